Context: an optimization exercise on an open-source flow, tuned for small area and a short achievable clock period. The choices shown serve that exercise and are no tape-out recipe. At most, simulation tests tie the RTL to the original design; equivalence was not proved. The runs stand in the order in which they began. Some may have run side by side, so a run need not build on the results above it, and the first need not be the original design. Some runs may be left out. An edit can pass the tests and still lose a function that they never use. For run 2, only the layout was checked, not whether the RTL still works. No driver is modelled on the clock port, so clocking that relies on it looks cheaper here than on a real chip. No activity file was given, so power comes from the tool's default toggle rates.

## design.v

```verilog
`timescale 1ns / 1ps
module CPU_TOP(clk, reset, switches, leds,
               imem_addr, imem_data,
               dmem_addr, dmem_wdata, dmem_we, dmem_rdata);
    input clk, reset;
    input[23:0] switches;
    output wire [23:0] leds;
    output wire [13:0] imem_addr;
    input  wire [31:0] imem_data;
    output wire [13:0] dmem_addr;
    output wire [31:0] dmem_wdata;
    output wire        dmem_we;
    input  wire [31:0] dmem_rdata;
    wire cpu_clock;
    wire Branch, nBranch, Jmp, Jal, Jr, Zero, RegWrite, RegDst;
    wire [31:0] Instruction; 
    wire [31:0] Addr_Result; 
    wire [31:0] Read_data_1;     
    wire [31:0] Read_data_2; 
    wire [31:0] read_data;
    wire [31:0] link_addr;
    wire [31:0] branch_base_addr;
    wire [31:0] pco;
    wire [31:0] Imme_extend;
    wire        ALUSrc;  
    wire        MemorIOtoReg; 
    wire        MemRead; 
    wire        MemWrite;
    wire        IORead;
    wire        IOWrite;
    wire        I_format;
    wire        Sftmd;
    wire [1:0]  ALUOp;
    wire [31:0] ALU_Result; 
    wire [31:0] read_data_from_memory; 
    wire [31:0] address; 
    wire [31:0] write_data; 
    wire [15:0] ioread_data;
    wire        switchcs;
    wire [15:0] switchrdata; 
    wire        ledcs;
    assign cpu_clock = clk;
    ControllerIO controller(
        .Opcode(Instruction[31:26]), 
        .Function_opcode(Instruction[5:0]), 
        .Jr(Jr), 
        .Jmp(Jmp), 
        .Jal(Jal), 
        .Branch(Branch), 
        .nBranch(nBranch),
        .RegDST(RegDst), 
        .Alu_resultHigh(ALU_Result[31:10]), 
        .MemorIOtoReg(MemorIOtoReg), 
        .RegWrite(RegWrite), 
        .MemRead(MemRead), 
        .MemWrite(MemWrite), 
        .IORead(IORead), 
        .IOWrite(IOWrite), 
        .ALUSrc(ALUSrc), 
        .I_format(I_format), 
        .Sftmd(Sftmd), 
        .ALUOp(ALUOp)
    );
    assign dmem_addr = address[15:2];
    assign dmem_wdata = write_data;
    assign dmem_we = MemWrite;
    assign read_data_from_memory = dmem_rdata;
    ALU alu(
        .Read_data_1(Read_data_1), 
        .Read_data_2(Read_data_2), 
        .Imme_extend(Imme_extend), 
        .Function_opcode(Instruction[5:0]), 
        .opcode(Instruction[31:26]), 
        .ALUOp(ALUOp), 
        .Shamt(Instruction[10:6]), 
        .Sftmd(Sftmd), 
        .ALUSrc(ALUSrc), 
        .I_format(I_format), 
        .Jr(Jr), 
        .PC_plus_4(branch_base_addr),
        .Zero(Zero), 
        .ALU_Result(ALU_Result), 
        .Addr_Result(Addr_Result)
    );
    Decoder decoder(
        .read_data_1(Read_data_1),
        .read_data_2(Read_data_2),
        .Instruction(Instruction),
        .read_data(read_data),
        .ALU_result(ALU_Result),
        .Jal(Jal),
        .RegWrite(RegWrite),
        .MemtoReg(MemorIOtoReg),
        .RegDst(RegDst),
        .imme_extend(Imme_extend),
        .clock(cpu_clock),
        .reset(reset),
        .opcplus4(link_addr)
    );
    IFetch fetchInstru(
        .Instruction(Instruction), 
        .branch_base_addr(branch_base_addr),
        .Addr_result(Addr_Result),
        .Read_data_1(Read_data_1),
        .Branch(Branch),
        .nBranch(nBranch),
        .Jmp(Jmp),
        .Jal(Jal),
        .Jr(Jr),
        .Zero(Zero),
        .clock(cpu_clock),
        .reset(reset),
        .link_addr(link_addr),
        .pco(pco),
        .imem_addr(imem_addr),
        .imem_data(imem_data)
    );
    Switch in_put(
        .switclk(cpu_clock),
        .switrst(reset), 
        .switchread(IORead), 
        .switchcs(switchcs),
        .switchaddr(address[1:0]), 
        .switchrdata(switchrdata), 
        .switch_i(switches)
    );
    LED out_put(
        .led_clk(cpu_clock), 
        .ledrst(reset), 
        .ledwrite(IOWrite), 
        .ledcs(ledcs), 
        .ledaddr(address[1:0]),
        .ledwdata(write_data[15:0]), 
        .ledout(leds)
    );
    assign ioread_data = switchrdata;
    MemOrIO muxx(
        .mRead(MemRead), 
        .mWrite(MemWrite), 
        .ioRead(IORead), 
        .ioWrite(IOWrite),
        .addr_in(ALU_Result), 
        .addr_out(address), 
        .m_rdata(read_data_from_memory), 
        .io_rdata(ioread_data), 
        .r_wdata(read_data), 
        .r_rdata(Read_data_2), 
        .write_data(write_data), 
        .LEDCtrl(ledcs), 
        .SwitchCtrl(switchcs)
    );
endmodule
`timescale 1ns / 1ps
module ControllerIO(Opcode, Function_opcode, Jr, Jmp, Jal, Branch, nBranch, RegDST, 
    Alu_resultHigh, 
    MemorIOtoReg, RegWrite, 
    MemRead, MemWrite, 
    IORead, IOWrite, 
    ALUSrc, I_format, Sftmd, ALUOp);
    input[5:0]   Opcode;     
    input[5:0]   Function_opcode;   
    input[21:0]  Alu_resultHigh;  
    output       Jr;         
    output       Jmp;        
    output       Jal;        
    output       Branch;     
    output       nBranch;    
    output       RegDST;     
    output       RegWrite;   
    output       MemWrite;   
    output       MemorIOtoReg;  
    output       MemRead;  
    output       IORead;  
    output       IOWrite;  
    output       ALUSrc;     
    output       I_format;   
    output       Sftmd;      
    output[1:0]  ALUOp;
    wire R_format, sw, lw;
    assign Jr = ((Function_opcode == 6'b001000) && (Opcode == 6'b000000)) ? 1'b1 : 1'b0;
    assign Jmp = (Opcode == 6'b000010) ? 1'b1 : 1'b0;
    assign Jal =  (Opcode == 6'b000011) ? 1'b1 : 1'b0;
    assign Branch =  (Opcode == 6'b000100) ? 1'b1 : 1'b0;
    assign nBranch = (Opcode == 6'b000101) ? 1'b1 : 1'b0;
    assign R_format = (Opcode == 6'b000000) ? 1'b1 : 1'b0;
    assign I_format = (Opcode[5:3] == 3'b001) ? 1'b1 : 1'b0;
    assign RegDST = R_format && (~I_format && ~lw);
    assign RegWrite = ((R_format || Jal || I_format || lw) && !(Jr)) ? 1'b1 : 1'b0;
    assign sw = (Opcode == 6'b101011) ? 1'b1 : 1'b0;
    assign lw = (Opcode == 6'b100011) ? 1'b1 : 1'b0;
    assign MemWrite = (sw  == 1'b1 && (Alu_resultHigh[21:0] != 22'h3FFFFF)) ? 1'b1 : 1'b0;
    assign MemRead = (lw  == 1'b1 && (Alu_resultHigh[21:0] != 22'h3FFFFF)) ? 1'b1 : 1'b0;
    assign IORead = (lw  == 1'b1 && (Alu_resultHigh[21:0] == 22'h3FFFFF)) ? 1'b1 : 1'b0;
    assign IOWrite = (sw  == 1'b1 && (Alu_resultHigh[21:0] == 22'h3FFFFF)) ? 1'b1 : 1'b0;
    assign MemorIOtoReg = IORead || MemRead;
    assign ALUOp = {(R_format || I_format), (Branch || nBranch)};
    assign Sftmd =  ((Function_opcode[5:3] == 3'b000) && R_format)? 1'b1:1'b0;
    assign ALUSrc = (I_format || lw || sw) ? 1'b1:1'b0;
endmodule
`timescale 1ns / 1ps
module ALU(
    Read_data_1, Read_data_2, Imme_extend, Function_opcode, opcode, ALUOp, Shamt, Sftmd, ALUSrc, I_format, Jr, PC_plus_4,
    Zero, ALU_Result, Addr_Result
);
    input [31:0] Read_data_1;            
    input [31:0] Read_data_2;            
    input [31:0] Imme_extend;            
    input [5:0] Function_opcode;         
    input [5:0] opcode;                  
    input [4:0] Shamt;                   
    input [31:0] PC_plus_4;              
    input [1:0] ALUOp;                   
    input ALUSrc;                        
    input I_format;                      
    input Sftmd;                         
    input Jr;                            
    output Zero;                         
    output reg [31:0] ALU_Result;        
    output [31:0] Addr_Result;           
    wire[31:0] Ainput,Binput;            
    wire[5:0] Exe_code;                  
    wire[2:0] ALU_ctl;                   
    wire[2:0] Sftm;                      
    reg[31:0] Shift_Result;              
    wire[32:0] Branch_Addr;              
    assign Sftm = Function_opcode[2:0];
    assign Ainput = Read_data_1;
    assign Binput = (ALUSrc == 1'b0) ? Read_data_2 : Imme_extend;
    assign Exe_code = (I_format == 1'b0) ? Function_opcode : { 3'b000 , opcode[2:0] };
    assign ALU_ctl[0] = (Exe_code[0] | Exe_code[3]) & ALUOp[1];
    assign ALU_ctl[1] = ( (!Exe_code[2]) | (!ALUOp[1]) );
    assign ALU_ctl[2] = (Exe_code[1] & ALUOp[1]) | ALUOp[0];
    assign Zero = ALU_output_mux == 32'd0 ? 1'b1 : 1'b0;
    assign Branch_Addr = PC_plus_4[31:2] + Imme_extend;
    assign Addr_Result = Branch_Addr;
    always @* begin  
        if(Sftmd) begin
            case(Sftm[2:0]) 
                3'b000:Shift_Result = Binput << Shamt;  
                3'b010:Shift_Result = Binput >> Shamt;  
                3'b100:Shift_Result = Binput << Ainput;  
                3'b110:Shift_Result = Binput >> Ainput;  
                3'b011:Shift_Result = $signed(Binput) >>> Shamt;  
                3'b111:Shift_Result = $signed(Binput) >>> Ainput;  
                default:Shift_Result = Binput; 
            endcase 
        end
        else begin
            Shift_Result = Binput; 
        end
    end
    reg[31:0] ALU_output_mux;            
    always @(ALU_ctl or Ainput or Binput) begin
        case (ALU_ctl)
            3'b000 : ALU_output_mux = Ainput & Binput;
            3'b001 : ALU_output_mux = Ainput | Binput;
            3'b010 : ALU_output_mux = Ainput + Binput;
            3'b011 : ALU_output_mux = Ainput + Binput; 
            3'b100 : ALU_output_mux = Ainput ^ Binput; 
            3'b101 : ALU_output_mux = ~(Ainput | Binput); 
            3'b110 : ALU_output_mux = Ainput - Binput;
            3'b111 : ALU_output_mux = Ainput - Binput; 
            default: ALU_output_mux = 32'h00000000;
        endcase
    end
    always @* begin 
        if(((ALU_ctl==3'b111) && (Exe_code[3]==1))||((ALU_ctl[2:1]==2'b11) && (I_format==1))) begin 
            ALU_Result =  ($signed(Ainput) < $signed(Binput)) ? 32'd1 : 32'd0; 
        end
        else if((ALU_ctl==3'b101) && (I_format==1)) begin 
            ALU_Result[31:0]={Binput[15:0],{16{1'b0}}}; 
        end
        else if(Sftmd==1) begin
            ALU_Result = Shift_Result; 
        end
        else begin
            ALU_Result = ALU_output_mux[31:0]; 
        end 
    end
endmodule
`timescale 1ns / 1ps
module Decoder(read_data_1,
                read_data_2, 
                Instruction, 
                read_data, 
                ALU_result, 
                Jal, 
                RegWrite, 
                MemtoReg, 
                RegDst, 
                imme_extend, 
                clock, 
                reset, 
                opcplus4);
    input[31:0]  Instruction;
    input[31:0]  read_data;  
    input[31:0]  ALU_result;
    input        Jal; 
    input        RegWrite;
    input        MemtoReg;
    input        RegDst;
    input        clock, reset;
    input[31:0]  opcplus4;       
    output[31:0] read_data_1;
    output[31:0] read_data_2;
    output[31:0] imme_extend;
    reg   [31:0] register_bud [0:31];
    wire  [4:0] rs, rt, rd;
    wire  [4:0] writereg;
    wire  [15:0] imm = {16{Instruction[15]}};
    wire  rst;
    assign rs = Instruction[25:21];
    assign rt = Instruction[20:16];
    assign rd = Instruction[15:11];
    assign read_data_1 = (rs == 0) ? 32'b0 : register_bud[rs];
    assign read_data_2 = (rt == 0) ? 32'b0 : register_bud[rt];
    assign imme_extend = {imm, Instruction[15:0]};
    assign rst = ~reset;
    always @(posedge clock or negedge rst) begin
        if (rst == 1'b0) begin
            register_bud[1] <= 32'b0;
            register_bud[2] <= 32'b0;
            register_bud[3] <= 32'b0;
            register_bud[4] <= 32'b0;
            register_bud[5] <= 32'b0;
            register_bud[6] <= 32'b0;
            register_bud[7] <= 32'b0;
            register_bud[8] <= 32'b0;
            register_bud[9] <= 32'b0;
            register_bud[10]<= 32'b0;
            register_bud[11]<= 32'b0;
            register_bud[12]<= 32'b0;
            register_bud[13]<= 32'b0;
            register_bud[14]<= 32'b0;
            register_bud[15]<= 32'b0;
            register_bud[16]<= 32'b0;
            register_bud[17]<= 32'b0;
            register_bud[18]<= 32'b0;
            register_bud[19]<= 32'b0;
            register_bud[20]<= 32'b0;
            register_bud[21]<= 32'b0;
            register_bud[22]<= 32'b0;
            register_bud[23]<= 32'b0;
            register_bud[24]<= 32'b0;
            register_bud[25]<= 32'b0;
            register_bud[26]<= 32'b0;
            register_bud[27]<= 32'b0;
            register_bud[28]<= 32'b0;
            register_bud[29]<= 32'b0;
            register_bud[30]<= 32'b0;
            register_bud[31]<= 32'b0;
        end
        else begin
            if (Jal == 1'b1) begin
                register_bud[31] <= opcplus4;
            end
            else if (RegWrite == 1'b1) begin
                if (MemtoReg == 1'b1) begin
                    if (RegDst == 1'b1 && rd != 0) begin
                        register_bud[rd] <= read_data;
                    end 
                    else if (rt != 0) begin
                        register_bud[rt] <= read_data;
                    end
                end 
                else begin
                    if (RegDst == 1'b1 && rd != 0) begin
                        register_bud[rd] <= ALU_result;
                    end 
                    else if (rt != 0) begin
                        register_bud[rt] <= ALU_result;
                    end
                end
            end
        end
    end
endmodule
`timescale 1ns / 1ps
module IFetch(
    Instruction, 
    branch_base_addr,
    Addr_result,
    Read_data_1,
    Branch,
    nBranch,
    Jmp,
    Jal,
    Jr,
    Zero,
    clock,
    reset,
    link_addr,
    pco,
    imem_addr,
    imem_data
    );
    input[31:0]  Addr_result;
    input[31:0]  Read_data_1;
    input        Branch;
    input        nBranch;
    input        Jmp;
    input        Jal;
    input        Jr;
    input        Zero;
    input        clock;
    input        reset;    
    input [31:0] imem_data;
    output     [31:0] Instruction;            
    output     [31:0] branch_base_addr;
    output     [31:0] link_addr;
    output reg [31:0] pco;       
    output     [13:0] imem_addr;
    reg [31:0] next_pc;
    wire [31:0] pc_plus4;
    assign pc_plus4[31:2] = pco[31:2] + 1'b1;
    assign pc_plus4[1:0] = pco[1:0];
    assign branch_base_addr = pc_plus4;
    assign imem_addr = pco[15:2];
    assign Instruction = imem_data;
    assign link_addr = next_pc / 4;
    always @(*) begin
         if(Jr == 1'b1)begin
            next_pc = Read_data_1 * 4;
         end
         else if((Branch == 1'b1 && Zero == 1'b1) || (nBranch == 1'b1 && Zero == 1'b0)) begin
            next_pc = Addr_result * 4;
         end
         else begin
            next_pc = branch_base_addr;
         end
    end
    always @(posedge clock or posedge reset) begin
        if (reset) begin
            pco <= 32'h0000_0000;
        end 
        else if (Jal == 1'b1 || Jmp == 1'b1) begin
            pco <= {4'b0000, Instruction[27:2], 2'b0};
        end
        else begin
            pco <= next_pc;
        end
    end
endmodule
`timescale 1ns / 1ps
module MemOrIO( mRead, mWrite, ioRead, ioWrite,addr_in, addr_out, m_rdata, io_rdata, r_wdata, r_rdata, write_data, LEDCtrl, SwitchCtrl); 
    input mRead;  
    input mWrite;  
    input ioRead;  
    input ioWrite;  
    input[31:0] addr_in;  
    output[31:0] addr_out;  
    input[31:0] m_rdata;  
    input[15:0] io_rdata;  
    output[31:0] r_wdata;  
    input[31:0] r_rdata;  
    output reg[31:0] write_data;  
    output LEDCtrl;  
    output SwitchCtrl;  
    assign addr_out = addr_in;
    assign r_wdata = (ioRead == 1'b1) ? {16'h0000, io_rdata} : m_rdata;
    assign LEDCtrl = (ioWrite == 1'b1) ? 1'b1 : 1'b0;
    assign SwitchCtrl = (ioRead == 1'b1) ? 1'b1 : 1'b0;
    always @(*) begin
        if ((mWrite==1)||(ioWrite==1)) begin
            write_data = ((mWrite == 1'b1) ? r_rdata : {16'b0000000000000000, r_rdata[15:0]});
        end
        else begin
            write_data = 32'h00000000; 
        end
    end
endmodule
`timescale 1ns / 1ps
module Switch(switclk, switrst, switchread, switchcs,switchaddr, switchrdata, switch_i);
    input switclk;
    input switrst;
    input switchcs;
    input[1:0] switchaddr;
    input switchread;
    output reg [15:0] switchrdata;
    input [23:0] switch_i;
    reg [15:0] switchreg;
    always @(*) begin
        if(switchcs && switchread) begin
            if(switchaddr==2'b00)
                switchrdata = switch_i[15:0];    
            else if(switchaddr==2'b10)
                switchrdata = { 8'h00, switch_i[23:16] };  
            else 
                switchrdata = switchreg;
        end
        else begin
            switchrdata = switchreg;
        end
    end
    always@(posedge switclk or posedge switrst) begin
        if(switrst) begin
            switchreg <= 0;
        end
        else begin
            switchreg <= switchrdata;
        end
    end
endmodule
`timescale 1ns / 1ps
`timescale 1ns / 1ps
module LED(led_clk, ledrst, ledwrite, ledcs, ledaddr,ledwdata, ledout);
    input led_clk;    		     
    input ledrst; 		         
    input ledwrite;		       	 
    input ledcs;		      	 
    input[1:0] ledaddr;	         
    input[15:0] ledwdata;	  	 
    output[23:0] ledout;		 
    reg [23:0] ledout;
    always@(posedge led_clk or posedge ledrst) begin
        if(ledrst) begin
            ledout <= 24'h000000;
        end
		else if(ledcs && ledwrite) begin
			if(ledaddr == 2'b00)
				ledout[23:0] <= { ledout[23:16], ledwdata[15:0] };
			else if(ledaddr == 2'b10 )
				ledout[23:0] <= { ledwdata[7:0], ledout[15:0] };
			else
				ledout <= ledout;
        end
		else begin
            ledout <= ledout;
        end
    end
endmodule
```

## run.sh

```bash
#!/bin/bash
# synth_recipe.tcl (not shown) runs the flow's synth.tcl, then flattens the netlist and writes it again
# the make line also repeats each setting of config.mk as NAME=value (left out here)
make -C /OpenROAD-flow-scripts/flow DESIGN_CONFIG=/design/flow/config.mk WORK_HOME=/design/flow/orfs CLKGATE_MAP_FILE= SYNTH_SCRIPT=/design/flow/synth_recipe.tcl finish
```

## constraint.sdc

```tcl
create_clock -name core_clock -period 20.0 [get_ports {clk}]
set_input_delay 4.0000 -clock core_clock [delete_from_list [all_inputs] [get_ports {clk}]]
set_output_delay 4.0000 -clock core_clock [all_outputs]
set_load 0.01 [all_outputs]
```

## config.mk

```make
export PLATFORM = sky130hd
export DESIGN_NAME = CPU_TOP
export DESIGN_NICKNAME = CPU_TOP
export VERILOG_FILES = /design/flow/design.v
export SDC_FILE = /design/flow/constraint.sdc
export NUM_CORES = 4
export LEC_CHECK = 0
export CAP_MARGIN = 20
export CELL_PAD_IN_SITES_DETAIL_PLACEMENT = 1
export CELL_PAD_IN_SITES_GLOBAL_PLACEMENT = 2
export CORE_MARGIN = 2
export CORE_UTILIZATION = 25
export PLACE_DENSITY = 0.3
export SLEW_MARGIN = 20
```

==> results.toml, run 1 <==
[logic_synthesis]
ys_types = 135
synth-edff-count = 0
ys_ff_latch = 1062
syn_inst = 8692
ys_warn_count = 7
synth-main-ff-cell = "dfrtp_1"
seq_area_frac_synth_pct = 36.5
synthArstFlopShare_pct = 100
netlist_area_sq_um = 72900
avgSynthCellArea_sq_um = 8.39

[clock_tree]
insertion_delay_ns = 0.88
cts.reportedPaths.clkPinSlew_ns = 0.06
cts_root_buf = "clkbuf_16"
cts_tree = "done"
cts_setup_buffers = 0
cts_hold_buf = 0
clk_path_buf_depth = 4
cts_resized = 0
clock_sinks = 1062
htree_levels = 4
cts_inserted_buffers = 148

[job]
drv_cap = 0

[min_path]
hold_class = "flip-flop to flip-flop"

[global_route]
grt_pass1_wl_um = 803000
antenna_found_initial = 83
grt_util_all_layers_pct = 40.4
grt-ovfl-total = 0
grt_pass1_vias = 78600
grt_max_degree = 145

[die]
top_level_ports = 175
dieArea_sq_um = 296000
coreArea_sq_um = 291000
rows = 198
initial_utilization_pct = 25.1
die_width_um = 544
die_y_um = 544

[layout]
final_cell_mix = "dfrtp_1 (1062), nand2_1 (869), and3_1 (717), o21ai_0 (673), nor2_1 (623)"
drive_above_1_share_pct = 16.4
layout.nets = 8882
regArea_sq_um = 26600
fin_area_sq_um = 86100
fillers = 33400
final_common_cell = "dfrtp_1"
multi_input_area_sq_um = 43300
areaGrowthSynthToFinish_pct = 18.1

[timing]
worst_pin_slew_ns = 1.28
hold_violations = 0
max_slew_margin_pct = 14.6
worst_hold_slack_ns = 0.476
fin_skew_ns = 0.100
setup_violations = 0
setup_slack_ns = 0.986
final_max_slew_viol_count = 0
timing.final.crit_share_pct = 95.1
fmax_ghz = 0.0526
rsz0062_at_grt = "false"
period_minus_slack_ns = 19.01
fin_tns_setup_ns = 0

[worst_setup_path]
crit_top_cell = "buf_4"
cpPeakStageDelay_ns = 1.11
worstPathMaxFanout = 44
reg2reg_slack_ns = 8.67
worst_path_max_delay_cell = "nor2_4"
cp.required_ns = 16.00
startpoint_type = "input port"
crit_arrival_ns = 15.01
critPathKind = "input port to output port"
end_kind = "output port"

[run_status]
status = "complete, no violations"

[route]
via_per_inst = 6.39
postRouteAntennaNets = 0
drtIter0Drc = 9688
routedWlPerCell_um = 48.3
drc = 0
wl_um = 614000
drt-pass1-iter-count = 5
vias = 81200

[pwr]
pwr_density_cell_nw_per_um2 = 103
peakVddDrop_uv = 65.5
p_leak_nw = 38.2
total_power_w = 0.00882

[placed_design]
preCtsSetupSlack_ns = 1.42
place_area_sq_um = 81000
dp_hpwl_um = 443000
numPortBuffers = 174
gp_congestion = 0.987
## critical path, delay by kind of cell
family / cells / cell delay [ns]
and+or+nand+nor: 11 / 4.40
muxes: 1 / 0.06
AOI/OAI and AO/OA: 12 / 4.35
buffers and inverters: 6 / 1.71
adders and majority gates: 1 / 0.38
## sequential cells by signal, summed over array words and instances (netlist names)
name / count
fetchInstru.pco: 30
decoder.register_bud: 992
in_put.switchreg: 16
out_put.ledout: 24
## synth_stat cells, drive strengths merged (17+ instances only)
master | count | area share (%)
dfrtp | 1062 | 36
nand2 | 887 | 4.6
and3 | 744 | 6.4
o21ai | 709 | 4.9
nor2 | 693 | 3.6
clkbuf | 682 | 3.8
a21oi | 597 | 4.1
nand3 | 330 | 2.3
mux2 | 318 | 5.0
a2111oi | 221 | 2.7
mux2i | 201 | 2.8
a22oi | 185 | 1.9
buf | 177 | 1.4
nand4 | 170 | 1.5
inv | 137 | 0.71
ha | 126 | 2.2
nor3 | 124 | 0.88
a221oi | 101 | 1.2
a31oi | 91 | 0.79
o211ai | 78 | 0.80
a211oi | 75 | 0.79
nor4 | 68 | 0.62
a22o | 55 | 0.66
o31ai | 55 | 0.61
xnor2 | 49 | 0.59
nand2b | 43 | 0.38
a21o | 41 | 0.42
and2 | 41 | 0.36
o22ai | 36 | 0.31
nor2b | 33 | 0.29
nand3b | 30 | 0.32
o21a | 29 | 0.30
or2 | 26 | 0.22
a2bb2oi | 25 | 0.30
o221ai | 24 | 0.29
or3 | 24 | 0.21
a221o | 21 | 0.29
a211o | 20 | 0.24
and4 | 20 | 0.25
nor3b | 18 | 0.19
o311ai | 17 | 0.20
## power by group
| group | leakage (nW) | switching [W] | internal, W |
|---|---|---|---|
| Combinational | 21.5 | 0.00224 | 0.000868 |
| Sequential | 14.3 | 0.000448 | 0.00247 |
| Clock | 2.39 | 0.00115 | 0.00165 |
| Total | 38.2 | 0.00384 | 0.00498 |
## metal layers
metal | up-vias | wire [um] | global-route usage [%]
li1 | 32300 | - | -
met1 | 42700 | 248000 | 50.9
met2 | 4711 | 267000 | 61.8
met3 | 1423 | 49200 | 8.67
met4 | 24 | 49200 | 27.6
met5 | - | 146 | 0
## path summary, 6_finish.rpt
kind                                            start                      endpoint  cells past startpoint
setup / recovery                        imem_data[17]                dmem_wdata[18]                     31
hold reg to reg                   in_put.switchreg[1]           in_put.switchreg[1]                      2
max in group asynchronous                       reset  decoder.register_bud[24][18]                      6
hold / removal                    in_put.switchreg[1]           in_put.switchreg[1]                      2
setup reg to reg           decoder.register_bud[7][8]  decoder.register_bud[31][29]                     30
min in group asynchronous                       reset    decoder.register_bud[8][5]                      2
## through the flow
stage | util, % | cells
final | 29.6 | 12700
after global routing | 29.6 | 12700
after CTS | 29.5 | 12700
after detailed placement | 27.9 | 12400
after global placement | 27.8 | 12400
after floorplan | - | 8692
## cells by family after synthesis
kind of cell    synth area share [%]
simple gates                    22.9
compound gates                  23.4
flops                           36.5
buf+inv                         6.07
mux                             8.11
fa+ha+maj                       2.25
xor+xnor                       0.769
## area by class of cell
class | instances | area share [%]
Clock buffer | 208 | 5.05
Sequential cell | 1062 | 30.9
Multi-Input combinational cell | 6627 | 50.3
Antenna cell | 47 | 0.137
Inverter | 142 | 0.624
Timing Repair Buffer | 682 | 6.72
Clock inverter | 41 | 0.626
Tap cell | 3900 | 5.67
==> run 2, diff against run 1 <==
==> design.v (replaced) <==
`timescale 1ns / 1ps
module CPU_TOP(clk, reset, switches, leds,
               imem_addr, imem_data,
               dmem_addr, dmem_wdata, dmem_we, dmem_rdata);
    input clk, reset;
    input[23:0] switches;
    output wire [23:0] leds;
    output wire [13:0] imem_addr;
    input  wire [31:0] imem_data;
    output wire [13:0] dmem_addr;
    output wire [31:0] dmem_wdata;
    output wire        dmem_we;
    input  wire [31:0] dmem_rdata;
    wire [31:0] instr = imem_data;
    wire [5:0]  op    = instr[31:26];
    wire [4:0]  rs    = instr[25:21];
    wire [4:0]  rt    = instr[20:16];
    wire [4:0]  rd    = instr[15:11];
    wire [5:0]  f     = instr[5:0];
    wire r_fmt  = (op == 6'b000000);
    wire i_fmt  = (op[5:3] == 3'b001);
    wire is_lw  = (op == 6'b100011);
    wire is_sw  = (op == 6'b101011);
    wire is_jal = (op == 6'b000011);
    wire is_jr  = r_fmt & (f == 6'b001000);
    reg  [31:2] pc;
    reg  [31:1] valid;
    reg  [23:0] led_r;
    reg  [15:0] sh_r;
    wire [32*32-1:0] rf;                       
    assign rf[31:0] = 32'b0;
    wire [31:0] sel_a, sel_b;
    assign sel_a[0] = 1'b0;
    assign sel_b[0] = 1'b0;
    genvar g, h;
    generate
        for (g = 1; g < 32; g = g + 1) begin : sel
            assign sel_a[g] = valid[g] & (rs == g);
            assign sel_b[g] = valid[g] & (rt == g);
        end
    endgenerate
    wire [31:0] A, B;
    generate
        for (g = 0; g < 32; g = g + 1) begin : rd_
            wire [31:1] col;
            for (h = 1; h < 32; h = h + 1) begin : c
                assign col[h] = rf[32*h + g];
            end
            rdbit ra (.s(sel_a[31:1]), .d(col), .y(A[g]));
            rdbit rb (.s(sel_b[31:1]), .d(col), .y(B[g]));
        end
    endgenerate
    wire [15:0] addr_lo;
    wire        is_io;
    agu u_agu (.a(A), .imm(instr[15:0]), .addr(addr_lo), .io(is_io));
    wire [31:0] alu_y;
    alu u_alu (.a(A), .b(B), .instr(instr), .y(alu_y));
    wire [31:2] pc_inc, pc_nxt;
    pcu u_pcu (.pc(pc), .a(A), .b(B), .instr(instr), .pc_inc(pc_inc), .pc_nxt(pc_nxt));
    wire [1:0]  a10 = addr_lo[1:0];
    wire [15:0] sw_val = (a10 == 2'b00) ? switches[15:0] :
                         (a10 == 2'b10) ? {8'b0, switches[23:16]} : sh_r;
    wire [31:0] ldata  = is_io ? {16'b0, sw_val} : dmem_rdata;
    wire        wen   = (r_fmt & ~is_jr) | i_fmt | is_lw | is_jal;
    wire [4:0]  waddr = is_jal ? 5'd31 : ((r_fmt & (rd != 5'd0)) ? rd : rt);
    wire [31:0] wd    = is_jal ? {2'b00, pc_inc} : (is_lw ? ldata : alu_y);
    generate
        for (g = 1; g < 32; g = g + 1) begin : regs
            reg  [31:0] q;
            wire [31:0] d;
            wire we   = wen & (waddr == g);
            wire we_n = ~we;
            for (h = 0; h < 32; h = h + 1) begin : b
                wrbit w (.we(we), .we_n(we_n), .wd(wd[h]), .q(q[h]), .d(d[h]));
            end
            always @(posedge clk)
                q <= d;
            always @(posedge clk or posedge reset)
                if (reset) valid[g] <= 1'b0;
                else if (we) valid[g] <= 1'b1;
            assign rf[32*g +: 32] = q;
        end
    endgenerate
    always @(posedge clk or posedge reset) begin
        if (reset) pc <= 30'b0;
        else       pc <= pc_nxt;
    end
    always @(posedge clk or posedge reset) begin
        if (reset) begin
            led_r <= 24'b0;
        end else if (is_sw & is_io) begin
            if (a10 == 2'b00)      led_r[15:0]  <= B[15:0];
            else if (a10 == 2'b10) led_r[23:16] <= B[7:0];
        end
    end
    always @(posedge clk or posedge reset) begin
        if (reset)                         sh_r <= 16'b0;
        else if (is_lw & is_io & ~a10[0])  sh_r <= sw_val;
    end
    assign leds       = led_r;
    assign imem_addr  = pc[15:2];
    assign dmem_addr  = addr_lo[15:2];
    assign dmem_wdata = B;
    assign dmem_we    = is_sw & ~is_io;
endmodule
module wrbit(we, we_n, wd, q, d);
    input  we, we_n, wd, q;
    output d;
    assign d = (we & wd) | (we_n & q);
endmodule
module rdbit(s, d, y);
    input  [31:1] s;
    input  [31:1] d;
    output        y;
    assign y = |(s & d);
endmodule
module agu(a, imm, addr, io);
    input  [31:0] a;
    input  [15:0] imm;
    output [15:0] addr;
    output        io;
    wire [31:0] se = {{16{imm[15]}}, imm};
    assign addr = a[15:0] + imm;
    wire [10:0] lo10 = {1'b0, a[9:0]} + {1'b0, imm[9:0]};
    wire [21:0] hx = a[31:10];
    wire [21:0] hy = se[31:10];
    wire [21:0] ht = hx ^ hy;
    wire [21:0] hg = hx & hy;
    assign io = (ht[0] ^ lo10[10]) & (&(ht[21:1] ^ hg[20:0]));
endmodule
module alu(a, b, instr, y);
    input  [31:0] a, b;
    input  [31:0] instr;
    output [31:0] y;
    wire [5:0]  op    = instr[31:26];
    wire [4:0]  shamt = instr[10:6];
    wire [5:0]  f     = instr[5:0];
    wire        i_fmt = (op[5:3] == 3'b001);
    wire [31:0] se    = {{16{instr[15]}}, instr[15:0]};
    wire [31:0] b2  = i_fmt ? se : b;
    wire [2:0]  ctl = i_fmt ? {op[1], ~op[2], op[0]} : {f[1], ~f[2], f[0] | f[3]};
    wire        sub = ctl[2] & ctl[1];
    wire [32:0] as1 = {a, 1'b1} + {b2 ^ {32{sub}}, sub};
    wire [31:0] addsub = as1[32:1];
    wire        lt  = (a[31] ^ b2[31]) ? a[31] : addsub[31];
    reg [31:0] logic_r;
    always @* begin
        case ({ctl[2], ctl[0]})
            2'b00:   logic_r = a & b2;
            2'b01:   logic_r = a | b2;
            2'b10:   logic_r = a ^ b2;
            default: logic_r = ~(a | b2);
        endcase
    end
    wire        sh_left = ~f[1];
    wire        fill    = f[1] & f[0] & b[31];
    wire [4:0]  amt     = f[2] ? a[4:0] : shamt;
    wire        big     = f[2] & (|a[31:5]);
    reg  [31:0] b_rev, r_rev;
    integer m;
    always @* for (m = 0; m < 32; m = m + 1) b_rev[m] = b[31-m];
    wire [31:0] sh_in  = sh_left ? b_rev : b;
    wire [63:0] sh_ext = {{32{fill}}, sh_in} >> amt;
    wire [31:0] sh_r0  = big ? {32{fill}} : sh_ext[31:0];
    always @* for (m = 0; m < 32; m = m + 1) r_rev[m] = sh_r0[31-m];
    wire [31:0] sh_out = (f[0] & ~f[1]) ? b : (sh_left ? r_rev : sh_r0);
    wire is_slt   = i_fmt ? (op[1] & ~op[2]) : ((ctl == 3'b111) & f[3]);
    wire is_lui   = i_fmt & (op[2:0] == 3'b111);
    wire is_shift = ~i_fmt & (f[5:3] == 3'b000);
    assign y = is_slt   ? {31'b0, lt} :
               is_lui   ? {instr[15:0], 16'b0} :
               is_shift ? sh_out :
               ctl[1]   ? addsub : logic_r;
endmodule
module pcu(pc, a, b, instr, pc_inc, pc_nxt);
    input  [31:2] pc;
    input  [31:0] a, b;
    input  [31:0] instr;
    output [31:2] pc_inc;
    output [31:2] pc_nxt;
    wire [5:0]  op     = instr[31:26];
    wire        is_beq = (op == 6'b000100);
    wire        is_bne = (op == 6'b000101);
    wire        is_jmp = (op[5:1] == 5'b00001);
    wire        is_jr  = (op == 6'b000000) & (instr[5:0] == 6'b001000);
    wire [29:0] se     = {{14{instr[15]}}, instr[15:0]};
    assign pc_inc = pc + 30'd1;
    wire [30:0] bt = {pc, 1'b1} + {se, 1'b1};
    wire [31:2] br_tgt = bt[30:1];
    wire        eq     = (a == b);
    wire        take   = (is_beq & eq) | (is_bne & ~eq);
    assign pc_nxt = is_jmp ? {4'b0000, instr[27:2]} :
                    is_jr  ? a[29:0] :
                    take   ? br_tgt : pc_inc;
endmodule
--- a/config.mk
+++ b/config.mk
@@ -9,6 +9,7 @@
 export CELL_PAD_IN_SITES_DETAIL_PLACEMENT = 1
 export CELL_PAD_IN_SITES_GLOBAL_PLACEMENT = 2
 export CORE_MARGIN = 2
-export CORE_UTILIZATION = 25
-export PLACE_DENSITY = 0.3
+export CORE_UTILIZATION = 45
+export PLACE_DENSITY = 0.55
 export SLEW_MARGIN = 20
+export SYNTH_HIERARCHICAL = 1
==> results.toml, run 2 <==
[layout]
layout.nets = 6457
areaGrowthSynthToFinish_pct = 17.1
largest_reg_flops = 992
drive_above_1_share_pct = 11.8
largest_register = "regs.q"
top_regs = "regs.q (992), valid (31), pc (30)"
instances_no_fill = 8000
fillers = 14000
final_common_cell = "a22o_1"
final_cell_mix = "a22o_1 (1059), dfxtp_1 (992), a22oi_1 (784), buf_4 (255), nand2_1 (236)"
fin_area_sq_um = 67500

[pwr]
pwr_density_cell_nw_per_um2 = 108
total_power_w = 0.00731
peakVddDrop_uv = 87.7
p_leak_nw = 27.1

[placed_design]
place_area_sq_um = 63000
dp_cells = 7735
numPortBuffers = 174
gp_congestion = 1.02
dp_hpwl_um = 207000

[die]
die_y_um = 362
rows = 131
top_level_ports = 175
dieArea_sq_um = 131000
die_width_um = 362
coreArea_sq_um = 127000
initial_utilization_pct = 45.3

[worst_setup_path]
end_kind = "output port"
worstPathMaxFanout = 32
crit_family = "simple AND/OR/NAND/NOR gates"
cp.required_ns = 16.00
rr_worst_depth = 22
crit_arrival_ns = 10.62
path_depth = 17
startpoint_type = "input port"
cp_cell_sequence = "clkdlybuf4s50_1, nor3b_1, and3_1, buf_4, a222oi_1, nand3_1, or4_1, ha_1, fa_1, a21oi_1, o21ai_1, a211oi_2, xnor2_1, and3_1, buf_4, nor4_1, clkdlybuf4s50_1"
cpPeakStageDelay_ns = 1.07
critPathKind = "input port to output port"
worst_path_max_delay_cell = "clkdlybuf4s50_1"
cp_num_buf_inv = 4

[global_route]
grt_pass1_vias = 58400
grt_pass1_wl_um = 450000
grt_max_degree = 68
grt_util_all_layers_pct = 47.2
grt-ovfl-total = 0
antenna_found_initial = 76

[clock_tree]
cts_inserted_buffers = 118
cts.reportedPaths.clkPinSlew_ns = 0.06
cts_root_buf = "clkbuf_16"
cts_hold_buf = 0
cts_setup_buffers = 0
clk_path_buf_depth = 3
insertion_delay_ns = 0.83
htree_levels = 3
clock_sinks = 1093
cts_resized = 0
cts_tree = "done"

[logic_synthesis]
synthSimpleGateAreaFrac_pct = 10.5
seq_area_frac_synth_pct = 38.8
ys_top_cells_by_area = "dfxtp_1 (34%), a22o_1 (16%), a22oi_1 (10%), dfrtp_1 (4.4%), ha_1 (3.6%)"
avgSynthCellArea_sq_um = 9.90
synth-edff-count = 0
synth_fa_ha_area_share_pct = 3.77
yosysTopAreaCell = "dfxtp_1"
synthXorXnorAreaFrac_pct = 3.05
synth_mux_area_share_pct = 4.18
synth_common_cells = "a22o_1 (1059), dfxtp_1 (992), a22oi_1 (784)"
synth_top_area_share_pct = 34.4
synth-main-ff-cell = "dfxtp_1"
yosys.cell_count.top_type = "a22o_1"
syn_inst = 5825
ys_ff_latch = 1093
netlist_area_sq_um = 57700
synth_compound_area_share_pct = 37.2
synth_top_family_by_area = "compound AO/OA/AOI/OAI gates"
ys_warn_count = 8
ys_types = 99
synthArstFlopShare_pct = 9.24

[timing]
fin_skew_ns = 0.0977
timing.final.crit_share_pct = 73.1
fin_tns_setup_ns = 0
fmax_ghz = 0.0684
final_max_slew_viol_count = 0
worst_pin_slew_ns = 1.29
setup_violations = 0
worst_hold_slack_ns = 0.484
rsz0062_at_grt = "false"
period_minus_slack_ns = 14.62
hold_violations = 0
max_slew_margin_pct = 14.3

[run_status]
status = "complete, no violations"

[job]
drv_cap = 0

[min_path]
whs_path_depth = 2
hold_class = "flip-flop to flip-flop"

[route]
vias = 60700
drtIter0Drc = 8781
via_per_inst = 7.58
postRouteAntennaNets = 0
wl_um = 321000
routedWlPerCell_um = 40.1
drc = 0
drt-pass1-iter-count = 9
[run 2: tightest hold or removal path, delay by kind of cell, from the launching register on]
family	cells	cell delay (ns)
compound gates	1	0.05
buf+inv	1	0.04
flops	1	0.35
[run 2: kinds of logic (layout without fill, tap and decap cells)]
logic type      Yosys count  count (layout)
mux                     188             188
fa+ha+maj               170             170
other cells               0              38
flops                  1093            1093
compound gates         2689            2689
simple gates           1156            1156
buf+inv                 328             803
xor+xnor                201             201
[run 2: layout make-up]
cell class	instances	area, sq um	share of cell area [%]
clock inverters	52	790	1.17
inverters	146	551	0.816
repair buffers	434	3780	5.60
multi-input cells	4404	34300	50.9
flip-flops and latches	1093	22400	33.2
well taps	1662	2080	3.08
clock buffers	171	3490	5.17
diodes	38	95.1	0.141
[run 2: path summary, 6_finish.rpt]
| check | from | endpoint | slack, ns |
|---|---|---|---|
| worst max-delay path | imem_data[21] | dmem_we | 5.38 |
| worst min-delay path | valid[19] | valid[19] | 0.48 |
| worst max register to register | valid[9] | regs[13].q[22] | 12.00 |
| worst min register to register | valid[19] | valid[19] | 0.48 |
| max in group asynchronous | reset | led_r[11] | 14.82 |
| min in group asynchronous | reset | sh_r[13] | 3.64 |
[run 2: per-module statistics from Yosys (local to each module, per instance)]
module / cells inside / times used
wrbit: 1 / 992
alu: 1255 / 1
pcu: 487 / 1
rdbit: 20 / 64
CPU_TOP: 1659 / 1
agu: 152 / 1
[run 2: report_power, final]
group	internal (W)	switching (W)	total (W)
sequential	0.00247	0.000285	0.00275
clock	0.00141	0.00100	0.00241
combinational	0.000761	0.00138	0.00215
[run 2: through the flow]
stage                     util (%)  setup slack [ns]
after floorplan                  -              7.46
after global placement        49.5              5.71
after detailed placement      49.5              5.66
after CTS                     52.8              5.66
after global routing          53.0              5.25
final                         53.0              5.38
[run 2: routing by layer]
layer	track usage, %	share of wire (%)	vias to the layer above
li1	-	-	24800
met5	0	0.11	-
met1	57.1	37	30600
met4	39.7	9.7	46
met3	13.6	11	1149
met2	69.2	42	4076
==> run 3, diff against run 2 <==
--- a/design.v
+++ b/design.v
@@ -33,12 +33,8 @@
     assign sel_a[0] = 1'b0;
     assign sel_b[0] = 1'b0;
     genvar g, h;
-    generate
-        for (g = 1; g < 32; g = g + 1) begin : sel
-            assign sel_a[g] = valid[g] & (rs == g);
-            assign sel_b[g] = valid[g] & (rt == g);
-        end
-    endgenerate
+    regsel u_sela (.r(rs), .v(valid), .s(sel_a[31:1]));
+    regsel u_selb (.r(rt), .v(valid), .s(sel_b[31:1]));
     wire [31:0] A, B;
     generate
         for (g = 0; g < 32; g = g + 1) begin : rd_
@@ -51,12 +47,19 @@
         end
     endgenerate
     wire [15:0] addr_lo;
-    wire        is_io;
-    agu u_agu (.a(A), .imm(instr[15:0]), .addr(addr_lo), .io(is_io));
+    agu u_agu (.a(A[15:0]), .imm(instr[15:0]), .addr(addr_lo));
+    wire [20:0] io_zh;
+    wire        io_t0, io_c10, rest_n, io_xn, is_io, we_o;
+    iocond u_ioc (.a(A), .imm(instr[15:0]), .zh(io_zh), .t0(io_t0), .c10(io_c10));
+    nand21 u_rst (.z(io_zh), .y(rest_n));
+    g_xnor2 u_ix (.a(io_t0), .b(io_c10), .y(io_xn));      
+    g_nor2  u_io (.a(rest_n), .b(io_xn), .y(is_io));
+    g_o21a  u_we (.a1(rest_n), .a2(io_xn), .b1(is_sw), .y(we_o));
     wire [31:0] alu_y;
-    alu u_alu (.a(A), .b(B), .instr(instr), .y(alu_y));
+    wire        eq;
+    alu u_alu (.a(A), .b(B), .instr(instr), .y(alu_y), .eq(eq));
     wire [31:2] pc_inc, pc_nxt;
-    pcu u_pcu (.pc(pc), .a(A), .b(B), .instr(instr), .pc_inc(pc_inc), .pc_nxt(pc_nxt));
+    pcu u_pcu (.pc(pc), .a(A), .eq(eq), .instr(instr), .pc_inc(pc_inc), .pc_nxt(pc_nxt));
     wire [1:0]  a10 = addr_lo[1:0];
     wire [15:0] sw_val = (a10 == 2'b00) ? switches[15:0] :
                          (a10 == 2'b10) ? {8'b0, switches[23:16]} : sh_r;
@@ -101,7 +104,53 @@
     assign imem_addr  = pc[15:2];
     assign dmem_addr  = addr_lo[15:2];
     assign dmem_wdata = B;
-    assign dmem_we    = is_sw & ~is_io;
+    assign dmem_we    = we_o;
+endmodule
+module g_aoi222(input a1, b1, a2, b2, a3, b3, output y);
+    assign y = ~((a1 & b1) | (a2 & b2) | (a3 & b3));
+endmodule
+module g_nand2(input a, b, output y);
+    assign y = ~(a & b);
+endmodule
+module g_nand3(input a, b, c, output y);
+    assign y = ~(a & b & c);
+endmodule
+module g_nand4(input a, b, c, d, output y);
+    assign y = ~(a & b & c & d);
+endmodule
+module g_or3(input a, b, c, output y);
+    assign y = a | b | c;
+endmodule
+module g_mux2i(input s, a1, a0, output y);
+    assign y = ~(s ? a1 : a0);
+endmodule
+module regsel(r, v, s);
+    input  [4:0]  r;
+    input  [31:1] v;
+    output [31:1] s;
+    wire [3:0] hi;
+    wire [7:0] lo;
+    predec2 ph (.r(r[4:3]), .y(hi));
+    predec3 pl (.r(r[2:0]), .y(lo));
+    genvar k;
+    generate
+        for (k = 1; k < 32; k = k + 1) begin : d
+            g_and3 a (.a(v[k]), .b(hi[k >> 3]), .c(lo[k & 7]), .y(s[k]));
+        end
+    endgenerate
+endmodule
+module predec2(r, y);
+    input  [1:0] r;
+    output [3:0] y;
+    assign y = 4'b1 << r;
+endmodule
+module predec3(r, y);
+    input  [2:0] r;
+    output [7:0] y;
+    assign y = 8'b1 << r;
+endmodule
+module g_and3(input a, b, c, output y);
+    assign y = a & b & c;
 endmodule
 module wrbit(we, we_n, wd, q, d);
     input  we, we_n, wd, q;
@@ -112,69 +161,256 @@
     input  [31:1] s;
     input  [31:1] d;
     output        y;
-    assign y = |(s & d);
+    wire [10:0] t;
+    wire [2:0]  u;
+    genvar i;
+    generate
+        for (i = 0; i < 10; i = i + 1) begin : g
+            g_aoi222 a (.a1(s[3*i+1]), .b1(d[3*i+1]), .a2(s[3*i+2]), .b2(d[3*i+2]),
+                        .a3(s[3*i+3]), .b3(d[3*i+3]), .y(t[i]));
+        end
+    endgenerate
+    g_nand2 n0 (.a(s[31]), .b(d[31]), .y(t[10]));
+    g_nand4 n1 (.a(t[0]), .b(t[1]), .c(t[2]), .d(t[3]), .y(u[0]));
+    g_nand4 n2 (.a(t[4]), .b(t[5]), .c(t[6]), .d(t[7]), .y(u[1]));
+    g_nand3 n3 (.a(t[8]), .b(t[9]), .c(t[10]), .y(u[2]));
+    g_or3   o1 (.a(u[0]), .b(u[1]), .c(u[2]), .y(y));
 endmodule
-module agu(a, imm, addr, io);
-    input  [31:0] a;
+module agu(a, imm, addr);
+    input  [15:0] a;
     input  [15:0] imm;
     output [15:0] addr;
-    output        io;
+    assign addr = a + imm;
+endmodule
+module iocond(a, imm, zh, t0, c10);
+    input  [31:0] a;
+    input  [15:0] imm;
+    output [20:0] zh;
+    output        t0, c10;
     wire [31:0] se = {{16{imm[15]}}, imm};
-    assign addr = a[15:0] + imm;
     wire [10:0] lo10 = {1'b0, a[9:0]} + {1'b0, imm[9:0]};
     wire [21:0] hx = a[31:10];
     wire [21:0] hy = se[31:10];
     wire [21:0] ht = hx ^ hy;
     wire [21:0] hg = hx & hy;
-    assign io = (ht[0] ^ lo10[10]) & (&(ht[21:1] ^ hg[20:0]));
+    assign zh  = ht[21:1] ^ hg[20:0];
+    assign t0  = ht[0];
+    assign c10 = lo10[10];
+endmodule
+module nand21(z, y);
+    input  [20:0] z;
+    output        y;
+    assign y = ~(&z);
+endmodule
+module g_o21a(input a1, a2, b1, output y);
+    assign y = (a1 | a2) & b1;
 endmodule
-module alu(a, b, instr, y);
+module alu(a, b, instr, y, eq);
     input  [31:0] a, b;
     input  [31:0] instr;
     output [31:0] y;
+    output        eq;                       
     wire [5:0]  op    = instr[31:26];
     wire [4:0]  shamt = instr[10:6];
     wire [5:0]  f     = instr[5:0];
     wire        i_fmt = (op[5:3] == 3'b001);
     wire [31:0] se    = {{16{instr[15]}}, instr[15:0]};
-    wire [31:0] b2  = i_fmt ? se : b;
     wire [2:0]  ctl = i_fmt ? {op[1], ~op[2], op[0]} : {f[1], ~f[2], f[0] | f[3]};
-    wire        sub = ctl[2] & ctl[1];
-    wire [32:0] as1 = {a, 1'b1} + {b2 ^ {32{sub}}, sub};
-    wire [31:0] addsub = as1[32:1];
-    wire        lt  = (a[31] ^ b2[31]) ? a[31] : addsub[31];
-    reg [31:0] logic_r;
-    always @* begin
-        case ({ctl[2], ctl[0]})
-            2'b00:   logic_r = a & b2;
-            2'b01:   logic_r = a | b2;
-            2'b10:   logic_r = a ^ b2;
-            default: logic_r = ~(a | b2);
-        endcase
-    end
-    wire        sh_left = ~f[1];
-    wire        fill    = f[1] & f[0] & b[31];
-    wire [4:0]  amt     = f[2] ? a[4:0] : shamt;
-    wire        big     = f[2] & (|a[31:5]);
-    reg  [31:0] b_rev, r_rev;
-    integer m;
-    always @* for (m = 0; m < 32; m = m + 1) b_rev[m] = b[31-m];
-    wire [31:0] sh_in  = sh_left ? b_rev : b;
-    wire [63:0] sh_ext = {{32{fill}}, sh_in} >> amt;
-    wire [31:0] sh_r0  = big ? {32{fill}} : sh_ext[31:0];
-    always @* for (m = 0; m < 32; m = m + 1) r_rev[m] = sh_r0[31-m];
-    wire [31:0] sh_out = (f[0] & ~f[1]) ? b : (sh_left ? r_rev : sh_r0);
+    wire        is_br = (op[5:1] == 5'b00010);
+    wire        sub = is_br | (ctl[2] & ctl[1]);
+    wire        i_fmt_n = ~i_fmt;
+    wire [31:0] bx;
+    genvar i;
+    generate
+        for (i = 0; i < 32; i = i + 1) begin : ob
+            wire b2;
+            g_ao22 m (.a1(i_fmt), .b1(se[i]), .a2(i_fmt_n), .b2(b[i]), .y(b2));
+            g_xor2 x (.a(b2), .b(sub), .y(bx[i]));
+        end
+    endgenerate
+    wire [31:0] p, g, sum;
+    wire [32:0] c;
+    generate
+        for (i = 0; i < 32; i = i + 1) begin : pg
+            g_ha h (.a(a[i]), .b(bx[i]), .s(p[i]), .c(g[i]));
+        end
+    endgenerate
+    carries u_c (.p(p), .g(g), .cin(sub), .c(c));
+    and32 u_eq (.z(p), .y(eq));
+    generate
+        for (i = 0; i < 32; i = i + 1) begin : sm
+            g_xor2 x (.a(p[i]), .b(c[i]), .y(sum[i]));
+        end
+    endgenerate
+    wire        lt = (a[31] ^ ~bx[31]) ? a[31] : sum[31];
+    wire [31:0] sh;
+    wire        fill = f[1] & f[0] & b[31];
+    shifter u_sh (.b(b), .a(a[4:0]), .f(f), .shamt(shamt), .fill(fill), .y(sh));
     wire is_slt   = i_fmt ? (op[1] & ~op[2]) : ((ctl == 3'b111) & f[3]);
     wire is_lui   = i_fmt & (op[2:0] == 3'b111);
     wire is_shift = ~i_fmt & (f[5:3] == 3'b000);
-    assign y = is_slt   ? {31'b0, lt} :
-               is_lui   ? {instr[15:0], 16'b0} :
-               is_shift ? sh_out :
-               ctl[1]   ? addsub : logic_r;
+    wire pass     = f[0] & ~f[1];
+    wire big      = f[2] & (|a[31:5]);
+    wire other    = ~is_slt & ~is_lui & ~is_shift;
+    wire e_sh   = is_shift & ~pass & ~big;
+    wire e_pass = is_shift & pass;
+    wire e_fill = is_shift & ~pass & big & fill;
+    wire e_ar   = other & ctl[1];
+    wire e_lg   = other & ~ctl[1];
+    wire e_and  = e_lg & ~ctl[2] & ~ctl[0];
+    wire e_or   = e_lg & ~ctl[2] &  ctl[0];
+    wire e_xor  = e_lg &  ctl[2] & ~ctl[0];
+    wire e_nor  = e_lg &  ctl[2] &  ctl[0];
+    wire k_g    = e_and | e_or;                 
+    wire k_p    = e_or | e_xor;                 
+    wire e_lui  = is_lui;
+    wire e_slt  = is_slt;
+    wire e_fill_n = ~e_fill;
+    generate
+        for (i = 0; i < 32; i = i + 1) begin : rb
+            wire xn;
+            if (i == 0)       g_nand2 xo (.a(e_slt), .b(lt), .y(xn));
+            else if (i >= 16) g_nand2 xo (.a(e_lui), .b(instr[i-16]), .y(xn));
+            else              assign xn = 1'b1;
+            resbit u (.sh(sh[i]), .sum(sum[i]), .p(p[i]), .g(g[i]), .b(b[i]), .xn(xn),
+                      .fn(e_fill_n), .e_sh(e_sh), .e_ar(e_ar), .k_g(k_g), .k_p(k_p),
+                      .e_nor(e_nor), .e_pass(e_pass), .y(y[i]));
+        end
+    endgenerate
+endmodule
+module resbit(sh, sum, p, g, b, xn, fn, e_sh, e_ar, k_g, k_p, e_nor, e_pass, y);
+    input sh, sum, p, g, b, xn, fn, e_sh, e_ar, k_g, k_p, e_nor, e_pass;
+    output y;
+    wire t1, t2, npg;
+    g_nor2   n  (.a(p), .b(g), .y(npg));
+    g_aoi222 a1 (.a1(e_sh), .b1(sh), .a2(e_ar), .b2(sum), .a3(k_g), .b3(g), .y(t1));
+    g_aoi222 a2 (.a1(k_p), .b1(p), .a2(e_nor), .b2(npg), .a3(e_pass), .b3(b), .y(t2));
+    g_nand4  o  (.a(t1), .b(t2), .c(xn), .d(fn), .y(y));
+endmodule
+module and32(z, y);
+    input  [31:0] z;
+    output        y;
+    assign y = &z;
+endmodule
+module carries(p, g, cin, c);
+    input  [31:0] p, g;
+    input         cin;
+    output [32:0] c;
+    reg [31:0] G, P;
+    reg [31:0] gg [0:5];
+    reg [31:0] pp [0:5];
+    integer l, j;
+    always @* begin
+        gg[0] = g;
+        pp[0] = p;
+        gg[0][0] = g[0] | (p[0] & cin);
+        for (l = 0; l < 5; l = l + 1) begin
+            gg[l+1] = gg[l];
+            pp[l+1] = pp[l];
+            for (j = 0; j < 32; j = j + 1)
+                if (((j + 1) % (1 << (l + 1))) == 0) begin
+                    gg[l+1][j] = gg[l][j] | (pp[l][j] & gg[l][j - (1 << l)]);
+                    pp[l+1][j] = pp[l][j] & pp[l][j - (1 << l)];
+                end
+        end
+        G = gg[5];
+        P = pp[5];
+        for (l = 3; l >= 0; l = l - 1)
+            for (j = 0; j < 32; j = j + 1)
+                if (((j + 1) % (1 << (l + 1))) == (1 << l) && j >= (1 << (l + 1))) begin
+                    G[j] = G[j] | (P[j] & G[j - (1 << l)]);
+                    P[j] = P[j] & P[j - (1 << l)];
+                end
+    end
+    assign c = {G, cin};
+endmodule
+module carries16(p, g, cin, c);
+    input  [15:0] p, g;
+    input         cin;
+    output [16:0] c;
+    reg [15:0] G, P;
+    reg [15:0] gg [0:4];
+    reg [15:0] pp [0:4];
+    integer l, j;
+    always @* begin
+        gg[0] = g;
+        pp[0] = p;
+        gg[0][0] = g[0] | (p[0] & cin);
+        for (l = 0; l < 4; l = l + 1) begin
+            gg[l+1] = gg[l];
+            pp[l+1] = pp[l];
+            for (j = 0; j < 16; j = j + 1)
+                if (((j + 1) % (1 << (l + 1))) == 0) begin
+                    gg[l+1][j] = gg[l][j] | (pp[l][j] & gg[l][j - (1 << l)]);
+                    pp[l+1][j] = pp[l][j] & pp[l][j - (1 << l)];
+                end
+        end
+        G = gg[4];
+        P = pp[4];
+        for (l = 2; l >= 0; l = l - 1)
+            for (j = 0; j < 16; j = j + 1)
+                if (((j + 1) % (1 << (l + 1))) == (1 << l) && j >= (1 << (l + 1))) begin
+                    G[j] = G[j] | (P[j] & G[j - (1 << l)]);
+                    P[j] = P[j] & P[j - (1 << l)];
+                end
+    end
+    assign c = {G, cin};
+endmodule
+module g_ao22(input a1, b1, a2, b2, output y);
+    assign y = (a1 & b1) | (a2 & b2);
+endmodule
+module g_xor2(input a, b, output y);
+    assign y = a ^ b;
+endmodule
+module g_ha(input a, b, output s, c);
+    assign s = a ^ b;
+    assign c = a & b;
+endmodule
+module g_xnor2(input a, b, output y);
+    assign y = ~(a ^ b);
+endmodule
+module g_or2(input a, b, output y);
+    assign y = a | b;
+endmodule
+module g_nor2(input a, b, output y);
+    assign y = ~(a | b);
 endmodule
-module pcu(pc, a, b, instr, pc_inc, pc_nxt);
+module g_inv(input a, output y);
+    assign y = ~a;
+endmodule
+module shifter(b, a, f, shamt, fill, y);
+    input  [31:0] b;
+    input  [4:0]  a;
+    input  [5:0]  f;
+    input  [4:0]  shamt;
+    input         fill;
+    output [31:0] y;
+    wire       left = ~f[1];
+    wire       right = f[1];
+    wire [4:0] amt  = f[2] ? a : shamt;
+    wire [31:0] x0, x1, x2, x3, x4, x5;
+    genvar i;
+    generate
+        for (i = 0; i < 32; i = i + 1) begin : st
+            g_ao22 m0 (.a1(left), .b1(b[31-i]), .a2(right), .b2(b[i]), .y(x0[i]));
+            if (i + 1 < 32)  g_mux2i m1 (.s(amt[0]), .a1(x0[i+1]),  .a0(x0[i]), .y(x1[i]));
+            else             g_mux2i m1 (.s(amt[0]), .a1(fill),     .a0(x0[i]), .y(x1[i]));
+            if (i + 2 < 32)  g_mux2i m2 (.s(amt[1]), .a1(x1[i+2]),  .a0(x1[i]), .y(x2[i]));
+            else             g_mux2i m2 (.s(amt[1]), .a1(~fill),    .a0(x1[i]), .y(x2[i]));
+            if (i + 4 < 32)  g_mux2i m3 (.s(amt[2]), .a1(x2[i+4]),  .a0(x2[i]), .y(x3[i]));
+            else             g_mux2i m3 (.s(amt[2]), .a1(fill),     .a0(x2[i]), .y(x3[i]));
+            if (i + 8 < 32)  g_mux2i m4 (.s(amt[3]), .a1(x3[i+8]),  .a0(x3[i]), .y(x4[i]));
+            else             g_mux2i m4 (.s(amt[3]), .a1(~fill),    .a0(x3[i]), .y(x4[i]));
+            if (i + 16 < 32) g_mux2i m5 (.s(amt[4]), .a1(x4[i+16]), .a0(x4[i]), .y(x5[i]));
+            else             g_mux2i m5 (.s(amt[4]), .a1(fill),     .a0(x4[i]), .y(x5[i]));
+            g_mux2i mo (.s(left), .a1(x5[31-i]), .a0(x5[i]), .y(y[i]));
+        end
+    endgenerate
+endmodule
+module pcu(pc, a, eq, instr, pc_inc, pc_nxt);
     input  [31:2] pc;
-    input  [31:0] a, b;
+    input  [31:0] a;
+    input         eq;
     input  [31:0] instr;
     output [31:2] pc_inc;
     output [31:2] pc_nxt;
@@ -183,13 +419,63 @@
     wire        is_bne = (op == 6'b000101);
     wire        is_jmp = (op[5:1] == 5'b00001);
     wire        is_jr  = (op == 6'b000000) & (instr[5:0] == 6'b001000);
-    wire [29:0] se     = {{14{instr[15]}}, instr[15:0]};
-    assign pc_inc = pc + 30'd1;
-    wire [30:0] bt = {pc, 1'b1} + {se, 1'b1};
-    wire [31:2] br_tgt = bt[30:1];
-    wire        eq     = (a == b);
-    wire        take   = (is_beq & eq) | (is_bne & ~eq);
-    assign pc_nxt = is_jmp ? {4'b0000, instr[27:2]} :
-                    is_jr  ? a[29:0] :
-                    take   ? br_tgt : pc_inc;
+    wire        s      = instr[15];
+    wire [13:0] hi   = pc[31:18];
+    wire [13:0] hi_p, hi_m;
+    wire [16:0] lo_i;
+    wire [30:0] ic;                       
+    wire [14:0] hc;                       
+    wire [14:0] nb;                       
+    assign ic[0] = 1'b1;
+    assign hc[0] = 1'b1;
+    assign nb[0] = 1'b0;
+    genvar k;
+    generate
+        for (k = 0; k < 16; k = k + 1) begin : inc_lo
+            g_ha h (.a(pc[k+2]), .b(ic[k]), .s(lo_i[k]), .c(ic[k+1]));
+        end
+        for (k = 0; k < 14; k = k + 1) begin : inc_hi
+            g_ha h (.a(hi[k]), .b(hc[k]), .s(hi_p[k]), .c(hc[k+1]));
+            g_xnor2 x (.a(hi[k]), .b(nb[k]), .y(hi_m[k]));
+            g_or2   o (.a(hi[k]), .b(nb[k]), .y(nb[k+1]));
+        end
+    endgenerate
+    assign lo_i[16] = ic[16];
+    assign pc_inc = {lo_i[16] ? hi_p : hi, lo_i[15:0]};
+    wire [15:0] bp, bg, bs;
+    wire [16:0] bc;
+    generate
+        for (k = 0; k < 16; k = k + 1) begin : bpg
+            g_ha h (.a(pc[k+2]), .b(instr[k]), .s(bp[k]), .c(bg[k]));
+            g_xor2 x (.a(bp[k]), .b(bc[k]), .y(bs[k]));
+        end
+    endgenerate
+    carries16 u_bc (.p(bp), .g(bg), .cin(1'b1), .c(bc));
+    wire [17:0] lo_b = {bc[16], bs, 1'b1};
+    wire        c16  = lo_b[17];
+    wire take  = (is_beq & eq) | (is_bne & ~eq);
+    wire e_j   = is_jmp;
+    wire e_jr  = is_jr;
+    wire e_bt  = take;
+    wire e_inc = ~is_jmp & ~is_jr & ~take;
+    wire k_p   = (e_bt & c16 & ~s) | (e_inc & lo_i[16]);
+    wire k_m   = e_bt & s & ~c16;
+    wire k_0   = (e_bt & (c16 == s)) | (e_inc & ~lo_i[16]);
+    wire [29:0] tgt = {4'b0000, instr[27:2]};
+    genvar i;
+    generate
+        for (i = 0; i < 16; i = i + 1) begin : lo
+            wire t1, t2;
+            g_aoi222 ua (.a1(e_j), .b1(tgt[i]), .a2(e_jr), .b2(a[i]), .a3(e_bt), .b3(lo_b[i+1]), .y(t1));
+            g_nand2  un (.a(e_inc), .b(lo_i[i]), .y(t2));
+            g_nand2  uo (.a(t1), .b(t2), .y(pc_nxt[i+2]));
+        end
+        for (i = 16; i < 30; i = i + 1) begin : hi_
+            wire t1, t2, t3;
+            g_aoi222 ua (.a1(e_j), .b1(tgt[i]), .a2(e_jr), .b2(a[i]), .a3(k_p), .b3(hi_p[i-16]), .y(t1));
+            g_nand2  un (.a(k_m), .b(hi_m[i-16]), .y(t2));
+            g_nand2  um (.a(k_0), .b(hi[i-16]), .y(t3));
+            g_nand3  uo (.a(t1), .b(t2), .c(t3), .y(pc_nxt[i+2]));
+        end
+    endgenerate
 endmodule
==> config.mk (replaced) <==
export PLATFORM = sky130hd
export DESIGN_NAME = CPU_TOP
export DESIGN_NICKNAME = CPU_TOP
export VERILOG_FILES = /design/flow/design.v
export SDC_FILE = /design/flow/constraint.sdc
export NUM_CORES = 4
export LEC_CHECK = 0
export CAP_MARGIN = 20
export CELL_PAD_IN_SITES_DETAIL_PLACEMENT = 0
export CELL_PAD_IN_SITES_GLOBAL_PLACEMENT = 1
export CORE_MARGIN = 2
export CORE_UTILIZATION = 40
export CTS_BUF_LIST = sky130_fd_sc_hd__clkbuf_16
export CTS_CLUSTER_DIAMETER = 60
export CTS_CLUSTER_SIZE = 18
export PLACE_DENSITY = 0.5
export SLEW_MARGIN = 20
export SYNTH_HIERARCHICAL = 1
==> results.toml, run 3 <==
[clock_tree]
insertion_delay_ns = 0.74
cts.reportedPaths.clkPinSlew_ns = 0.07
cts_tree = "done"
cts_inserted_buffers = 107
clk_path_buf_depth = 3
cts_resized = 0
cts_setup_buffers = 0
clock_sinks = 1093
cts_hold_buf = 0
htree_levels = 3
cts_root_buf = "clkbuf_16"

[die]
dieArea_sq_um = 132000
rows = 131
top_level_ports = 175
die_y_um = 364
initial_utilization_pct = 40.4
die_width_um = 364
coreArea_sq_um = 128000

[placed_design]
dp_hpwl_um = 172000
gp_congestion = 0.927
preCtsSetupSlack_ns = 6.47
dp_cells = 6742
numPortBuffers = 174
place_area_sq_um = 57400

[worst_setup_path]
end_kind = "output port"
startpoint_type = "input port"
worstPathMaxFanout = 32
cp.required_ns = 16.00
worst_path_max_delay_cell = "clkdlybuf4s50_1"
critPathKind = "input port to output port"
cpPeakStageDelay_ns = 0.82
crit_arrival_ns = 9.79
cp_cell_sequence = "clkdlybuf4s50_1, nor2_1, and3_2, a222oi_1, nand4_1, or3_1, ha_1, a21oi_1, o21ai_0, or3_1, xnor2_1, o21a_1, clkdlybuf4s50_1"

[route]
vias = 52800
routedWlPerCell_um = 39.9
drt-pass1-iter-count = 15
via_per_inst = 7.59
drtIter0Drc = 11600
drc = 0
wl_um = 278000
postRouteAntennaNets = 0

[layout]
areaGrowthSynthToFinish_pct = 18.2
fin_area_sq_um = 61200
fillers = 11900
drive_above_1_share_pct = 12.5
largest_register = "regs.q"
final_common_cell = "a22o_1"
top_regs = "regs.q (992), valid (31), pc (30)"
final_cell_mix = "a22o_1 (1057), dfxtp_1 (992), a222oi_1 (734), mux2i_1 (219), buf_4 (199)"
layout.nets = 5339
largest_reg_flops = 992
instances_no_fill = 6961

[timing]
hold_violations = 0
rsz0062_at_grt = "false"
setup_violations = 0
fin_skew_ns = 0.0448
worst_pin_slew_ns = 1.26
fmax_ghz = 0.0725
worst_hold_slack_ns = 0.500
final_max_slew_viol_count = 0
max_slew_margin_pct = 16.2
period_minus_slack_ns = 13.79
fin_tns_setup_ns = 0
setup_slack_ns = 6.21
timing.final.crit_share_pct = 69.0

[global_route]
grt_pass1_wl_um = 383000
grt_util_all_layers_pct = 39.9
grt_pass1_vias = 49100
grt-ovfl-total = 0
antenna_found_initial = 41
grt_max_degree = 65

[pwr]
p_leak_nw = 24.9
peakVddDrop_uv = 71.1
pwr_density_cell_nw_per_um2 = 110

[run_status]
status = "complete, no violations"

[logic_synthesis]
syn_inst = 4690
netlist_area_sq_um = 51800
ys_warn_count = 13
avgSynthCellArea_sq_um = 11.0

[job]
drv_cap = 0

[min_path]
hold_class = "flip-flop to flip-flop"
run 3: changes by cell type in the layout (fill, tap and decap cells not counted), moves of 56 or more:
cell,before,now
a22oi_1,784,8
a222oi_1,64,734
xnor2_1,153,25
o21ai_0,154,28
a21oi_1,169,46
mux2i_1,108,219
nand3_1,205,100
nor2_1,182,84
inv_1,145,60
a221oi_2,64,0
or4_1,69,5
xor2_1,48,108
buf_4,255,199
run 3: routing by layer:
layer	vias to the layer above	part of all wire (%)	global-route usage [%]
met1	26000	38	49.0
met2	4135	43	60.7
met4	30	6.8	25.5
li1	21700	-	-
met5	-	0.080	0
met3	980	12	12.4
run 3: critical path: cells and delay by family:
kind	cells	cell delay, ns
compound gates	4	1.07
buf+inv	2	1.38
xor+xnor	1	0.24
fa+ha+maj	1	0.42
simple gates	5	2.61
run 3: area by class of cell:
cell class	count	area [sq um]	area share (%)
diodes	15	37.5	0.0613
flip-flops and latches	1093	22400	36.6
well taps	1729	2160	3.54
clock inverters	90	913	1.49
multi-input cells	3489	29300	47.9
repair buffers	379	3360	5.49
inverters	55	210	0.344
clock buffers	111	2780	4.54
run 3: final timing paths:
path / from / endpoint / slack [ns] / depth (start not counted)
setup / recovery: imem_data[25] / dmem_we / 6.21 / 13
hold / removal: regs[8].q[29] / regs[8].q[29] / 0.50 / 1
setup reg to reg: valid[4] / regs[9].q[23] / 12.66 / 15
hold reg to reg: regs[8].q[29] / regs[8].q[29] / 0.50 / 1
max in group asynchronous: reset / led_r[17] / 14.99 / 3
min in group asynchronous: reset / sh_r[15] / 3.81 / 2
run 3: where the power goes:
part / internal, W / leakage [nW] / switching [W]
Clock: 0.00112 / 1.82 / 0.00105
Combinational: 0.000678 / 13.8 / 0.00111
Sequential: 0.00251 / 9.28 / 0.000291
run 3: per-stage QoR:
step	utilization [%]	total power (W)
3_3_place_gp	44.8	0.00453
4_1_cts	47.7	0.00669
5_1_grt	47.8	0.00697
3_5_place_dp	44.8	0.00455
6_report	47.8	0.00676
2_1_floorplan	-	0.00379
==> run 4, diff against run 3 <==
==> flow/run.sh (new file) <==
#!/bin/bash
# Own flow: the standard layout (standard.sh) with
#  - ports buffered with buf_4 instead of the default delay-buffer choice,
#  - timing repair aiming below the clock period (setup margin).
# Each tool's full output is in orfs/logs/; standard.sh's own output in standard.log.
set -uo pipefail
here=$(pwd)
export BUFFER_PORTS_ARGS="-buffer_cell sky130_fd_sc_hd__buf_4"
export SETUP_SLACK_MARGIN=9
bash standard.sh > $here/standard.log 2>&1
==> standard.sh (new file) <==
#!/bin/bash
# synth_recipe.tcl (not shown) runs the flow's synth.tcl, then flattens the netlist and writes it again
# the make line also repeats each setting of config.mk as NAME=value (left out here)
make -C /OpenROAD-flow-scripts/flow DESIGN_CONFIG=/design/flow/config.mk WORK_HOME=/design/flow/orfs CLKGATE_MAP_FILE= SYNTH_SCRIPT=/design/flow/synth_recipe.tcl "${@:-finish}"
removed: run.sh
==> results.toml, run 4 <==
[pwr]
total_power_w = 0.00690
clock_power_share_pct = 32.3
pwr_density_cell_nw_per_um2 = 111
intPower_w = 0.00436
switching_share_pct = 36.8
peakVddDrop_uv = 72.5
p_leak_nw = 25.5
pwr-share-comb_pct = 27.2
power.sequential.fraction_pct = 40.6
switchingPower_w = 0.00254

[min_path]
hold_end = "valid[27]"
hold_class = "flip-flop to flip-flop"
whs_path_depth = 2
min-delay-start = "valid[27]"

[timing]
max_slew_margin_pct = 17.2
fin_skew_ns = 0.0586
setup_slack_ns = 7.97
rsz0062_at_grt = "true"
fmax_ghz = 0.0831
period_minus_slack_ns = 12.03
final_max_slew_viol_count = 0
worst_pin_slew_ns = 1.24
fin_tns_setup_ns = 0
timing.final.crit_share_pct = 60.2
hold_violations = 0
setup_violations = 0

[logic_synthesis]
netlist_area_sq_um = 51800
avgSynthCellArea_sq_um = 11.0
syn_inst = 4690
ys_warn_count = 13

[layout]
layout.nets = 5383
drive_above_1_share_pct = 18.0
top_regs = "regs.q (992), valid (31), pc (30)"
areaGrowthSynthToFinish_pct = 20.3
final_common_cell = "a22o_1"
regArea_sq_um = 22400
instances_no_fill = 7008
final_core_util_pct = 48.6
multi_input_area_sq_um = 29900
fillers = 11800
largest_reg_flops = 992
final_cell_mix = "a22o_1 (1057), dfxtp_1 (992), a222oi_1 (734), buf_4 (379), mux2i_1 (219)"
largest_register = "regs.q"

[die]
die_y_um = 364
die_width_um = 364
rows = 131
initial_utilization_pct = 40.4
dieArea_sq_um = 132000
coreArea_sq_um = 128000
top_level_ports = 175

[global_route]
grt_util_all_layers_pct = 41.7
grt_pass1_vias = 49200
grt-ovfl-total = 0
antenna_found_initial = 20
grt_pass1_wl_um = 394000
grt_max_degree = 65

[clock_tree]
cts_hold_buf = 0
clk_path_buf_depth = 3
cts_tree = "done"
cts_root_buf = "clkbuf_16"
htree_levels = 3
cts_inserted_buffers = 108
clock_sinks = 1093
cts.reportedPaths.clkPinSlew_ns = 0.07
insertion_delay_ns = 0.76

[placed_design]
dp_cells = 6736
numPortBuffers = 174
preCtsSetupSlack_ns = 7.28
gp_congestion = 0.931
dp_hpwl_um = 172000

[worst_setup_path]
r2r-end = "regs[2].q[0]"
rr_worst_depth = 25
timing.rr.start = "valid[1]"
cp_cell_sequence = "buf_6, nor3b_1, and3_2, buf_8, a222oi_1, nand4_1, or3_4, ha_4, nand2_4, nor3_4, o211ai_2, buf_4, nand2_2, xor2_1, buf_4"
crit_top_cell = "buf_4"
cp.required_ns = 16.00
startpoint_type = "input port"
end_kind = "output port"
crit_family = "simple AND/OR/NAND/NOR gates"
reg2reg_slack_ns = 12.60
cpPeakStageDelay_ns = 0.80
critPathKind = "input port to output port"
worst_path_max_delay_cell = "or3_4"
worstPathMaxFanout = 32
cp_num_buf_inv = 4
crit_arrival_ns = 8.03

[route]
drt-pass1-iter-count = 14
drtIter0Drc = 13300
via_per_inst = 7.67
drc = 0
postRouteAntennaNets = 0
wl_um = 293000
vias = 53800
routedWlPerCell_um = 41.8

[job]
drv_cap = 0

[run_status]
status = "complete, no violations"
[run 4: layer usage]
layer | wire length [um] | up-vias | GRT usage [%]
met4 | 23100 | 20 | 29.1
met5 | 214 | - | 0.508
met1 | 110000 | 26600 | 52.6
met2 | 119000 | 4477 | 59.3
met3 | 40600 | 946 | 14.6
li1 | - | 21800 | -
[run 4: per-stage QoR]
step | instance area (sq um) | hold WS (ns)
after CTS | 61600 | 0.485
after detailed placement | 56900 | 0.470
after floorplan | 51900 | 0.442
after global routing | 62200 | 0.508
after global placement | 56900 | 0.469
final | 62300 | 0.492
[run 4: timing repair]
action                                  4_1_cts  5_1_grt
cloned                                        5        8
pin swaps                                    46       62
buffers inserted                             17       22
endpoints found under the setup margin       29       22
resized for setup                           111       53
[run 4: power groups by stage]
stage / logic, W / clock network, W / registers, W
after floorplan: 0.00105 / 0 / 0.00274
after global placement: 0.00173 / 0 / 0.00283
after detailed placement: 0.00174 / 0 / 0.00282
after CTS: 0.00178 / 0.00223 / 0.00278
after global routing: 0.00195 / 0.00232 / 0.00283
final: 0.00187 / 0.00223 / 0.00280
[run 4: how the worst max path moves through the flow]
stage	start	endpoint	slack [ns]	depth (start not counted)
6_report	imem_data[22]	dmem_addr[7]	7.97	15
5_1_grt	imem_data[25]	dmem_addr[9]	8.00	14
4_1_cts	imem_data[25]	dmem_we	8.03	14
3_5_place_dp	imem_data[23]	dmem_addr[9]	7.28	14
3_3_place_gp	imem_data[23]	dmem_we	7.21	14
2_1_floorplan	imem_data[24]	dmem_addr[10]	9.00	12
[run 4: tightest hold or removal path, cell delays in order (launching register included)]
cell     delay, ns
dfrtp_1       0.36
inv_1         0.04
o31ai_1       0.05
[run 4: cell type report]
type | count | share of cell area, %
Sequential cell | 1093 | 35.9
Inverter | 55 | 0.338
Tap cell | 1729 | 3.47
Multi-Input combinational cell | 3489 | 48.1
Clock buffer | 110 | 4.42
Timing Repair Buffer | 422 | 5.99
Antenna cell | 17 | 0.0683
Clock inverter | 93 | 1.70
==> run 5, diff against run 4 <==
--- a/design.v
+++ b/design.v
@@ -63,10 +63,27 @@
     wire [1:0]  a10 = addr_lo[1:0];
     wire [15:0] sw_val = (a10 == 2'b00) ? switches[15:0] :
                          (a10 == 2'b10) ? {8'b0, switches[23:16]} : sh_r;
-    wire [31:0] ldata  = is_io ? {16'b0, sw_val} : dmem_rdata;
     wire        wen   = (r_fmt & ~is_jr) | i_fmt | is_lw | is_jal;
     wire [4:0]  waddr = is_jal ? 5'd31 : ((r_fmt & (rd != 5'd0)) ? rd : rt);
-    wire [31:0] wd    = is_jal ? {2'b00, pc_inc} : (is_lw ? ldata : alu_y);
+    wire [31:0] link  = {2'b00, pc_inc};
+    wire [31:0] wd;
+    wire e_jal = is_jal;
+    wire e_mem = is_lw & ~is_io;
+    wire e_sw  = is_lw & is_io;
+    wire e_alu = ~is_jal & ~is_lw;
+    generate
+        for (g = 0; g < 32; g = g + 1) begin : wdm
+            wire t1, t2;
+            g_aoi222 ua (.a1(e_jal), .b1(link[g]), .a2(e_mem), .b2(dmem_rdata[g]),
+                         .a3(e_alu), .b3(alu_y[g]), .y(t1));
+            if (g < 16) begin : s
+                g_nand2 un (.a(e_sw), .b(sw_val[g]), .y(t2));
+                g_nand2 uo (.a(t1), .b(t2), .y(wd[g]));
+            end else begin : n
+                g_inv   uo (.a(t1), .y(wd[g]));
+            end
+        end
+    endgenerate
     generate
         for (g = 1; g < 32; g = g + 1) begin : regs
             reg  [31:0] q;
@@ -372,12 +389,12 @@
 module g_or2(input a, b, output y);
     assign y = a | b;
 endmodule
-module g_nor2(input a, b, output y);
-    assign y = ~(a | b);
-endmodule
 module g_inv(input a, output y);
     assign y = ~a;
 endmodule
+module g_nor2(input a, b, output y);
+    assign y = ~(a | b);
+endmodule
 module shifter(b, a, f, shamt, fill, y);
     input  [31:0] b;
     input  [4:0]  a;
==> config.mk (replaced) <==
export PLATFORM = sky130hd
export DESIGN_NAME = CPU_TOP
export DESIGN_NICKNAME = CPU_TOP
export VERILOG_FILES = /design/flow/design.v
export SDC_FILE = /design/flow/constraint.sdc
export NUM_CORES = 4
export LEC_CHECK = 0
export CAP_MARGIN = 10
export CELL_PAD_IN_SITES_DETAIL_PLACEMENT = 0
export CELL_PAD_IN_SITES_GLOBAL_PLACEMENT = 1
export CORE_MARGIN = 2
export CORE_UTILIZATION = 40
export CTS_BUF_LIST = sky130_fd_sc_hd__clkbuf_16
export CTS_CLUSTER_DIAMETER = 120
export CTS_CLUSTER_SIZE = 24
export PLACE_DENSITY = 0.5
export SLEW_MARGIN = 10
export SYNTH_HIERARCHICAL = 1
==> results.toml, run 5 <==
[logic_synthesis]
avgSynthCellArea_sq_um = 11.2
netlist_area_sq_um = 51400
syn_inst = 4591
ys_warn_count = 13

[placed_design]
dp_hpwl_um = 164000
gp_congestion = 1.03
preCtsSetupSlack_ns = 7.53
numPortBuffers = 174
dp_cells = 6565

[clock_tree]
cts_inserted_buffers = 53
cts_tree = "done"
insertion_delay_ns = 0.73
clock_sinks = 1093
cts_hold_buf = 0
clk_path_buf_depth = 3
htree_levels = 2
cts_root_buf = "clkbuf_16"
cts.reportedPaths.clkPinSlew_ns = 0.08

[route]
drc = 0
wl_um = 293000
vias = 53100
drt-pass1-iter-count = 14
drtIter0Drc = 13700
routedWlPerCell_um = 43.0
via_per_inst = 7.78
postRouteAntennaNets = 0

[global_route]
grt_pass1_vias = 48000
grt_max_degree = 65
antenna_found_initial = 24
grt_pass1_wl_um = 397000
grt-ovfl-total = 0
grt_util_all_layers_pct = 42.2

[die]
die_y_um = 363
dieArea_sq_um = 131000
top_level_ports = 175
initial_utilization_pct = 40.3
coreArea_sq_um = 128000
rows = 131
die_width_um = 363

[timing]
fmax_ghz = 0.0833
fin_skew_ns = 0.0473
setup_slack_ns = 8.00
max_slew_margin_pct = 6.64
final_max_slew_viol_count = 0
hold_violations = 0
setup_violations = 0
fin_tns_setup_ns = 0
period_minus_slack_ns = 12.00
timing.final.crit_share_pct = 60.0
worst_pin_slew_ns = 1.40
rsz0062_at_grt = "true"

[worst_setup_path]
rr_worst_depth = 26
critPathKind = "input port to output port"
startpoint_type = "input port"
crit_arrival_ns = 8.00
cp.required_ns = 16.00
end_kind = "output port"
worstPathMaxFanout = 7

[layout]
largest_register = "regs.q"
drive_above_1_share_pct = 17.9
multi_input_area_sq_um = 30200
largest_reg_flops = 992
regArea_sq_um = 22400
fillers = 11900
top_regs = "regs.q (992), valid (31), pc (30)"
areaGrowthSynthToFinish_pct = 17.7
final_cell_mix = "a22o_1 (1057), dfxtp_1 (992), a222oi_1 (766), buf_4 (427), nand2_1 (227)"
instances_no_fill = 6822
final_common_cell = "a22o_1"
layout.nets = 5349

[pwr]
p_leak_nw = 24.6
peakVddDrop_uv = 79.6
pwr_density_cell_nw_per_um2 = 85.5

[min_path]
hold_class = "flip-flop to flip-flop"
whs_path_depth = 2

[job]
drv_cap = 0

[run_status]
status = "complete, no violations"
run 5: cell count changes in the layout (fill, tap and decap cells not counted), sizes merged, moves of 22 or more:
cell	change
a222oi	+32
and3	+27
buf	+71
clkbuf	-60
clkinv	-27
inv	-52
mux2i	-22
nand2	+38
nor3	-29
o31ai	-32
or3	-33
run 5: per-layer routing:
metal | part of all wire [%] | vias up | global-route usage, %
met4 | 7.9 | 14 | 26.9
met3 | 14 | 907 | 14.9
met1 | 38 | 26200 | 53.5
met2 | 41 | 4441 | 60.6
li1 | - | 21500 | -
met5 | 0.030 | - | 0
run 5: worst paths after layout:
| check | startpoint | slack (ns) | endpoint |
|---|---|---|---|
| worst max-delay path | imem_data[21] | 8.00 | dmem_addr[12] |
| worst min-delay path | sh_r[9] | 0.49 | sh_r[9] |
| worst max register to register | valid[24] | 12.09 | regs[7].q[0] |
| worst min register to register | sh_r[9] | 0.49 | sh_r[9] |
| max in group asynchronous | reset | 15.26 | led_r[23] |
| min in group asynchronous | reset | 3.40 | sh_r[15] |
run 5: where the power goes:
| group | internal (W) | switching, W |
|---|---|---|
| clock network | 0.000502 | 0.000791 |
| logic | 0.000466 | 0.000653 |
| registers | 0.00248 | 0.000289 |
| total | 0.00344 | 0.00173 |
run 5: what timing repair did:
| item | 4_1_cts | 5_1_grt |
|---|---|---|
| buffers inserted | 127 | 17 |
| pin swaps | 122 | 55 |
| gates resized for setup | 167 | 52 |
| endpoints found under the setup margin | 109 | 48 |
| gates cloned | 30 | 2 |
run 5: layout make-up:
class                   instances  area share, %
flip-flops and latches       1093           37.0
clock inverters                15          0.194
repair buffers                485           6.97
multi-input cells            3463           49.9
diodes                         10         0.0413
clock buffers                  55           2.27
inverters                      39          0.248
well taps                    1662           3.43
run 5: per-stage QoR:
stage / area, sq um / utilization, % / total power, W / hold WS, ns
final: 60600 / 47.5 / 0.00518 / 0.488
after global routing: 60500 / 47.5 / 0.00533 / 0.510
after CTS: 60100 / 47.2 / 0.00509 / 0.495
after detailed placement: 56400 / 44.2 / 0.00378 / 0.464
after global placement: 56400 / 44.2 / 0.00378 / 0.464
after floorplan: 51700 / - / 0.00336 / 0.442
run 5: critical path, stage by stage:
cell and delay (ns):
buf_12 0.11, nor3b_4 0.14, buf_6 0.14, and3_4 0.22, buf_4 0.15, buf_12 0.14
buf_12 0.14, a222oi_1 0.42, nand4_1 0.32, or3_4 0.58, ha_4 0.23, a211oi_2 0.25
o21ai_0 0.16, o311a_2 0.18, or4b_4 0.54, o311ai_4 0.10, buf_4 0.17
==> run 6, diff against run 5 <==
==> flow/run.sh (replaced) <==
#!/bin/bash
# Own flow: the standard layout (standard.sh) with
#  - ports buffered with buf_4 instead of the default delay-buffer choice,
#  - timing repair aiming below the clock period (setup margin),
#  - after CTS, area recovery (downsizing) of cells whose paths stay within
#    that same target (post_cts.tcl).
# Each tool's full output is in orfs/logs/; standard.sh's own output in standard.log.
set -uo pipefail
here=$(pwd)
export BUFFER_PORTS_ARGS="-buffer_cell sky130_fd_sc_hd__buf_4"
export SETUP_SLACK_MARGIN=9
export POST_CTS_TCL=$here/flow/post_cts.tcl
bash standard.sh > $here/standard.log 2>&1
==> flow/post_cts.tcl (new file) <==
# Area recovery: downsize cells off the critical paths. The setup margin is
# applied as clock uncertainty while it runs, so no path is made slower than
# the repair target; the uncertainty is removed again afterwards.
set margin $::env(SETUP_SLACK_MARGIN)
set_clock_uncertainty -setup $margin [all_clocks]
report_worst_slack
log_cmd repair_timing -recover_power 100
report_worst_slack
set_clock_uncertainty -setup 0 [all_clocks]
log_cmd detailed_placement
check_placement -verbose
report_design_area
==> results.toml, run 6 <==
[run_status]
status = "complete, no violations"

[placed_design]
dp_hpwl_um = 164000
gp_congestion = 1.03
dp_cells = 6565
numPortBuffers = 174

[logic_synthesis]
ys_warn_count = 13
avgSynthCellArea_sq_um = 11.2
netlist_area_sq_um = 51400
syn_inst = 4591

[route]
routedWlPerCell_um = 43.0
vias = 53000
drc = 0
drt-pass1-iter-count = 15
drtIter0Drc = 13500
postRouteAntennaNets = 0
via_per_inst = 7.77
wl_um = 294000

[worst_setup_path]
worst_path_max_delay_cell = "or3_4"
r2r-end = "regs[2].q[0]"
worstPathMaxFanout = 7
cpPeakStageDelay_ns = 0.60
cp_cell_sequence = "buf_12, nor3b_4, buf_6, and3_4, buf_4, buf_12, buf_12, a222oi_1, nand4_1, or3_4, ha_4, a211oi_2, o21ai_0, o311a_2, or4b_4, o311ai_4, buf_4"
cp_num_buf_inv = 6
timing.rr.start = "valid[24]"
cp.required_ns = 16.00
reg2reg_slack_ns = 12.01
end_kind = "output port"
critPathKind = "input port to output port"
crit_family = "simple AND/OR/NAND/NOR gates"
crit_arrival_ns = 8.03
crit_top_cell = "buf_12"
startpoint_type = "input port"
rr_worst_depth = 26

[timing]
max_slew_margin_pct = 8.82
worst_hold_slack_ns = 0.488
hold_violations = 0
period_minus_slack_ns = 12.03
fin_tns_setup_ns = 0
setup_violations = 0
timing.final.crit_share_pct = 60.1
final_max_slew_viol_count = 0
rsz0062_at_grt = "true"
worst_pin_slew_ns = 1.37
fin_skew_ns = 0.0461
fmax_ghz = 0.0831

[global_route]
grt_pass1_wl_um = 397000
antenna_found_initial = 23
grt_pass1_vias = 48100
grt-ovfl-total = 0
grt_max_degree = 65
grt_util_all_layers_pct = 42.2

[min_path]
min-delay-start = "sh_r[9]"
hold_class = "flip-flop to flip-flop"
hold_end = "sh_r[9]"
whs_path_depth = 2

[die]
rows = 131
coreArea_sq_um = 128000
top_level_ports = 175
die_y_um = 363
die_width_um = 363
dieArea_sq_um = 131000
initial_utilization_pct = 40.3

[job]
drv_cap = 0

[layout]
final_common_cell = "a22o_1"
final_cell_mix = "a22o_1 (1057), dfxtp_1 (992), a222oi_1 (766), buf_4 (377), nand2_1 (225)"
largest_reg_flops = 992
fillers = 11900
top_regs = "regs.q (992), valid (31), pc (30)"
instances_no_fill = 6822
final_core_util_pct = 47.4
largest_register = "regs.q"
areaGrowthSynthToFinish_pct = 17.5
drive_above_1_share_pct = 17.1
layout.nets = 5349

[clock_tree]
insertion_delay_ns = 0.73
cts.reportedPaths.clkPinSlew_ns = 0.08
cts_tree = "done"
clock_sinks = 1093

[pwr]
p_leak_nw = 24.4
peakVddDrop_uv = 80.4
pwr_density_cell_nw_per_um2 = 85.4
==> run 6: final cells by class <==
| class | instances | area (sq um) | area share (%) |
|---|---|---|---|
| Antenna cell | 10 | 25.0 | 0.0414 |
| Clock buffer | 55 | 1380 | 2.28 |
| Clock inverter | 15 | 118 | 0.195 |
| Inverter | 39 | 151 | 0.250 |
| Multi-Input combinational cell | 3463 | 30200 | 49.9 |
| Sequential cell | 1093 | 22400 | 37.0 |
| Tap cell | 1662 | 2080 | 3.44 |
| Timing Repair Buffer | 485 | 4120 | 6.82 |
==> run 6: worst max-delay path by stage <==
stage	startpoint	end	slack, ns	depth (start not counted)
after floorplan	imem_data[25]	dmem_addr[12]	9.00	12
after global placement	imem_data[22]	dmem_addr[7]	7.56	13
after detailed placement	imem_data[22]	dmem_addr[7]	7.53	13
after global routing	imem_data[22]	dmem_addr[7]	8.07	15
final	imem_data[21]	dmem_addr[12]	7.97	17
==> run 6: stage by stage <==
stage          area (sq um)  power, W  worst slack (ns)
2_1_floorplan         51700   0.00336              9.00
3_3_place_gp          56400   0.00378              7.56
3_5_place_dp          56400   0.00378              7.53
5_1_grt               60400   0.00532              8.07
6_report              60500   0.00516              7.97
==> run 6: worst reg2reg max path: stages (launching register included) <==
cell       delay [ns]
dfrtp_1          0.57
and3_2           0.29
buf_4            0.30
a222oi_1         0.51
nand4_1          0.41
or3_1            0.48
buf_4            0.25
a22o_1           0.26
xor2_1           0.17
ha_2             0.35
and4_1           0.20
and2_1           0.16
a211o_4          0.37
nand4_2          0.13
a21oi_2          0.12
a221o_1          0.44
a31oi_4          0.21
o21bai_1         0.10
xor2_1           0.19
maj3_1           0.41
nand2_1          0.08
nand4_1          0.23
a222oi_1         0.92
nand2_2          0.06
buf_4            0.21
clkbuf_16        0.22
a22o_1           0.23
==> run 6: layer usage <==
metal	GRT usage, %	vias up	share of wire (%)
li1	-	21500	-
met1	53.1	26100	37
met2	60.5	4393	41
met3	15.4	894	14
met4	27.1	18	8.0
met5	0	-	0.068
==> run 6: power by group <==
part | internal [W] | total (W) | switching, W
clock | 0.000502 | 0.00129 | 0.000789
combinational | 0.000457 | 0.00111 | 0.000654
sequential | 0.00248 | 0.00276 | 0.000287
==> run 7, diff against run 6 <==
--- a/design.v
+++ b/design.v
@@ -105,17 +105,28 @@
         if (reset) pc <= 30'b0;
         else       pc <= pc_nxt;
     end
-    always @(posedge clk or posedge reset) begin
-        if (reset) begin
-            led_r <= 24'b0;
-        end else if (is_sw & is_io) begin
-            if (a10 == 2'b00)      led_r[15:0]  <= B[15:0];
-            else if (a10 == 2'b10) led_r[23:16] <= B[7:0];
+    wire led_lo = is_sw & is_io & (a10 == 2'b00);
+    wire led_hi = is_sw & is_io & (a10 == 2'b10);
+    wire sh_en  = is_lw & is_io & ~a10[0];
+    wire led_lo_n = ~led_lo, led_hi_n = ~led_hi, sh_en_n = ~sh_en;
+    wire [23:0] led_d;
+    wire [15:0] sh_d;
+    generate
+        for (g = 0; g < 16; g = g + 1) begin : ledl
+            g_ao22 m (.a1(led_lo), .b1(B[g]), .a2(led_lo_n), .b2(led_r[g]), .y(led_d[g]));
+            g_ao22 s (.a1(sh_en), .b1(sw_val[g]), .a2(sh_en_n), .b2(sh_r[g]), .y(sh_d[g]));
         end
+        for (g = 16; g < 24; g = g + 1) begin : ledh
+            g_ao22 m (.a1(led_hi), .b1(B[g-16]), .a2(led_hi_n), .b2(led_r[g]), .y(led_d[g]));
+        end
+    endgenerate
+    always @(posedge clk or posedge reset) begin
+        if (reset) led_r <= 24'b0;
+        else       led_r <= led_d;
     end
     always @(posedge clk or posedge reset) begin
-        if (reset)                         sh_r <= 16'b0;
-        else if (is_lw & is_io & ~a10[0])  sh_r <= sw_val;
+        if (reset) sh_r <= 16'b0;
+        else       sh_r <= sh_d;
     end
     assign leds       = led_r;
     assign imem_addr  = pc[15:2];
@@ -289,9 +300,14 @@
             if (i == 0)       g_nand2 xo (.a(e_slt), .b(lt), .y(xn));
             else if (i >= 16) g_nand2 xo (.a(e_lui), .b(instr[i-16]), .y(xn));
             else              assign xn = 1'b1;
-            resbit u (.sh(sh[i]), .sum(sum[i]), .p(p[i]), .g(g[i]), .b(b[i]), .xn(xn),
-                      .fn(e_fill_n), .e_sh(e_sh), .e_ar(e_ar), .k_g(k_g), .k_p(k_p),
-                      .e_nor(e_nor), .e_pass(e_pass), .y(y[i]));
+            if (i == 0 || i >= 16)
+                resbit u (.sh(sh[i]), .sum(sum[i]), .p(p[i]), .g(g[i]), .b(b[i]), .xn(xn),
+                          .fn(e_fill_n), .e_sh(e_sh), .e_ar(e_ar), .k_g(k_g), .k_p(k_p),
+                          .e_nor(e_nor), .e_pass(e_pass), .y(y[i]));
+            else
+                resbit3 u (.sh(sh[i]), .sum(sum[i]), .p(p[i]), .g(g[i]), .b(b[i]),
+                           .fn(e_fill_n), .e_sh(e_sh), .e_ar(e_ar), .k_g(k_g), .k_p(k_p),
+                           .e_nor(e_nor), .e_pass(e_pass), .y(y[i]));
         end
     endgenerate
 endmodule
@@ -304,6 +320,15 @@
     g_aoi222 a2 (.a1(k_p), .b1(p), .a2(e_nor), .b2(npg), .a3(e_pass), .b3(b), .y(t2));
     g_nand4  o  (.a(t1), .b(t2), .c(xn), .d(fn), .y(y));
 endmodule
+module resbit3(sh, sum, p, g, b, fn, e_sh, e_ar, k_g, k_p, e_nor, e_pass, y);
+    input sh, sum, p, g, b, fn, e_sh, e_ar, k_g, k_p, e_nor, e_pass;
+    output y;
+    wire t1, t2, npg;
+    g_nor2   n  (.a(p), .b(g), .y(npg));
+    g_aoi222 a1 (.a1(e_sh), .b1(sh), .a2(e_ar), .b2(sum), .a3(k_g), .b3(g), .y(t1));
+    g_aoi222 a2 (.a1(k_p), .b1(p), .a2(e_nor), .b2(npg), .a3(e_pass), .b3(b), .y(t2));
+    g_nand3  o  (.a(t1), .b(t2), .c(fn), .y(y));
+endmodule
 module and32(z, y);
     input  [31:0] z;
     output        y;
@@ -458,7 +483,14 @@
         end
     endgenerate
     assign lo_i[16] = ic[16];
-    assign pc_inc = {lo_i[16] ? hi_p : hi, lo_i[15:0]};
+    wire        lc   = lo_i[16];
+    wire        lc_n = ~lc;
+    generate
+        for (k = 0; k < 14; k = k + 1) begin : incm
+            g_ao22 m (.a1(lc), .b1(hi_p[k]), .a2(lc_n), .b2(hi[k]), .y(pc_inc[k+18]));
+        end
+    endgenerate
+    assign pc_inc[17:2] = lo_i[15:0];
     wire [15:0] bp, bg, bs;
     wire [16:0] bc;
     generate
--- a/config.mk
+++ b/config.mk
@@ -11,8 +11,8 @@
 export CORE_MARGIN = 2
 export CORE_UTILIZATION = 40
 export CTS_BUF_LIST = sky130_fd_sc_hd__clkbuf_16
-export CTS_CLUSTER_DIAMETER = 120
-export CTS_CLUSTER_SIZE = 24
+export CTS_CLUSTER_DIAMETER = 100
+export CTS_CLUSTER_SIZE = 20
 export PLACE_DENSITY = 0.5
 export SLEW_MARGIN = 10
 export SYNTH_HIERARCHICAL = 1
==> results.toml, run 7 <==
[global_route]
grt_pass1_wl_um = 402000
antenna_found_initial = 17
grt_max_degree = 65
grt_util_all_layers_pct = 42.9
grt-ovfl-total = 0
grt_pass1_vias = 49000

[worst_setup_path]
cpPeakStageDelay_ns = 0.54
critPathKind = "input port to output port"
crit_top_cell = "buf_12"
crit_family = "simple AND/OR/NAND/NOR gates"
cp.required_ns = 16.00
cp_num_buf_inv = 6
worst_path_max_delay_cell = "or3_4"
end_kind = "output port"
startpoint_type = "input port"
worstPathMaxFanout = 8
cp_cell_sequence = "buf_12, nor3b_4, buf_6, and3_4, buf_4, buf_12, buf_12, a222oi_1, nand4_1, or3_4, ha_4, a211oi_2, o21ai_0, o311a_2, or4b_4, o311ai_4, buf_4"
crit_arrival_ns = 8.01

[placed_design]
gp_congestion = 0.985
dp_hpwl_um = 164000
numPortBuffers = 174
place_area_sq_um = 56100

[pwr]
power.sequential.fraction_pct = 52.0
p_leak_nw = 24.5
peakVddDrop_uv = 58.2
pwr-share-comb_pct = 18.9
pwr_density_cell_nw_per_um2 = 83.0
switching_share_pct = 32.4
clock_power_share_pct = 29.2
switchingPower_w = 0.00164
intPower_w = 0.00343

[timing]
max_slew_margin_pct = 9.54
timing.final.crit_share_pct = 60.0
rsz0062_at_grt = "true"
period_minus_slack_ns = 12.01
fin_tns_setup_ns = 0
final_max_slew_viol_count = 0
setup_violations = 0
fin_skew_ns = 0.0397
hold_violations = 0
worst_pin_slew_ns = 1.35
fmax_ghz = 0.0833

[layout]
fin_area_sq_um = 61100
final_common_cell = "a22o_1"
areaGrowthSynthToFinish_pct = 19.1
final_cell_mix = "a22o_1 (1110), dfxtp_1 (992), a222oi_1 (766), buf_4 (399), nand2_1 (219)"
layout.nets = 5389
largest_register = "regs.q"
largest_reg_flops = 992
top_regs = "regs.q (992), valid (31), pc (30)"
drive_above_1_share_pct = 17.3

[job]
drv_cap = 0

[die]
initial_utilization_pct = 40.3
top_level_ports = 175
dieArea_sq_um = 131000
coreArea_sq_um = 127000
rows = 131
die_width_um = 362
die_y_um = 362

[min_path]
hold_class = "flip-flop to flip-flop"

[route]
drt-pass1-iter-count = 13
vias = 54100
drc = 0
postRouteAntennaNets = 0
via_per_inst = 7.87
wl_um = 296000
drtIter0Drc = 13800
routedWlPerCell_um = 43.2

[logic_synthesis]
avgSynthCellArea_sq_um = 11.2
netlist_area_sq_um = 51300
ys_warn_count = 13
syn_inst = 4591

[clock_tree]
cts_tree = "done"
cts.reportedPaths.clkPinSlew_ns = 0.09
clock_sinks = 1093
insertion_delay_ns = 0.71

[run_status]
status = "complete, no violations"
## run 7: worst paths after layout
check / from / endpoint / slack (ns) / cells after the start
setup / recovery: imem_data[22] / dmem_addr[12] / 7.99 / 17
hold / removal: valid[26] / valid[26] / 0.49 / 1
setup reg to reg: valid[24] / regs[15].q[0] / 12.20 / 24
hold reg to reg: valid[26] / valid[26] / 0.49 / 1
max in group asynchronous: reset / pc[30] / 15.51 / 5
min in group asynchronous: reset / sh_r[12] / 3.31 / 2
## run 7: worst reg2reg max path: cells and delay by family, from the launching register on
kind,cells,cell delay [ns]
AO/OA/AOI/OAI,11,3.52
AND/OR/NAND/NOR,6,1.63
adder cells (fa/ha/maj),2,0.83
buffers and inverters,3,0.78
flip-flops,1,0.60
XOR/XNOR,2,0.32
## run 7: layout make-up
type / instances / area (sq um)
inverter: 41 / 163
sequential: 1093 / 22400
clock buffer: 70 / 1750
antenna: 9 / 22.5
timing repair buffer: 522 / 4490
tap: 1662 / 2080
fill: 11800 / 66300
clock inverter: 19 / 165
multi-input combinational: 3450 / 30000
## run 7: power by group through the flow
stage | Sequential (W) | Clock, W | Combinational [W]
after floorplan | 0.00259 | 0 | 0.000564
after global placement | 0.00265 | 0 | 0.000871
after detailed placement | 0.00264 | 0 | 0.000877
after global routing | 0.00265 | 0.00156 | 0.000995
final | 0.00263 | 0.00148 | 0.000956
## run 7: layer usage
layer	global-route usage [%]	up-vias	wire, um
met5	0	-	69
met1	54.4	26700	110000
li1	-	21700	-
met4	30.5	12	24400
met2	60.0	4735	119000
met3	15.2	944	42400
## run 7: through the flow
step,setup slack [ns],total power (W),std cells,hold WS [ns],util [%]
after floorplan,9.00,0.00315,4600,0.442,-
after global routing,7.99,0.00520,6857,0.491,47.9
final,7.99,0.00507,6866,0.486,48.0
after detailed placement,7.31,0.00352,6545,0.471,44.0
after global placement,7.31,0.00352,6545,0.462,44.0
==> run 8, diff against run 7 <==
--- a/design.v
+++ b/design.v
@@ -47,12 +47,13 @@
         end
     endgenerate
     wire [15:0] addr_lo;
-    agu u_agu (.a(A[15:0]), .imm(instr[15:0]), .addr(addr_lo));
+    wire        io_c10n;                    
+    agu u_agu (.a(A[15:0]), .imm(instr[15:0]), .addr(addr_lo), .c10n(io_c10n));
     wire [20:0] io_zh;
-    wire        io_t0, io_c10, rest_n, io_xn, is_io, we_o;
-    iocond u_ioc (.a(A), .imm(instr[15:0]), .zh(io_zh), .t0(io_t0), .c10(io_c10));
+    wire        io_t0, rest_n, io_xn, is_io, we_o;
+    iocond u_ioc (.a(A), .imm(instr[15:0]), .zh(io_zh), .t0(io_t0));
     nand21 u_rst (.z(io_zh), .y(rest_n));
-    g_xnor2 u_ix (.a(io_t0), .b(io_c10), .y(io_xn));      
+    g_xor2  u_ix (.a(io_t0), .b(io_c10n), .y(io_xn));     
     g_nor2  u_io (.a(rest_n), .b(io_xn), .y(is_io));
     g_o21a  u_we (.a1(rest_n), .a2(io_xn), .b1(is_sw), .y(we_o));
     wire [31:0] alu_y;
@@ -204,26 +205,75 @@
     g_nand3 n3 (.a(t[8]), .b(t[9]), .c(t[10]), .y(u[2]));
     g_or3   o1 (.a(u[0]), .b(u[1]), .c(u[2]), .y(y));
 endmodule
-module agu(a, imm, addr);
+module agu(a, imm, addr, c10n);
     input  [15:0] a;
     input  [15:0] imm;
     output [15:0] addr;
-    assign addr = a + imm;
+    output        c10n;
+    wire [15:0] gn0, tn0, p;
+    wire [15:0] g1, t1;                     
+    wire [15:0] gn2, tn2;                   
+    wire [15:0] g3, t3;                     
+    wire [15:0] gn4;                        
+    genvar i;
+    generate
+        for (i = 0; i < 16; i = i + 1) begin : b
+            g_nand2 l0g (.a(a[i]), .b(imm[i]), .y(gn0[i]));
+            g_nor2  l0t (.a(a[i]), .b(imm[i]), .y(tn0[i]));
+            g_xor2  l0p (.a(a[i]), .b(imm[i]), .y(p[i]));
+            if (i >= 1) begin : l1
+                g_o21ai ug (.a1(tn0[i]), .a2(gn0[i-1]), .b1(gn0[i]), .y(g1[i]));
+                g_nor2  ut (.a(tn0[i]), .b(tn0[i-1]), .y(t1[i]));
+            end else begin : l1c
+                g_inv   ug (.a(gn0[i]), .y(g1[i]));
+                assign t1[i] = 1'b0;
+            end
+            if (i >= 2) begin : l2
+                g_aoi21 ug (.a1(t1[i]), .a2(g1[i-2]), .b1(g1[i]), .y(gn2[i]));
+                g_nand2 ut (.a(t1[i]), .b(t1[i-2]), .y(tn2[i]));
+            end else begin : l2c
+                g_inv   ug (.a(g1[i]), .y(gn2[i]));
+                assign tn2[i] = 1'b1;
+            end
+            if (i >= 4) begin : l3
+                g_o21ai ug (.a1(tn2[i]), .a2(gn2[i-4]), .b1(gn2[i]), .y(g3[i]));
+                g_nor2  ut (.a(tn2[i]), .b(tn2[i-4]), .y(t3[i]));
+            end else begin : l3c
+                g_inv   ug (.a(gn2[i]), .y(g3[i]));
+                assign t3[i] = 1'b0;
+            end
+            if (i >= 8) begin : l4
+                g_aoi21 ug (.a1(t3[i]), .a2(g3[i-8]), .b1(g3[i]), .y(gn4[i]));
+            end else begin : l4c
+                g_inv   ug (.a(g3[i]), .y(gn4[i]));
+            end
+            if (i == 0) begin : s0
+                assign addr[i] = p[i];
+            end else begin : s
+                g_xnor2 us (.a(p[i]), .b(gn4[i-1]), .y(addr[i]));
+            end
+        end
+    endgenerate
+    assign c10n = gn4[9];
+endmodule
+module g_o21ai(input a1, a2, b1, output y);
+    assign y = ~((a1 | a2) & b1);
+endmodule
+module g_aoi21(input a1, a2, b1, output y);
+    assign y = ~((a1 & a2) | b1);
 endmodule
-module iocond(a, imm, zh, t0, c10);
+module iocond(a, imm, zh, t0);
     input  [31:0] a;
     input  [15:0] imm;
     output [20:0] zh;
-    output        t0, c10;
+    output        t0;
     wire [31:0] se = {{16{imm[15]}}, imm};
-    wire [10:0] lo10 = {1'b0, a[9:0]} + {1'b0, imm[9:0]};
     wire [21:0] hx = a[31:10];
     wire [21:0] hy = se[31:10];
     wire [21:0] ht = hx ^ hy;
     wire [21:0] hg = hx & hy;
     assign zh  = ht[21:1] ^ hg[20:0];
     assign t0  = ht[0];
-    assign c10 = lo10[10];
 endmodule
 module nand21(z, y);
     input  [20:0] z;
==> results.toml, run 8 <==
[worst_setup_path]
cp.required_ns = 16.00
startpoint_type = "input port"
cpPeakStageDelay_ns = 0.55
worst_path_max_delay_cell = "or3_4"
critPathKind = "input port to output port"
end_kind = "output port"
cp-startpoint = "imem_data[23]"
r2r-end = "regs[2].q[0]"
timing.rr.start = "valid[7]"
reg2reg_slack_ns = 12.08
crit_family = "simple AND/OR/NAND/NOR gates"
crit_arrival_ns = 7.65
rr_worst_depth = 26
cp_cell_sequence = "buf_12, and3b_2, buf_6, and3_4, buf_8, buf_4, a222oi_1, nand4_1, or3_4, ha_4, xor2_1, nand4_1, nor2_2, nand2_4, o21a_1, buf_6"
worstPathMaxFanout = 7
cp_num_buf_inv = 5

[layout]
top_regs = "regs.q (992), valid (31), pc (30)"
layout.nets = 5337
fin_area_sq_um = 60800
final_cell_mix = "a22o_1 (1110), dfxtp_1 (992), a222oi_1 (766), buf_4 (349), nand2_1 (235)"
final_core_util_pct = 47.8
areaGrowthSynthToFinish_pct = 18.9
final_common_cell = "a22o_1"
largest_reg_flops = 992
instances_no_fill = 6837
drive_above_1_share_pct = 17.0
largest_register = "regs.q"

[logic_synthesis]
avgSynthCellArea_sq_um = 11.1
netlist_area_sq_um = 51100
ys_warn_count = 13
syn_inst = 4613

[timing]
worst_pin_slew_ns = 1.38
timing.final.crit_share_pct = 58.2
fin_skew_ns = 0.0425
final_max_slew_viol_count = 0
setup_violations = 0
worst_hold_slack_ns = 0.498
max_slew_margin_pct = 7.69
rsz0062_at_grt = "true"
period_minus_slack_ns = 11.65
fmax_ghz = 0.0859
hold_violations = 0
fin_tns_setup_ns = 0

[pwr]
p_leak_nw = 24.3
pwr_density_cell_nw_per_um2 = 83.4
peakVddDrop_uv = 59.7

[global_route]
grt_util_all_layers_pct = 42.0
grt_max_degree = 65
grt_pass1_wl_um = 393000
grt-ovfl-total = 0
antenna_found_initial = 10
grt_pass1_vias = 47700

[route]
drc = 0
routedWlPerCell_um = 42.6
vias = 53300
via_per_inst = 7.79
drt-pass1-iter-count = 15
wl_um = 292000
postRouteAntennaNets = 0
drtIter0Drc = 13300

[clock_tree]
cts_tree = "done"
insertion_delay_ns = 0.71
clock_sinks = 1093
cts.reportedPaths.clkPinSlew_ns = 0.09

[min_path]
hold_end = "valid[27]"
hold_class = "flip-flop to flip-flop"
min-delay-start = "valid[27]"
whs_path_depth = 1

[die]
top_level_ports = 175
coreArea_sq_um = 127000
die_y_um = 362
die_width_um = 362
initial_utilization_pct = 40.2
dieArea_sq_um = 131000
rows = 131

[placed_design]
dp_hpwl_um = 167000
numPortBuffers = 174
gp_congestion = 0.996
dp_cells = 6590
place_area_sq_um = 56000

[run_status]
status = "complete, no violations"

[job]
drv_cap = 0
[run 8: power breakdown]
group	total, W	leakage (nW)	internal, W	switching (W)
Combinational	0.000959	13.9	0.000367	0.000592
Sequential	0.00262	9.41	0.00241	0.000208
Clock	0.00149	0.992	0.000653	0.000839
Total	0.00507	24.3	0.00343	0.00164
[run 8: layout make-up]
cell class | count | area, sq um
Inverter | 49 | 191
Fill cell | 11900 | 66400
Clock buffer | 71 | 1780
Antenna cell | 6 | 15.0
Timing Repair Buffer | 478 | 4380
Sequential cell | 1093 | 22400
Tap cell | 1662 | 2080
Multi-Input combinational cell | 3458 | 29800
Clock inverter | 20 | 188
[run 8: layer usage]
| layer | part of all wire [%] | track usage, % | vias up | wire length (um) |
|---|---|---|---|---|
| li1 | - | - | 21600 | - |
| met1 | 38 | 55.0 | 26500 | 112000 |
| met2 | 41 | 59.6 | 4432 | 119000 |
| met3 | 13 | 13.1 | 811 | 39100 |
| met4 | 7.6 | 26.8 | 2 | 22100 |
| met5 | 0.0031 | 0 | - | 9 |
[run 8: worst max path at each step]
stage	slack, ns	endpoint	cells past startpoint
2_1_floorplan	9.10	regs[11].q[0]	22
3_3_place_gp	7.82	dmem_we	13
3_5_place_dp	7.77	dmem_we	13
5_1_grt	8.39	dmem_addr[7]	17
6_report	8.35	dmem_we	16
[run 8: per-stage QoR]
| step | total power, W | setup slack [ns] |
|---|---|---|
| 2_1_floorplan | 0.00315 | 9.10 |
| 3_3_place_gp | 0.00353 | 7.82 |
| 3_5_place_dp | 0.00353 | 7.77 |
| 5_1_grt | 0.00522 | 8.39 |
| 6_report | 0.00507 | 8.35 |
==> run 9, diff against run 8 <==
--- a/flow/run.sh
+++ b/flow/run.sh
@@ -8,6 +8,6 @@
 set -uo pipefail
 here=$(pwd)
 export BUFFER_PORTS_ARGS="-buffer_cell sky130_fd_sc_hd__buf_4"
-export SETUP_SLACK_MARGIN=9
+export SETUP_SLACK_MARGIN=9.5
 export POST_CTS_TCL=$here/flow/post_cts.tcl
 bash standard.sh > $here/standard.log 2>&1
==> results.toml, run 9 <==
[layout]
top_regs = "regs.q (992), valid (31), pc (30)"
layout.nets = 5405
final_core_util_pct = 48.7
largest_reg_flops = 992
final_common_cell = "a22o_1"
fillers = 11700
areaGrowthSynthToFinish_pct = 21.1
largest_register = "regs.q"
final_cell_mix = "a22o_1 (1110), dfxtp_1 (992), a222oi_1 (766), buf_4 (345), nand2_1 (236)"
fin_area_sq_um = 61900
drive_above_1_share_pct = 18.2

[logic_synthesis]
avgSynthCellArea_sq_um = 11.1
netlist_area_sq_um = 51100
ys_warn_count = 13
syn_inst = 4613

[worst_setup_path]
cp_num_buf_inv = 3
crit_family = "simple AND/OR/NAND/NOR gates"
worst_path_max_delay_cell = "a222oi_1"
cpPeakStageDelay_ns = 0.82
end_kind = "output port"
crit_top_cell = "nand4_1"
cp.required_ns = 16.00
cp_cell_sequence = "clkbuf_16, nor3b_4, and3_4, buf_12, a222oi_1, nand4_1, or3_4, ha_4, xor2_1, nand4_1, nor2_1, nand2_2, o21a_1, buf_6"
startpoint_type = "input port"
crit_arrival_ns = 7.71
critPathKind = "input port to output port"
worstPathMaxFanout = 16

[timing]
setup_violations = 0
worst_pin_slew_ns = 1.33
rsz0062_at_grt = "true"
fin_tns_setup_ns = 0
period_minus_slack_ns = 11.71
timing.final.crit_share_pct = 58.6
final_max_slew_viol_count = 0
worst_hold_slack_ns = 0.502
max_slew_margin_pct = 11.3
hold_violations = 0
fin_skew_ns = 0.0402
fmax_ghz = 0.0854

[pwr]
peakVddDrop_uv = 61.1
intPower_w = 0.00344
total_power_w = 0.00507
switchingPower_w = 0.00164
pwr-share-comb_pct = 19.2
pwr_density_cell_nw_per_um2 = 81.9
power.sequential.fraction_pct = 51.7
switching_share_pct = 32.3
clock_power_share_pct = 29.1
p_leak_nw = 24.7

[run_status]
status = "complete, no violations"

[route]
postRouteAntennaNets = 0
wl_um = 298000
drt-pass1-iter-count = 11
routedWlPerCell_um = 43.1
drc = 0
drtIter0Drc = 13700
vias = 54200
via_per_inst = 7.84

[global_route]
grt_util_all_layers_pct = 42.4
grt_max_degree = 65
grt_pass1_vias = 48500
grt_pass1_wl_um = 398000
antenna_found_initial = 11
grt-ovfl-total = 0

[die]
die_y_um = 362
top_level_ports = 175
coreArea_sq_um = 127000
die_width_um = 362
dieArea_sq_um = 131000
rows = 131
initial_utilization_pct = 40.2

[clock_tree]
insertion_delay_ns = 0.69
cts_tree = "done"
cts.reportedPaths.clkPinSlew_ns = 0.08
clock_sinks = 1093

[placed_design]
place_area_sq_um = 55900
gp_congestion = 0.975
numPortBuffers = 174
dp_hpwl_um = 164000

[min_path]
hold_class = "flip-flop to flip-flop"

[job]
drv_cap = 0
## run 9: layer usage
metal  global-route usage (%)  wire length, um  vias up
li1                         -                -    21700
met1                     54.6           113000    27000
met2                     60.2           121000     4581
met3                     14.1            40400      875
met4                     27.7            23200        2
met5                    0.481               12        -
## run 9: worst paths after layout
path                          startpoint             to  slack [ns]  cells after the start
min                              sh_r[2]        sh_r[2]        0.50                      1
max                        imem_data[23]        dmem_we        8.29                     14
min in group asynchronous          reset       sh_r[12]        3.34                      2
min reg2reg                      sh_r[2]        sh_r[2]        0.50                      1
max reg2reg                    valid[19]  regs[20].q[0]       12.44                     28
max in group asynchronous          reset         pc[30]       15.50                      5
## run 9: per-stage QoR
| stage | cells | worst slack (ns) |
|---|---|---|
| global placement | 6567 | 7.83 |
| global route | 6899 | 8.30 |
| detailed placement | 6567 | 7.78 |
| finish | 6908 | 8.29 |
| floorplan | 4622 | 9.50 |
## run 9: power groups by stage
| stage | combinational, W | sequential (W) | clock [W] |
|---|---|---|---|
| after floorplan | 0.000559 | 0.00259 | 0 |
| after global placement | 0.000868 | 0.00264 | 0 |
| after detailed placement | 0.000875 | 0.00264 | 0 |
| after global routing | 0.00101 | 0.00265 | 0.00155 |
| final | 0.000976 | 0.00262 | 0.00147 |
## run 9: layout make-up
| class | count | area (sq um) | share of cell area (%) |
|---|---|---|---|
| timing repair buffer | 531 | 5370 | 8.66 |
| inverter | 49 | 190 | 0.307 |
| clock buffer | 70 | 1750 | 2.83 |
| sequential | 1093 | 22400 | 36.1 |
| antenna | 9 | 22.5 | 0.0364 |
| clock inverter | 20 | 169 | 0.273 |
| multi-input combinational | 3474 | 30000 | 48.4 |
| tap | 1662 | 2080 | 3.36 |

==> static timing again, ports no longer ideal <==
Ports are ideal in the flow. The routed layouts listed here were re-timed in OpenROAD.
Step 1, drivers: a clkbuf_16 drives clk and a buf_2 each remaining input, both assumed.
Step 2, shift: input delay + t, output delay - t, t = (earliest + latest rising clock arrival at the registers) / 2. This alone moves slack from input paths to output paths.
Three values: ideal, step 1, step 2; two values: the first two.
run	shift t [ns]	slack for setup (ns)	clock arrival spread, ns
run 1	0.933	0.986 / 0.957 / 0.957	0.100 / 0.100
run 2	0.867	5.378 / 5.354 / 5.354	0.098 / 0.098
run 3	0.805	6.208 / 6.176 / 6.176	0.044 / 0.045
run 4	0.805	7.965 / 7.815 / 7.815	0.059 / 0.058
run 5	0.776	7.995 / 7.786 / 7.786	0.048 / 0.048
run 6	0.775	7.971 / 7.763 / 7.763	0.046 / 0.046
run 7	0.772	7.994 / 7.793 / 7.793	0.040 / 0.039
run 8	0.774	8.352 / 8.194 / 8.074	0.043 / 0.043
run 9	0.758	8.285 / 8.122 / 8.122	0.041 / 0.041
After both steps setup and hold are still met in every run listed. For run 8, which loses most, drivers alone change the setup slack by -0.158 ns; drivers and shift together by -0.278 ns.
